This is an optimization exercise on Yosys and OpenROAD, whose aim is small area, not a production implementation.
Where RTL was checked, it was by simulation tests only, not by an equivalence proof against the original.
Order is by start time. A run may have started before the one above it ended, and the first run may already hold edits.
Some runs may be left out. An edit can pass the tests and still lose a function that they never use.
No functional check of the RTL was part of run 1.
Power is estimated from default activity; no workload was simulated.

--- design/flow/design.v ---
module decralp (
	input [7:0] in1, in2, in3, in4,
	input clk,
	input [255:0] key,
	input [3:0] r,
	output reg [7:0] out1, out2, out3, out4);
genvar k;
wire [7:0] imd5[0:3];
generate
	for (k=0; k<8; k=k+1)
	begin
		xor(imd5[0][k], in1[k], key[k+224-8*r]);
		xor(imd5[1][k], in2[k], key[k+232-8*r]);
		xor(imd5[2][k], in3[k], key[k+240-8*r]);
		xor(imd5[3][k], in4[k], key[k+248-8*r]);
	end
endgenerate
reg [7:0] imd4[0:3];
always@(posedge clk)
begin
if (r==0||r==8)
	begin
		imd4 [0][7:0]<={imd5 [0][0],imd5 [0][7:1]};
		imd4 [1][7:0]<={imd5 [1][0],imd5 [1][7:1]};
		imd4 [2][7:0]<={imd5 [2][0],imd5 [2][7:1]};
		imd4 [3][7:0]<={imd5 [3][0],imd5 [3][7:1]};
	end
else if (r==1||r==9)
	begin
		imd4 [0][7:0]<={imd5 [0][1:0],imd5 [0][7:2]};
		imd4 [1][7:0]<={imd5 [1][1:0],imd5 [1][7:2]};
		imd4 [2][7:0]<={imd5 [2][1:0],imd5 [2][7:2]};
		imd4 [3][7:0]<={imd5 [3][1:0],imd5 [3][7:2]};
	end
else if (r==2||r==10)
	begin
		imd4 [0][7:0]<={imd5 [0][2:0],imd5 [0][7:3]};
		imd4 [1][7:0]<={imd5 [1][2:0],imd5 [1][7:3]};
		imd4 [2][7:0]<={imd5 [2][2:0],imd5 [2][7:3]};
		imd4 [3][7:0]<={imd5 [3][2:0],imd5 [3][7:3]};
	end
else if (r==3||r==11)
	begin
		imd4 [0][7:0]<={imd5 [0][3:0],imd5 [0][7:4]};
		imd4 [1][7:0]<={imd5 [1][3:0],imd5 [1][7:4]};
		imd4 [2][7:0]<={imd5 [2][3:0],imd5 [2][7:4]};
		imd4 [3][7:0]<={imd5 [3][3:0],imd5 [3][7:4]};
	end
else if (r==4||r==12)
	begin
		imd4 [0][7:0]<={imd5 [0][4:0],imd5 [0][7:5]};
		imd4 [1][7:0]<={imd5 [1][4:0],imd5 [1][7:5]};
		imd4 [2][7:0]<={imd5 [2][4:0],imd5 [2][7:5]};
		imd4 [3][7:0]<={imd5 [3][4:0],imd5 [3][7:5]};
	end
else if (r==5||r==13)
	begin
		imd4 [0][7:0]<={imd5 [0][5:0],imd5 [0][7:6]};
		imd4 [1][7:0]<={imd5 [1][5:0],imd5 [1][7:6]};
		imd4 [2][7:0]<={imd5 [2][5:0],imd5 [2][7:6]};
		imd4 [3][7:0]<={imd5 [3][5:0],imd5 [3][7:6]};
	end
else if (r==6||r==14)
	begin
		imd4 [0][7:0]<={imd5 [0][6:0],imd5 [0][7]};
		imd4 [1][7:0]<={imd5 [1][6:0],imd5 [1][7]};
		imd4 [2][7:0]<={imd5 [2][6:0],imd5 [2][7]};
		imd4 [3][7:0]<={imd5 [3][6:0],imd5 [3][7]};
	end
else
	begin
		imd4 [0][7:0]<=imd5 [0][7:0];
		imd4 [1][7:0]<=imd5 [1][7:0];
		imd4 [2][7:0]<=imd5 [2][7:0];
		imd4 [3][7:0]<=imd5 [3][7:0];
	end
end
wire [7:0] a1, a2, a3, a4;
wire [7:0] b1, b2, b3, b4;
wire [7:0] x1, x2, x3, x4;
reg [7:0] y1, y2, y3, y4;
wire [7:0] z1, z2, z3, z4;
assign a1 = imd4 [0];
assign a2 = imd4 [1];
assign a3 = imd4 [2];
assign a4 = imd4 [3];
assign x1=a1<<1;
assign x2=a2<<1;
assign x3=a3<<1;
assign x4=a4<<1;
always@(posedge clk)
begin
	if (a1[7]==1)
	begin
	y1<=(x1^8'h1B);
	end
	else
	begin
	y1<=x1;
	end
	if (a2[7]==1)
	begin
	y2<=(x2^8'h1B);
	end
	else
	begin
	y2<=x2;
	end
	if (a3[7]==1)
	begin
	y3<=(x3^8'h1B);
	end
	else
	begin
	y3<=x3;
	end
	if (a4[7]==1)
	begin
	y4<=(x4^8'h1B);
	end
	else
	begin
	y4<=x4;
	end
end
assign z1=(y1^a1);
assign z2=(y2^a2);
assign z3=(y3^a3);
assign z4=(y4^a4);
wire [7:0] p1, p2, p3, p4;
reg [7:0] q1, q2, q3, q4;
wire [7:0] r1, r2, r3, r4;
assign p1=y1<<1;
assign p2=y2<<1;
assign p3=y3<<1;
assign p4=y4<<1;
always@(posedge clk)
begin
	if (y1[7]==1)
	begin
	q1<=(p1^8'h1B);
	end
	else
	begin
	q1<=p1;
	end
	if (y2[7]==1)
	begin
	q2<=(p2^8'h1B);
	end
	else
	begin
	q2<=p2;
	end
	if (y3[7]==1)
	begin
	q3<=(p3^8'h1B);
	end
	else
	begin
	q3<=p3;
	end
	if (y4[7]==1)
	begin
	q4<=(p4^8'h1B);
	end
	else
	begin
	q4<=p4;
	end
end
assign r1=(q1^a1);
assign r2=(q2^a2);
assign r3=(q3^a3);
assign r4=(q4^a4);
wire [7:0] s1, s2, s3, s4;
reg [7:0] t1, t2, t3, t4;
wire [7:0] u1, u2, u3, u4;
assign s1=q1<<1;
assign s2=q2<<1;
assign s3=q3<<1;
assign s4=q4<<1;
always@(posedge clk)
begin
	if (q1[7]==1)
	begin
	t1<=(s1^8'h1B);
	end
	else
	begin
	t1<=s1;
	end
	if (q2[7]==1)
	begin
	t2<=(s2^8'h1B);
	end
	else
	begin
	t2<=s2;
	end
	if (q3[7]==1)
	begin
	t3<=(s3^8'h1B);
	end
	else
	begin
	t3<=s3;
	end
	if (q4[7]==1)
	begin
	t4<=(s4^8'h1B);
	end
	else
	begin
	t4<=s4;
	end
end
assign u1=(t1^a1);
assign u2=(t2^a2);
assign u3=(t3^a3);
assign u4=(t4^a4);
wire [7:0] d1, d2, d3, d4;
reg [7:0] e1, e2, e3, e4;
wire [7:0] f1, f2, f3, f4;
assign d1=r1<<1;
assign d2=r2<<1;
assign d3=r3<<1;
assign d4=r4<<1;
always@(posedge clk)
begin
	if (r1[7]==1)
	begin
	e1<=(d1^8'h1B);
	end
	else
	begin
	e1<=d1;
	end
	if (r2[7]==1)
	begin
	e2<=(d2^8'h1B);
	end
	else
	begin
	e2<=d2;
	end
	if (r3[7]==1)
	begin
	e3<=(d3^8'h1B);
	end
	else
	begin
	e3<=d3;
	end
	if (r4[7]==1)
	begin
	e4<=(d4^8'h1B);
	end
	else
	begin
	e4<=d4;
	end
end
assign f1=(e1^a1);
assign f2=(e2^a2);
assign f3=(e3^a3);
assign f4=(e4^a4);
wire [7:0] g1, g2, g3, g4;
reg [7:0] h1, h2, h3, h4;
wire [7:0] i1, i2, i3, i4;
assign g1=z1<<1;
assign g2=z2<<1;
assign g3=z3<<1;
assign g4=z4<<1;
always@(posedge clk)
begin
	if (z1[7]==1)
	begin
	h1<=(g1^8'h1B);
	end
	else
	begin
	h1<=g1;
	end
	if (z2[7]==1)
	begin
	h2<=(g2^8'h1B);
	end
	else
	begin
	h2<=g2;
	end
	if (z3[7]==1)
	begin
	h3<=(g3^8'h1B);
	end
	else
	begin
	h3<=g3;
	end
	if (z4[7]==1)
	begin
	h4<=(g4^8'h1B);
	end
	else
	begin
	h4<=g4;
	end
end
assign i1=(h1^a1);
assign i2=(h2^a2);
assign i3=(h3^a3);
assign i4=(h4^a4);
wire [7:0] j1, j2, j3, j4;
reg [7:0] k1, k2, k3, k4;
wire [7:0] l1, l2, l3, l4;
assign j1=h1<<1;
assign j2=h2<<1;
assign j3=h3<<1;
assign j4=h4<<1;
always@(posedge clk)
begin
	if (h1[7]==1)
	begin
	k1<=(j1^8'h1B);
	end
	else
	begin
	k1<=j1;
	end
	if (h2[7]==1)
	begin
	k2<=(j2^8'h1B);
	end
	else
	begin
	k2<=j2;
	end
	if (h3[7]==1)
	begin
	k3<=(j3^8'h1B);
	end
	else
	begin
	k3<=j3;
	end
	if (h4[7]==1)
	begin
	k4<=(j4^8'h1B);
	end
	else
	begin
	k4<=j4;
	end
end
assign l1=(k1^a1);
assign l2=(k2^a2);
assign l3=(k3^a3);
assign l4=(k4^a4);
wire [7:0] m1, m2, m3, m4;
reg [7:0] n1, n2, n3, n4;
assign m1=i1<<1;
assign m2=i2<<1;
assign m3=i3<<1;
assign m4=i4<<1;
always@(posedge clk)
begin
	if (i1[7]==1)
	begin
	n1<=(m1^8'h1B);
	end
	else
	begin
	n1<=m1;
	end
	if (i2[7]==1)
	begin
	n2<=(m2^8'h1B);
	end
	else
	begin
	n2<=m2;
	end
	if (i3[7]==1)
	begin
	n3<=(m3^8'h1B);
	end
	else
	begin
	n3<=m3;
	end
	if (i4[7]==1)
	begin
	n4<=(m4^8'h1B);
	end
	else
	begin
	n4<=m4;
	end
end
assign b1=(n1^f2^l3^u4);
assign b2=(u1^n2^f3^l4);
assign b3=(l1^u2^n3^f4);
assign b4=(f1^l2^u3^n4);
wire [7:0] bimd4[0:3];
assign bimd4 [0] = b1;
assign bimd4 [1] = b2;
assign bimd4 [2] = b3;
assign bimd4 [3] = b4;
wire [3:0] imd3[0:7];
generate
	for (k=0; k<4; k=k+1)
	begin
		assign imd3 [4][k] = bimd4 [0][k];
		assign imd3 [5][k] = bimd4 [0][k+4];
		assign imd3 [6][k] = bimd4 [1][k];
		assign imd3 [7][k] = bimd4 [1][k+4];
		assign imd3 [0][k] = bimd4 [2][k];
		assign imd3 [1][k] = bimd4 [2][k+4];
		assign imd3 [2][k] = bimd4 [3][k];
		assign imd3 [3][k] = bimd4 [3][k+4];
	end
endgenerate
wire [63:0] sbox[0:3];
assign sbox[0]=64'h0123456789ABCDEF;
assign sbox[1]=64'h543210EDCBA9876F;
assign sbox[2]=64'hBA9EDC601572438F;
assign sbox[3]=64'hEDC01245B3A6987F;
wire [3:0] imd2[0:7];
generate
	for (k=0; k<8; k=k+1)
	begin
		assign imd2 [k][0] = sbox [ {key[8*(r+2*k)+1],key[8*(r+2*k)]} ] [4*imd3 [k]];
		assign imd2 [k][1] = sbox [ {key[8*(r+2*k)+1],key[8*(r+2*k)]} ] [4*imd3 [k]+1];
		assign imd2 [k][2] = sbox [ {key[8*(r+2*k)+1],key[8*(r+2*k)]} ] [4*imd3 [k]+2];
		assign imd2 [k][3] = sbox [ {key[8*(r+2*k)+1],key[8*(r+2*k)]} ] [4*imd3 [k]+3];
	end
endgenerate
wire [7:0] splimd1[0:3];
generate
	for (k=0; k<4; k=k+1)
	begin
		assign splimd1 [0][k]	= imd2 [0][k];
		assign splimd1 [0][k+4] = imd2 [1][k];
		assign splimd1 [1][k]	= imd2 [2][k];
		assign splimd1 [1][k+4] = imd2 [3][k];
		assign splimd1 [2][k]	= imd2 [4][k];
		assign splimd1 [2][k+4] = imd2 [5][k];
		assign splimd1 [3][k]	= imd2 [6][k];
		assign splimd1 [3][k+4] = imd2 [7][k];
	end
endgenerate
wire [7:0] imd1[0:3];
generate
	for (k=0; k<8; k=k+1)
	begin
		xor(imd1[0][k], splimd1[0][k], key[k+8*r]);
		xor(imd1[1][k], splimd1[1][k], key[k+8+8*r]);
		xor(imd1[2][k], splimd1[2][k], key[k+16+8*r]);
		xor(imd1[3][k], splimd1[3][k], key[k+24+8*r]);
	end
endgenerate
always@(posedge clk)
begin
	out1<=imd1[0];
	out2<=imd1[1];
	out3<=imd1[2];
	out4<=imd1[3];
end
endmodule
--- design/flow/config.mk ---
export PLATFORM = sky130hd
export DESIGN_NAME = decralp
export DESIGN_NICKNAME = decralp
export VERILOG_FILES = /design/flow/design.v
export SDC_FILE = /design/flow/constraint.sdc
export NUM_CORES = 4
export LEC_CHECK = 0
export CAP_MARGIN = 20
export CORE_MARGIN = 2
export CORE_UTILIZATION = 40
export SLEW_MARGIN = 20
--- design/flow/constraint.sdc ---
create_clock -name core_clock -period 5.0 [get_ports {clk}]
set_input_delay 1.0000 -clock core_clock [delete_from_list [all_inputs] [get_ports {clk}]]
set_output_delay 1.0000 -clock core_clock [all_outputs]
set_load 0.01 [all_outputs]
--- design/flow/run.sh ---
#!/bin/bash
# synth_recipe.tcl (not shown) runs the flow's synth.tcl, then flattens the netlist and writes it again
# the make line also repeats each setting of config.mk as NAME=value (left out here)
make -C /OpenROAD-flow-scripts/flow DESIGN_CONFIG=/design/flow/config.mk WORK_HOME=/design/flow/orfs CLKGATE_MAP_FILE= SYNTH_SCRIPT=/design/flow/synth_recipe.tcl finish
==> results_dict.tcl, run 1 <==
set metrics [dict create \
    root_buffer "clkbuf_16" \
    design_area_um2 32310 \
    pwr-share-comb_pct 75.7 \
    tritoncts "yes" \
    grt-ovfl-total 0 \
    syn_area_per_cell_um2 9.665 \
    hold_slack_ps 356.5 \
    synth_top_family_by_area "multiplexers" \
    power.share.clock_pct 8.4 \
    fin_ws_ps 531.3 \
    finalSetupViolCount 0 \
    die_w_um 262.7 \
    top_register "imd4" \
    required_ps 5480 \
    avgRoutedWirePerCell_um 27.31 \
    ys.warnings.count 2 \
    slew-limit-headroom_pct 22.42 \
    tns_ps 0 \
    first_pass_iters 9 \
    dpl_cell_area_um2 31200 \
    power_density_nw_per_um2 842.2 \
    grt_pass1_wl_um 158800 \
    finalClockSkew_ps 14.71 \
    area_growth_syn_to_layout_pct 20.73 \
    drive_gt1_share_pct 18.48 \
    critPathMaxFanout 29 \
    register_area_um2 5766 \
    syn_area_um2 26760 \
    synth_edf_count 0 \
    post-route-min-period_ps 4469 \
    crit_arrival_ps 4950 \
    synth_fp_nets 3126 \
    switching_share_pct 50.49 \
    initial_core_util_pct 40.56 \
    rsz0062_at_grt "no" \
    yosysSeqAreaShare_pct 21.54 \
    status "complete, no violations" \
    synthSimpleGateAreaFrac_pct 9.907 \
    post_cts_resized 0 \
    multi_input_area_um2 19810 \
    insertion_delay_ps 590 \
    coreArea_um2 65980 \
    port_buffers 324 \
    vdd_drop_max_mv 0.5590 \
    drc_errors 0 \
    hold_viol 0 \
    drt-vias-per-instance 6.381 \
    post-route-period-util_pct 89.37 \
    nets 3397 \
    cts_setup_buffers 0 \
    rows 94 \
    leakagePower_uw 0.01224 \
    power_switching_uw 13740 \
    largest_register_ffs 32 \
    fmax_mhz 223.8 \
    seq_power_share_pct 15.9 \
    first_global_vias 24310 \
    postRouteAntennaNets 0 \
    synth_compound_gate_area_share_pct 16.11 \
    cts_sinks 288 \
    grtUsageTotal_pct 30.00 \
    p_int_uw 13470 \
    cts_max_level 1 \
    crit_path_end_kind "flip-flop" \
    netlist_instances 2769 \
    clkTransAtPathRegs_ps 70 \
    start_kind "primary input" \
    worstMarginPinSlew_ps 1155 \
    gp_congestion 0.9975 \
    hold_path.class "reg -> reg" \
    grt_start_max_net_pins 78 \
    cts.path.max_buffers 3 \
    synth-async-reset-ratio_pct 0 \
    dieArea_um2 68990 \
    dr_total_vias 25160 \
    dp_hpwl_um 83760 \
    place_ws_ps 16.67 \
    drt_iter0_markers 3129 \
    hold_buffers 0 \
    synth_ff_type "dfxtp_1" \
    yosys_register_bits 288 \
    yosys.cell_types.count 88 \
    die_h_um 262.7 \
    synthMuxAreaShare_pct 31.41 \
    cts_inserted_buffers 30 \
    synthXorXnorAreaFrac_pct 13.26 \
    slew_violations 0 \
    critPathKind "in -> reg" \
    final.fill_count 6054 \
    cap_violations 0 \
    io_pins 325 \
    power.total_uw 27210 \
    routed_wl_um 107700 \
    antenna_found_initial 23 \
    synthAdderAreaFrac_pct 2.992 \
]
layout make-up:
type,instances,share of cell area [%]
diodes,17,0.1317
clock buffers,40,2.564
clock inverters,14,0.6312
inverters,43,0.4996
multi-input cells,2220,61.31
flip-flops and latches,288,17.84
well taps,864,3.346
repair buffers,457,13.68
cells in the mapped netlist, types with 7 or more instances:
cell type | instances | area share [%]
mux2_2 | 74 | 3.1
nor2_1 | 183 | 2.6
nor2b_1 | 10 | 0.23
a21oi_1 | 178 | 3.3
o21ai_1 | 10 | 0.19
xor2_1 | 217 | 7.1
clkbuf_1 | 116 | 1.6
a31oi_1 | 26 | 0.61
o22ai_1 | 53 | 1.2
a21o_1 | 7 | 0.20
buf_4 | 24 | 0.67
buf_1 | 14 | 0.20
a221o_1 | 7 | 0.26
and3_1 | 13 | 0.30
xnor2_1 | 179 | 5.9
o221ai_1 | 40 | 1.3
buf_2 | 47 | 0.88
dfxtp_1 | 288 | 22
inv_1 | 37 | 0.52
nand2_1 | 256 | 3.6
a22oi_1 | 22 | 0.62
a311oi_1 | 10 | 0.33
nand3_1 | 28 | 0.52
nand2b_1 | 20 | 0.47
a211oi_1 | 30 | 0.84
mux2i_1 | 154 | 5.8
ha_1 | 64 | 3.0
o211ai_1 | 36 | 1.0
mux4_2 | 265 | 22
o21a_1 | 12 | 0.34
and2_1 | 13 | 0.30
or3_1 | 11 | 0.26
a22o_1 | 7 | 0.23
buf_6 | 13 | 0.55
o21ai_0 | 112 | 2.1
a221oi_1 | 32 | 1.0
nor3_1 | 37 | 0.69
stage by stage:
step | cells | utilization (%)
after floorplan | 2769 | -
after global placement | 3872 | 47.26
after detailed placement | 3872 | 47.28
after CTS | 3926 | 48.85
after global routing | 3941 | 48.96
final | 3943 | 48.97
cells by family (layout without fill, tap and decap cells):
family,after synthesis,count (layout)
compound gates,654,654
xor+xnor,401,401
fa+ha+maj,64,64
buf+inv,261,554
flops,288,288
mux,496,496
other cells,0,17
simple gates,605,605
placed cells by master, fill, tap and decap left out, types with 36 or more instances in the layout:
| master | instances |
|---|---|
| inv_1 | 37 |
| nor3_1 | 37 |
| buf_4 | 120 |
| xor2_1 | 216 |
| o221ai_1 | 40 |
| mux2_2 | 74 |
| dfxtp_1 | 288 |
| nor2_1 | 182 |
| o21ai_0 | 112 |
| o22ai_1 | 53 |
| mux2i_1 | 154 |
| nand2_1 | 256 |
| ha_1 | 62 |
| mux4_2 | 265 |
| o211ai_1 | 36 |
| a21oi_1 | 178 |
| clkdlybuf4s50_1 | 320 |
| xnor2_1 | 171 |
worst max-delay path: stages:
cell and delay (ps):
buf_8 250, inv_2 90, ha_4 410, buf_12 250, clkinv_1 200, buf_4 240, a211oi_1 240, o21bai_1 130
a31oi_1 520, nor2_1 240, xnor2_1 790, a221oi_1 210, a221o_1 320
path summary, 6_finish.rpt:
| path | cells past startpoint | to | slack [ps] | from |
|---|---|---|---|---|
| hold reg to reg | 0 | q1[7] | 360 | y1[6] |
| setup / recovery | 13 | imd4[0][0] | 530 | r[0] |
| hold / removal | 0 | q1[7] | 360 | y1[6] |
| setup reg to reg | 9 | out2[3] | 1490 | imd4[0][1] |
power by group through the flow:
stage,clock network (µW),registers [µW],logic (µW)
finish,2300,4310,20600
detailed placement,0,4370,20200
CTS,2340,4330,20300
global route,2450,4420,22200
floorplan,0,4120,14100
global placement,0,4340,20100
layer usage:
layer,share of wire (%),wire [µm],global-route usage (%)
met1,40,42980,40.48
met2,44,47690,46.22
met3,11,11520,6.531
met4,5.0,5410,13.17
met5,0.062,67,0
==> run 2: changes to the inputs <==
==> design/flow/design.v (replaced) <==
module decralp (
	input [7:0] in1, in2, in3, in4,
	input clk,
	input [255:0] key,
	input [3:0] r,
	output reg [7:0] out1, out2, out3, out4);
function [7:0] xt;
	input [7:0] v;
	xt = {v[6:0], 1'b0} ^ (v[7] ? 8'h1B : 8'h00);
endfunction
function [7:0] rotr;
	input [7:0] v;
	input [2:0] n;
	rotr = ({v, v} >> n);
endfunction
function [3:0] sb;
	input [3:0] v;
	input [1:0] sel;
	reg [63:0] t;
	begin
		case (sel)
			2'd0: t = 64'h0123456789ABCDEF;
			2'd1: t = 64'h543210EDCBA9876F;
			2'd2: t = 64'hBA9EDC601572438F;
			default: t = 64'hEDC01245B3A6987F;
		endcase
		sb = t[4*v +: 4];
	end
endfunction
wire [1:0] rh = r[3:2];
wire [1:0] rl = r[1:0];
reg [7:0] tw [25:31];
integer m;
always @* begin
	for (m = 25; m <= 31; m = m + 1)
		case (rh)
			2'd0: tw[m] = key[8*m +: 8];
			2'd1: tw[m] = key[8*(m-4) +: 8];
			2'd2: tw[m] = key[8*(m-8) +: 8];
			default: tw[m] = key[8*(m-12) +: 8];
		endcase
end
reg [7:0] kw1, kw2, kw3, kw4;
always @* begin
	case (rl)
		2'd0: begin kw1 = tw[28]; kw2 = tw[29]; kw3 = tw[30]; kw4 = tw[31]; end
		2'd1: begin kw1 = tw[27]; kw2 = tw[28]; kw3 = tw[29]; kw4 = tw[30]; end
		2'd2: begin kw1 = tw[26]; kw2 = tw[27]; kw3 = tw[28]; kw4 = tw[29]; end
		default: begin kw1 = tw[25]; kw2 = tw[26]; kw3 = tw[27]; kw4 = tw[28]; end
	endcase
end
wire [7:0] w1 = in1 ^ kw1;
wire [7:0] w2 = in2 ^ kw2;
wire [7:0] w3 = in3 ^ kw3;
wire [7:0] w4 = in4 ^ kw4;
wire [2:0] rn = r[2:0] + 3'd1;
wire [7:0] a1 = rotr(w1, rn);
wire [7:0] a2 = rotr(w2, rn);
wire [7:0] a3 = rotr(w3, rn);
wire [7:0] a4 = rotr(w4, rn);
reg [7:0] c1, c2, c3, c4;
wire [7:0] p13 = a1 ^ a3;
wire [7:0] p24 = a2 ^ a4;
always @(posedge clk) begin
	c1 <= p13 ^ p24;
	c2 <= p24 ^ xt(c1);
	c3 <= a2 ^ a3 ^ xt(c2);
	c4 <= p13 ^ a4 ^ xt(c3);
end
wire [7:0] b2 = c4;
wire [7:0] b3 = c3 ^ c4;
wire [7:0] b4 = c2 ^ c4;
wire [7:0] b1 = c1 ^ c2 ^ b3;
reg [7:0] uo [0:6];
reg [1:0] us [0:17];
always @* begin
	for (m = 0; m <= 17; m = m + 1)
		case (rh)
			2'd0: us[m] = key[8*m +: 2];
			2'd1: us[m] = key[8*(m+4) +: 2];
			2'd2: us[m] = key[8*(m+8) +: 2];
			default: us[m] = key[8*(m+12) +: 2];
		endcase
	for (m = 0; m <= 6; m = m + 1)
		case (rh)
			2'd0: uo[m] = key[8*m +: 8];
			2'd1: uo[m] = key[8*(m+4) +: 8];
			2'd2: uo[m] = key[8*(m+8) +: 8];
			default: uo[m] = key[8*(m+12) +: 8];
		endcase
end
reg [7:0] ko1, ko2, ko3, ko4;
reg [1:0] s0, s1, s2, s3, s4, s5, s6, s7;
always @* begin
	case (rl)
		2'd0: begin ko1 = uo[0]; ko2 = uo[1]; ko3 = uo[2]; ko4 = uo[3];
			s1 = us[2]; s2 = us[4]; s3 = us[6]; s4 = us[8]; s5 = us[10]; s6 = us[12]; s7 = us[14]; end
		2'd1: begin ko1 = uo[1]; ko2 = uo[2]; ko3 = uo[3]; ko4 = uo[4];
			s1 = us[3]; s2 = us[5]; s3 = us[7]; s4 = us[9]; s5 = us[11]; s6 = us[13]; s7 = us[15]; end
		2'd2: begin ko1 = uo[2]; ko2 = uo[3]; ko3 = uo[4]; ko4 = uo[5];
			s1 = us[4]; s2 = us[6]; s3 = us[8]; s4 = us[10]; s5 = us[12]; s6 = us[14]; s7 = us[16]; end
		default: begin ko1 = uo[3]; ko2 = uo[4]; ko3 = uo[5]; ko4 = uo[6];
			s1 = us[5]; s2 = us[7]; s3 = us[9]; s4 = us[11]; s5 = us[13]; s6 = us[15]; s7 = us[17]; end
	endcase
	s0 = ko1[1:0];
end
always @(posedge clk) begin
	out1 <= {sb(b3[7:4], s1), sb(b3[3:0], s0)} ^ ko1;
	out2 <= {sb(b4[7:4], s3), sb(b4[3:0], s2)} ^ ko2;
	out3 <= {sb(b1[7:4], s5), sb(b1[3:0], s4)} ^ ko3;
	out4 <= {sb(b2[7:4], s7), sb(b2[3:0], s6)} ^ ko4;
end
endmodule
==> run 2 against run 1 <==
Fmax decreased by 3.2%. Clock skew decreased by 3.9 ps. Sequential power decreased by 71%. Non-clock buffer count decreased by 48. Flip-flop and latch count decreased by 224. Setup slack got worse by 150 ps. Routed wire length decreased by 41%. Cell count decreased by 38%. Final area decreased by 43%. Global-route usage increased by 3.6 points. Critical path type unchanged. Critical endpoint is now c1[2]. Highest routed layer is now met4.
==> results_dict.tcl, run 2 <==
set metrics [dict create \
    ys.warnings.count 4 \
    place_ws_ps 161.7 \
    postRouteAntennaNets 0 \
    synth_commonest_cells "nor2_1 (147), nand2_1 (145), a21oi_1 (139)" \
    critPathKind "in -> reg" \
    syn_area_um2 14230 \
    fmax_mhz 216.7 \
    synth_ff_type "dfxtp_1" \
    drt_iter0_markers 1892 \
    synth_most_common_cell "nor2_1" \
    finalClockSkew_ps 10.77 \
    dp.cells 2432 \
    die_h_um 192.6 \
    netlist_instances 1710 \
    cp_cell_sequence "clkdlybuf4s50_1, clkinv_1, ha_2, buf_4, nand2b_1, o22ai_1, a2111oi_0, a21oi_1, xnor2_2, o22ai_1, o31a_1, xnor2_2, xor2_1" \
    register_area_um2 1281 \
    antenna_found_initial 5 \
    cts_sinks 64 \
    final_cell_mix "clkdlybuf4s50_1 (322), nor2_1 (147), nand2_1 (145), a21oi_1 (139), xnor2_1 (116)" \
    tns_ps 0 \
    post-route-min-period_ps 4615 \
    cap_violations 0 \
    port_buffers 324 \
    synth_area_leader_cell "mux4_2" \
    root_buffer "clkbuf_16" \
    power_density_nw_per_um2 568.6 \
    synth-async-reset-ratio_pct 0 \
    clkTransAtPathRegs_ps 60 \
    vdd_drop_max_mv 0.5347 \
    hold_path.class "reg -> reg" \
    yosysSeqAreaShare_pct 9.004 \
    first_global_vias 14770 \
    drc_errors 0 \
    cts.path.max_buffers 2 \
    yosys_register_bits 64 \
    grt_pass1_wl_um 93140 \
    worst_path_largest_cell_delay_ps 550 \
    critPathMaxFanout 16 \
    dr_total_vias 15710 \
    crit_path_end_kind "flip-flop" \
    synth_fp_nets 2080 \
    dieArea_um2 37100 \
    design_area_um2 18440 \
    post_cts_resized 0 \
    status "complete, no violations" \
    cts_max_level 3 \
    cts_inserted_buffers 9 \
    area_growth_syn_to_layout_pct 29.60 \
    yosys.area.top_type_share_pct 15.99 \
    fin_ws_ps 384.8 \
    gp_congestion 0.9894 \
    dpl_cell_area_um2 18060 \
    io_pins 325 \
    synth_edf_count 0 \
    final.fill_count 3301 \
    insertion_delay_ps 350 \
    slew-limit-headroom_pct 28.11 \
    crit_arrival_ps 4890 \
    die_w_um 192.6 \
    critPathSlowestCell "a2111oi_0" \
    grt-ovfl-total 0 \
    required_ps 5270 \
    yosys.cell_types.count 88 \
    drt-vias-per-instance 6.406 \
    routed_wl_um 63280 \
    cts_setup_buffers 0 \
    finalSetupViolCount 0 \
    start_kind "primary input" \
    stdcell_count 2452 \
    avgRoutedWirePerCell_um 25.81 \
    dp_hpwl_um 53060 \
    nets 2352 \
    multi_input_area_um2 12110 \
    grtUsageTotal_pct 33.63 \
    final_util_pct 52.23 \
    post-route-period-util_pct 92.30 \
    rows 69 \
    leakagePower_uw 0.006849 \
    layout_commonest_cell "clkdlybuf4s50_1" \
    coreArea_um2 35310 \
    syn_area_per_cell_um2 8.322 \
    synth.area.top_cells "mux4_2 (16%), dfxtp_1 (9.0%), xnor2_1 (7.3%)" \
    slew_violations 0 \
    drive_gt1_share_pct 15.60 \
    tritoncts "yes" \
    grt_start_max_net_pins 55 \
    worstMarginPinSlew_ps 1071 \
    initial_core_util_pct 40.30 \
    hold_buffers 0 \
    first_pass_iters 9 \
    hold_viol 0 \
    rsz0062_at_grt "no" \
]
run 2: cell types whose count changed after synthesis, sizes merged, moves of 56 or more:
cell / before / now
xor2: 220 / 58
mux2i: 154 / 75
mux4: 267 / 101
xnor2: 181 / 125
dfxtp: 288 / 64
nand2: 256 / 145
run 2: worst paths after layout:
kind	startpoint	endpoint	slack [ps]	cells past startpoint
setup / recovery	r[0]	c1[2]	380	13
hold / removal	c1[1]	c2[2]	480	1
setup reg to reg	c4[0]	out3[1]	1810	13
hold reg to reg	c1[1]	c2[2]	480	1
run 2: layer usage:
layer,share of wire [%],global-route usage (%)
met5,0,0
met4,3.6,11.89
met3,8.9,5.601
met2,47,55.64
met1,41,44.11
run 2: report_power, final:
group / total (µW) / switching, µW / internal [µW]
sequential: 1240 / 376 / 867
clock: 763 / 269 / 494
combinational: 8480 / 4840 / 3640
run 2: area by class of cell:
class	count	share of cell area, %
sequential	64	6.948
clock inverter	7	0.6920
multi-input combinational	1448	65.68
inverter	50	1.018
antenna	4	0.05428
timing repair buffer	409	21.26
tap	461	3.128
clock buffer	9	1.221
run 2: kinds of logic after synthesis:
logic type      after synthesis  share of synthesized area [%]
compound gates              556                          27.83
simple gates                397                          12.23
mux                         235                          26.26
buf+inv                     198                          6.216
xor+xnor                    183                          11.69
fa+ha+maj                    77                          6.770
flops                        64                          9.004
run 2: stage by stage:
step / hold slack (ps) / total power (µW)
2_1_floorplan: 451.1 / 7154
3_3_place_gp: 468.6 / 9499
3_5_place_dp: 480.7 / 9585
4_1_cts: 483.4 / 10380
5_1_grt: 512.2 / 11350
6_report: 484.9 / 10490
run 2: critical path, delay by kind of cell:
family / cells / cell delay, ps
adder cells (fa/ha/maj): 1 / 310
AO/OA/AOI/OAI: 5 / 1510
buffers and inverters: 3 / 1000
AND/OR/NAND/NOR: 1 / 340
XOR/XNOR: 3 / 720
==> run 3: changes to the inputs <==
==> design/flow/design.v (replaced) <==
module decralp (
	input [7:0] in1, in2, in3, in4,
	input clk,
	input [255:0] key,
	input [3:0] r,
	output reg [7:0] out1, out2, out3, out4);
function [7:0] xt;
	input [7:0] v;
	xt = {v[6:0], 1'b0} ^ (v[7] ? 8'h1B : 8'h00);
endfunction
function [3:0] sb;
	input [3:0] v;
	input [1:0] sel;
	reg [63:0] t;
	begin
		case (sel)
			2'd0: t = 64'h0123456789ABCDEF;
			2'd1: t = 64'h543210EDCBA9876F;
			2'd2: t = 64'hBA9EDC601572438F;
			default: t = 64'hEDC01245B3A6987F;
		endcase
		sb = t[4*v +: 4];
	end
endfunction
wire [3:0] h = 4'b0001 << r[3:2];
wire [3:0] l = 4'b0001 << r[1:0];
function [7:0] sel4;
	input [3:0] s;
	input [7:0] d0, d1, d2, d3;
	sel4 = ({8{s[0]}} & d0) | ({8{s[1]}} & d1) | ({8{s[2]}} & d2) | ({8{s[3]}} & d3);
endfunction
function [7:0] kb;
	input [255:0] k;
	input integer i;
	kb = k[8*i +: 8];
endfunction
wire [7:0] tw [25:31];
genvar g;
generate
	for (g = 25; g <= 31; g = g + 1) begin : gtw
		assign tw[g] = sel4(h, kb(key, g), kb(key, g-4), kb(key, g-8), kb(key, g-12));
	end
endgenerate
wire [7:0] kw1 = sel4(l, tw[28], tw[27], tw[26], tw[25]);
wire [7:0] kw2 = sel4(l, tw[29], tw[28], tw[27], tw[26]);
wire [7:0] kw3 = sel4(l, tw[30], tw[29], tw[28], tw[27]);
wire [7:0] kw4 = sel4(l, tw[31], tw[30], tw[29], tw[28]);
function [7:0] rot;
	input [7:0] v;
	input [3:0] s;
	input b2;
	reg [7:0] u;
	begin
		u = sel4(s, v, {v[0], v[7:1]}, {v[1:0], v[7:2]}, {v[2:0], v[7:3]});
		u = b2 ? {u[3:0], u[7:4]} : u;
		rot = {u[0], u[7:1]};
	end
endfunction
wire [7:0] a1 = rot(in1 ^ kw1, l, r[2]);
wire [7:0] a2 = rot(in2 ^ kw2, l, r[2]);
wire [7:0] a3 = rot(in3 ^ kw3, l, r[2]);
wire [7:0] a4 = rot(in4 ^ kw4, l, r[2]);
reg [7:0] c1, c2, c3, c4;
wire [7:0] p13 = a1 ^ a3;
wire [7:0] p24 = a2 ^ a4;
always @(posedge clk) begin
	c1 <= p13 ^ p24;
	c2 <= p24 ^ xt(c1);
	c3 <= a2 ^ a3 ^ xt(c2);
	c4 <= p13 ^ a4 ^ xt(c3);
end
wire [7:0] b2 = c4;
wire [7:0] b3 = c3 ^ c4;
wire [7:0] b4 = c2 ^ c4;
wire [7:0] b1 = c1 ^ c2 ^ b3;
wire [7:0] uo [0:17];
generate
	for (g = 0; g <= 6; g = g + 1) begin : guo
		assign uo[g] = sel4(h, kb(key, g), kb(key, g+4), kb(key, g+8), kb(key, g+12));
	end
	for (g = 7; g <= 17; g = g + 1) begin : gus
		assign uo[g][1:0] = sel4(h, kb(key, g), kb(key, g+4), kb(key, g+8), kb(key, g+12));
		assign uo[g][7:2] = 6'd0;
	end
endgenerate
wire [7:0] ko1 = sel4(l, uo[0], uo[1], uo[2], uo[3]);
wire [7:0] ko2 = sel4(l, uo[1], uo[2], uo[3], uo[4]);
wire [7:0] ko3 = sel4(l, uo[2], uo[3], uo[4], uo[5]);
wire [7:0] ko4 = sel4(l, uo[3], uo[4], uo[5], uo[6]);
wire [7:0] s2 = sel4(l, uo[4], uo[5], uo[6], uo[7]);
wire [7:0] s3 = sel4(l, uo[6], uo[7], uo[8], uo[9]);
wire [7:0] s4 = sel4(l, uo[8], uo[9], uo[10], uo[11]);
wire [7:0] s5 = sel4(l, uo[10], uo[11], uo[12], uo[13]);
wire [7:0] s6 = sel4(l, uo[12], uo[13], uo[14], uo[15]);
wire [7:0] s7 = sel4(l, uo[14], uo[15], uo[16], uo[17]);
wire [1:0] s0 = ko1[1:0];
wire [1:0] s1 = ko3[1:0];
always @(posedge clk) begin
	out1 <= {sb(b3[7:4], s1), sb(b3[3:0], s0)} ^ ko1;
	out2 <= {sb(b4[7:4], s3[1:0]), sb(b4[3:0], s2[1:0])} ^ ko2;
	out3 <= {sb(b1[7:4], s5[1:0]), sb(b1[3:0], s4[1:0])} ^ ko3;
	out4 <= {sb(b2[7:4], s7[1:0]), sb(b2[3:0], s6[1:0])} ^ ko4;
end
endmodule
==> design/flow/flow/run.sh (new file) <==
#!/bin/bash
# Own layout flow: ORFS as in standard.sh, with
#  - synthesis as synth_recipe.tcl, but mapping with an area-oriented ABC script
#    and without the half/full adder extraction (registers are untouched: ABC
#    runs without -dff, so the registers and their names are the standard ones)
#  - the smallest buffer on the ports, and CTS without dummy loads.
set -euo pipefail
W=$(pwd)
F=$W/flow
mkdir -p $W/mysynth
sed -e 's|log_cmd abc {\*}\$abc_args|set abc_args [lreplace $abc_args 1 1 '"$F"'/area.abc]\n  log_cmd abc {*}$abc_args|' \
    -e 's|  \[dont_use_adder_kinds\] ne "none"|  0|' \
    $FLOW_HOME/scripts/synth.tcl > $W/mysynth/synth.tcl
grep -q "area.abc" $W/mysynth/synth.tcl
sed "s|source \$::env(SCRIPTS_DIR)/synth.tcl|source $W/mysynth/synth.tcl|" $W/synth_recipe.tcl > $W/mysynth/synth_recipe.tcl
grep -q "mysynth/synth.tcl" $W/mysynth/synth_recipe.tcl

ORFS_DIR=$W/orfs
RES=$ORFS_DIR/results/$FLOW_PLATFORM/decralp/base
make -C $FLOW_HOME DESIGN_CONFIG=$W/config.mk WORK_HOME=$ORFS_DIR CLKGATE_MAP_FILE= \
  SYNTH_SCRIPT=$W/mysynth/synth_recipe.tcl \
  "BUFFER_PORTS_ARGS=-buffer_cell sky130_fd_sc_hd__buf_1" \
  "CTS_ARGS=-sink_clustering_enable -repair_clock_nets -dont_use_dummy_load" \
  finish > $W/make.log 2>&1
: # left out here: write the final layout as DEF
==> design/flow/flow/area.abc (new file) <==
strash
dch
map -a
mfs2
strash
dch
map -a
topo
==> design/flow/standard.sh (new file) <==
#!/bin/bash
# synth_recipe.tcl (not shown) runs the flow's synth.tcl, then flattens the netlist and writes it again
# the make line also repeats each setting of config.mk as NAME=value (left out here)
make -C /OpenROAD-flow-scripts/flow DESIGN_CONFIG=/design/flow/config.mk WORK_HOME=/design/flow/orfs CLKGATE_MAP_FILE= SYNTH_SCRIPT=/design/flow/synth_recipe.tcl "${@:-finish}"
--- a/design/flow/config.mk
+++ b/design/flow/config.mk
@@ -7,5 +7,5 @@
 export LEC_CHECK = 0
 export CAP_MARGIN = 20
 export CORE_MARGIN = 2
-export CORE_UTILIZATION = 40
+export CORE_UTILIZATION = 60
 export SLEW_MARGIN = 20
removed: design/flow/run.sh
==> run 3 against run 2 <==
Area after synthesis is 29% lower. Count of clock-buffer cells in the layout did not move. Setup slack improved by 230 ps. Clock power shrank 28%. Critical path depth is 4 higher. Worst hold slack better by 20 ps. Register-to-register slack worse by 300 ps. Utilization rose by 22 points. Via count down 3.5%. Cell count decreased by 9.3%. Clock skew up 7.2 ps. Sequential power fell by 8%. Largest cell class unchanged.
==> results_dict.tcl, run 3 <==
set metrics [dict create \
    crit_path_end_kind "flip-flop" \
    r2r-start "c4[0]" \
    grt-ovfl-total 0 \
    avgRoutedWirePerCell_um 20.24 \
    post-route-period-util_pct 87.78 \
    synth_top_family_by_area "compound AO/OA/AOI/OAI gates" \
    place_ws_ps 373.9 \
    synth-async-reset-ratio_pct 0 \
    pwr-share-comb_pct 77.2 \
    cp_cell_sequence "buf_1, clkinv_1, nor2_4, clkinv_2, o211ai_1, a21oi_1, nand3_1, clkinv_1, nor2_1, clkinv_1, nor2_1, clkinv_1, nor2_1, nor3_1, o21ai_0, a32oi_1, xor2_1" \
    port_buffers 324 \
    slew_violations 0 \
    hold_viol 0 \
    layout_commonest_cell "nand2_1" \
    yosys.area.top_type_share_pct 18.49 \
    r2r_cells 11 \
    syn_area_per_cell_um2 6.170 \
    ys.warnings.count 1 \
    fmax_mhz 227.9 \
    yosys.cell_types.count 34 \
    insertion_delay_ps 350 \
    post_cts_resized 0 \
    start_kind "primary input" \
    clkTransAtPathRegs_ps 60 \
    slew-limit-headroom_pct 45.18 \
    cap_violations 0 \
    hp-start "c1[6]" \
    dr_total_vias 15160 \
    critPathMaxFanout 15 \
    synth_commonest_cells "nand2_1 (353), a22oi_1 (250), nor2_1 (161)" \
    final_cell_mix "nand2_1 (353), buf_1 (323), a22oi_1 (250), nor2_1 (151), clkinv_1 (138)" \
    initial_core_util_pct 61.20 \
    netlist_instances 1645 \
    vdd_drop_max_mv 0.3029 \
    synth_compound_gate_area_share_pct 42.60 \
    die_h_um 134.1 \
    synthXorXnorAreaFrac_pct 13.72 \
    area_growth_syn_to_layout_pct 20.92 \
    grt_start_max_net_pins 103 \
    cts_inserted_buffers 9 \
    coreArea_um2 16580 \
    seq_power_share_pct 15.4 \
    yosysSeqAreaShare_pct 12.62 \
    p_int_uw 3144 \
    fin_ws_ps 611.1 \
    synthMuxAreaShare_pct 0 \
    tritoncts "yes" \
    synthAdderAreaFrac_pct 0 \
    tns_ps 0 \
    power.total_uw 7408 \
    power.share.clock_pct 7.4 \
    routed_wl_um 45010 \
    synth_fp_nets 1938 \
    rrSetupSlack_ps 1510 \
    multi_input_area_um2 8427 \
    required_ps 5230 \
    leakagePower_uw 0.004476 \
    drive_gt1_share_pct 3.944 \
    first_global_vias 13400 \
    syn_area_um2 10150 \
    cts.path.max_buffers 2 \
    grt_pass1_wl_um 68470 \
    first_pass_iters 16 \
    finalClockSkew_ps 17.94 \
    critPathSlowestCell "o211ai_1" \
    io_pins 325 \
    final.fill_count 1427 \
    gp_congestion 1.056 \
    hold_path_end "c2[7]" \
    switching_share_pct 57.56 \
    grtUsageTotal_pct 47.73 \
    drt_iter0_markers 2502 \
    cts_sinks 64 \
    synthSimpleGateAreaFrac_pct 25.84 \
    cp_common_cell "clkinv_1" \
    rows 47 \
    power_density_nw_per_um2 603.6 \
    register_area_um2 1281 \
    worstHoldPathCells 1 \
    dieArea_um2 17970 \
    synth_most_common_cell "nand2_1" \
    worst_path_largest_cell_delay_ps 480 \
    cts_setup_buffers 0 \
    root_buffer "clkbuf_16" \
    finalSetupViolCount 0 \
    drt-vias-per-instance 6.816 \
    post-route-min-period_ps 4389 \
    stdcell_count 2224 \
    crit_arrival_ps 4610 \
    synth_edf_count 0 \
    cts_max_level 3 \
    synth.area.top_cells "a22oi_1 (18%), nand2_1 (13%), dfxtp_1 (13%)" \
    synth_ff_type "dfxtp_1" \
    nets 2298 \
    yosys_register_bits 64 \
    worstMarginPinSlew_ps 816.4 \
    dp_hpwl_um 34290 \
    hold_buffers 0 \
    worstReg2RegEnd "out3[2]" \
    critPathKind "in -> reg" \
    hold_path.class "reg -> reg" \
    dp.cells 2214 \
    power_switching_uw 4264 \
    synth_area_leader_cell "a22oi_1" \
    die_w_um 134.1 \
    postRouteAntennaNets 0 \
    rsz0062_at_grt "no" \
    antenna_found_initial 2 \
    drc_errors 0 \
    status "complete, no violations" \
]
==> run 3: changes by cell type after synthesis, sizes merged, moves of 77 or more <==
cell    before  now
a22oi       37  250
clkbuf      91    0
ha          77    0
clkinv       4  141
nand3       14  104
nand2      145  353
mux4       101    0
==> run 3: metal layers <==
layer / track usage (%) / part of all wire [%]
met1: 56.62 / 35
met2: 77.24 / 44
met3: 10.28 / 13
met4: 32.69 / 7.8
met5: 0 / 0.024
==> run 3: worst max path at each step <==
stage                          to  slack (ps)  cells after the start  startpoint
after detailed placement  out1[1]         370                     20        r[3]
final                     out1[1]         610                     17        r[3]
after CTS                 out1[1]         730                     20        r[3]
after global placement    out1[1]         510                     17        r[3]
after global routing      out1[5]         450                     18        r[3]
after floorplan             c1[0]          30                     13        r[2]
==> run 3: final cells by class <==
type / instances / area share [%]
Multi-Input combinational cell: 1440 / 68.66
Tap cell: 220 / 2.243
Antenna cell: 1 / 0.02039
Timing Repair Buffer: 349 / 12.37
Clock buffer: 9 / 1.835
Inverter: 141 / 4.435
Sequential cell: 64 / 10.44
==> run 3: cells by family after synthesis <==
family | after synthesis
buffers and inverters | 141
AOI/OAI and AO/OA | 633
xor gates and xnor gates | 159
and+or+nand+nor | 648
DFF | 64
==> run 3: power groups by stage <==
stage / clock [µW] / sequential, µW / combinational, µW
after floorplan: 0 / 1120 / 3960
after global placement: 0 / 1130 / 5480
after detailed placement: 0 / 1140 / 5470
after CTS: 538 / 1130 / 5520
after global routing: 558 / 1170 / 6210
final: 547 / 1140 / 5720
==> run 3: critical path, delay by kind of cell <==
family	cells	cell delay, ps
AO/OA/AOI/OAI	4	880
XOR/XNOR	1	170
buffers and inverters	6	1330
AND/OR/NAND/NOR	6	1220
==> run 3: metrics by stage <==
stage	hold slack, ps	utilization, %	instance area [µm²]
2_1_floorplan	454.1	-	10250
3_3_place_gp	463.7	72.63	12050
3_5_place_dp	493.9	72.63	12050
4_1_cts	502.6	73.99	12270
5_1_grt	506.1	74.01	12270
6_report	504.6	74.01	12270
==> run 4: changes to the inputs <==
--- a/design/flow/design.v
+++ b/design/flow/design.v
@@ -7,20 +7,6 @@
 function [7:0] xt;
 	input [7:0] v;
 	xt = {v[6:0], 1'b0} ^ (v[7] ? 8'h1B : 8'h00);
-endfunction
-function [3:0] sb;
-	input [3:0] v;
-	input [1:0] sel;
-	reg [63:0] t;
-	begin
-		case (sel)
-			2'd0: t = 64'h0123456789ABCDEF;
-			2'd1: t = 64'h543210EDCBA9876F;
-			2'd2: t = 64'hBA9EDC601572438F;
-			default: t = 64'hEDC01245B3A6987F;
-		endcase
-		sb = t[4*v +: 4];
-	end
 endfunction
 wire [3:0] h = 4'b0001 << r[3:2];
 wire [3:0] l = 4'b0001 << r[1:0];
@@ -95,10 +81,35 @@
 wire [7:0] s7 = sel4(l, uo[14], uo[15], uo[16], uo[17]);
 wire [1:0] s0 = ko1[1:0];
 wire [1:0] s1 = ko3[1:0];
+wire [7:0] y1, y2, y3, y4;
+dec_sbox u_sb0 (.v(b3[3:0]), .s(s0),      .k(ko1[3:0]), .y(y1[3:0]));
+dec_sbox u_sb1 (.v(b3[7:4]), .s(s1),      .k(ko1[7:4]), .y(y1[7:4]));
+dec_sbox u_sb2 (.v(b4[3:0]), .s(s2[1:0]), .k(ko2[3:0]), .y(y2[3:0]));
+dec_sbox u_sb3 (.v(b4[7:4]), .s(s3[1:0]), .k(ko2[7:4]), .y(y2[7:4]));
+dec_sbox u_sb4 (.v(b1[3:0]), .s(s4[1:0]), .k(ko3[3:0]), .y(y3[3:0]));
+dec_sbox u_sb5 (.v(b1[7:4]), .s(s5[1:0]), .k(ko3[7:4]), .y(y3[7:4]));
+dec_sbox u_sb6 (.v(b2[3:0]), .s(s6[1:0]), .k(ko4[3:0]), .y(y4[3:0]));
+dec_sbox u_sb7 (.v(b2[7:4]), .s(s7[1:0]), .k(ko4[7:4]), .y(y4[7:4]));
 always @(posedge clk) begin
-	out1 <= {sb(b3[7:4], s1), sb(b3[3:0], s0)} ^ ko1;
-	out2 <= {sb(b4[7:4], s3[1:0]), sb(b4[3:0], s2[1:0])} ^ ko2;
-	out3 <= {sb(b1[7:4], s5[1:0]), sb(b1[3:0], s4[1:0])} ^ ko3;
-	out4 <= {sb(b2[7:4], s7[1:0]), sb(b2[3:0], s6[1:0])} ^ ko4;
+	out1 <= y1;
+	out2 <= y2;
+	out3 <= y3;
+	out4 <= y4;
 end
 endmodule
+module dec_sbox (
+	input [3:0] v,
+	input [1:0] s,
+	input [3:0] k,
+	output [3:0] y);
+reg [63:0] t;
+always @* begin
+	case (s)
+		2'd0: t = 64'h0123456789ABCDEF;
+		2'd1: t = 64'h543210EDCBA9876F;
+		2'd2: t = 64'hBA9EDC601572438F;
+		default: t = 64'hEDC01245B3A6987F;
+	endcase
+end
+assign y = t[4*v +: 4] ^ k;
+endmodule
==> design/flow/flow/run.sh (replaced) <==
#!/bin/bash
# Own layout flow: ORFS as in standard.sh, with
#  - synthesis as synth_recipe.tcl, but the S-box module dec_sbox replaced by a
#    pre-mapped netlist of the same function (flow/dec_sbox_mapped.v), the rest
#    mapped with an area-oriented ABC script and without the half/full adder
#    extraction (registers are untouched: ABC runs without -dff, so the
#    registers and their names are the standard ones)
#  - the smallest buffer on the ports, and CTS without dummy loads.
set -euo pipefail
W=$(pwd)
F=$W/flow
mkdir -p $W/mysynth
sed -e 's|log_cmd abc {\*}\$abc_args|set abc_args [lreplace $abc_args 1 1 '"$F"'/area.abc]\n  log_cmd abc {*}$abc_args|' \
    -e 's|  \[dont_use_adder_kinds\] ne "none"|  0|' \
    $FLOW_HOME/scripts/synth.tcl > $W/mysynth/synth.tcl
grep -q "area.abc" $W/mysynth/synth.tcl
sed "s|source \$::env(SCRIPTS_DIR)/synth.tcl|source $W/mysynth/synth.tcl|" $W/synth_recipe.tcl > $W/mysynth/synth_recipe.tcl
grep -q "mysynth/synth.tcl" $W/mysynth/synth_recipe.tcl
cat > $W/mysynth/premap.tcl <<EOT
read_verilog -overwrite $F/dec_sbox_mapped.v
hierarchy -check -top \$::env(DESIGN_NAME)
EOT

ORFS_DIR=$W/orfs
RES=$ORFS_DIR/results/$FLOW_PLATFORM/decralp/base
make -C $FLOW_HOME DESIGN_CONFIG=$W/config.mk WORK_HOME=$ORFS_DIR CLKGATE_MAP_FILE= \
  SYNTH_SCRIPT=$W/mysynth/synth_recipe.tcl \
  SYNTH_CANONICALIZE_TCL=$W/mysynth/premap.tcl \
  REMOVE_ABC_BUFFERS=1 \
  "BUFFER_PORTS_ARGS=-buffer_cell sky130_fd_sc_hd__buf_1" \
  "CTS_ARGS=-sink_clustering_enable -repair_clock_nets -dont_use_dummy_load -buf_list {sky130_fd_sc_hd__clkbuf_4 sky130_fd_sc_hd__clkbuf_8}" \
  finish > $W/make.log 2>&1
: # left out here: write the final layout as DEF
==> design/flow/flow/dec_sbox_mapped.v (new file) <==
// dec_sbox mapped by ABC (&deepsyn -J 5000 -S 7; dch; map -a)
module dec_sbox (input [3:0] v, input [1:0] s, input [3:0] k, output [3:0] y);
  wire new_n15, new_n16, new_n17, new_n18, new_n19, new_n20, new_n21,
    new_n22, new_n23, new_n24, new_n25, new_n26, new_n27, new_n28, new_n29,
    new_n30, new_n31, new_n32, new_n33, new_n34, new_n35, new_n36, new_n37,
    new_n38, new_n39, new_n40, new_n41, new_n42, new_n44, new_n45, new_n46,
    new_n47, new_n48, new_n49, new_n50, new_n51, new_n52, new_n53, new_n55,
    new_n56, new_n57, new_n58, new_n59, new_n60, new_n61, new_n63, new_n64,
    new_n65, new_n66;
  sky130_fd_sc_hd__nand3_1                          g00(.A(v[1]), .B(v[2]), .C(s[1]), .Y(new_n15));
  sky130_fd_sc_hd__clkinv_1                         g01(.A(v[1]), .Y(new_n16));
  sky130_fd_sc_hd__clkinv_1                         g02(.A(s[0]), .Y(new_n17));
  sky130_fd_sc_hd__clkinv_1                         g03(.A(s[1]), .Y(new_n18));
  sky130_fd_sc_hd__nor2_1                           g04(.A(v[0]), .B(v[3]), .Y(new_n19));
  sky130_fd_sc_hd__a21oi_1                          g05(.A1(new_n19), .A2(new_n18), .B1(new_n16), .Y(new_n20));
  sky130_fd_sc_hd__nand2_1                          g06(.A(v[2]), .B(s[1]), .Y(new_n21));
  sky130_fd_sc_hd__nor2_1                           g07(.A(v[1]), .B(v[2]), .Y(new_n22));
  sky130_fd_sc_hd__clkinv_1                         g08(.A(new_n22), .Y(new_n23));
  sky130_fd_sc_hd__o21ai_0                          g09(.A1(new_n17), .A2(new_n21), .B1(new_n23), .Y(new_n24));
  sky130_fd_sc_hd__nor2_1                           g10(.A(new_n17), .B(new_n18), .Y(new_n25));
  sky130_fd_sc_hd__clkinv_1                         g11(.A(new_n25), .Y(new_n26));
  sky130_fd_sc_hd__a21oi_1                          g12(.A1(new_n26), .A2(new_n21), .B1(new_n24), .Y(new_n27));
  sky130_fd_sc_hd__nor2_1                           g13(.A(v[0]), .B(new_n27), .Y(new_n28));
  sky130_fd_sc_hd__nand2_1                          g14(.A(new_n22), .B(new_n17), .Y(new_n29));
  sky130_fd_sc_hd__nand3_1                          g15(.A(new_n29), .B(v[0]), .C(new_n15), .Y(new_n30));
  sky130_fd_sc_hd__nand2_1                          g16(.A(new_n30), .B(v[3]), .Y(new_n31));
  sky130_fd_sc_hd__o32ai_1                          g17(.A1(new_n16), .A2(new_n17), .A3(new_n20), .B1(new_n31), .B2(new_n28), .Y(new_n32));
  sky130_fd_sc_hd__clkinv_1                         g18(.A(new_n24), .Y(new_n33));
  sky130_fd_sc_hd__o21ai_0                          g19(.A1(v[3]), .A2(s[1]), .B1(s[0]), .Y(new_n34));
  sky130_fd_sc_hd__nor2_1                           g20(.A(v[2]), .B(v[3]), .Y(new_n35));
  sky130_fd_sc_hd__o21ai_0                          g21(.A1(new_n18), .A2(new_n35), .B1(new_n34), .Y(new_n36));
  sky130_fd_sc_hd__nor2_1                           g22(.A(v[0]), .B(new_n17), .Y(new_n37));
  sky130_fd_sc_hd__nor2_1                           g23(.A(v[3]), .B(new_n26), .Y(new_n38));
  sky130_fd_sc_hd__o21ai_0                          g24(.A1(new_n37), .A2(new_n38), .B1(new_n22), .Y(new_n39));
  sky130_fd_sc_hd__o21ai_0                          g25(.A1(v[0]), .A2(new_n36), .B1(new_n39), .Y(new_n40));
  sky130_fd_sc_hd__a31oi_1                          g26(.A1(v[0]), .A2(new_n33), .A3(new_n36), .B1(new_n40), .Y(new_n41));
  sky130_fd_sc_hd__o21ai_0                          g27(.A1(new_n15), .A2(new_n32), .B1(new_n41), .Y(new_n42));
  sky130_fd_sc_hd__xor2_1                           g28(.A(k[0]), .B(new_n42), .X(y[0]));
  sky130_fd_sc_hd__clkinv_1                         g29(.A(new_n35), .Y(new_n44));
  sky130_fd_sc_hd__a21oi_1                          g30(.A1(new_n44), .A2(new_n37), .B1(s[1]), .Y(new_n45));
  sky130_fd_sc_hd__o31ai_1                          g31(.A1(new_n18), .A2(new_n19), .A3(new_n37), .B1(v[2]), .Y(new_n46));
  sky130_fd_sc_hd__o21ai_0                          g32(.A1(v[3]), .A2(s[1]), .B1(new_n23), .Y(new_n47));
  sky130_fd_sc_hd__a221oi_1                         g33(.A1(v[3]), .A2(s[1]), .B1(new_n46), .B2(new_n25), .C1(new_n47), .Y(new_n48));
  sky130_fd_sc_hd__o21ai_0                          g34(.A1(new_n45), .A2(new_n48), .B1(new_n16), .Y(new_n49));
  sky130_fd_sc_hd__a21oi_1                          g35(.A1(s[1]), .A2(new_n19), .B1(new_n38), .Y(new_n50));
  sky130_fd_sc_hd__nor2_1                           g36(.A(new_n27), .B(new_n50), .Y(new_n51));
  sky130_fd_sc_hd__nor2_1                           g37(.A(new_n51), .B(new_n32), .Y(new_n52));
  sky130_fd_sc_hd__nand2_1                          g38(.A(new_n52), .B(new_n49), .Y(new_n53));
  sky130_fd_sc_hd__xor2_1                           g39(.A(k[1]), .B(new_n53), .X(y[1]));
  sky130_fd_sc_hd__nor2_1                           g40(.A(s[0]), .B(new_n19), .Y(new_n55));
  sky130_fd_sc_hd__xnor2_1                          g41(.A(v[2]), .B(new_n55), .Y(new_n56));
  sky130_fd_sc_hd__nor3_1                           g42(.A(new_n20), .B(new_n46), .C(new_n38), .Y(new_n57));
  sky130_fd_sc_hd__nor2_1                           g43(.A(v[0]), .B(v[1]), .Y(new_n58));
  sky130_fd_sc_hd__nor2_1                           g44(.A(new_n22), .B(new_n58), .Y(new_n59));
  sky130_fd_sc_hd__a221oi_1                         g45(.A1(new_n38), .A2(new_n59), .B1(new_n56), .B2(new_n20), .C1(new_n57), .Y(new_n60));
  sky130_fd_sc_hd__o31ai_1                          g46(.A1(v[1]), .A2(s[0]), .A3(new_n53), .B1(new_n60), .Y(new_n61));
  sky130_fd_sc_hd__xnor2_1                          g47(.A(k[2]), .B(new_n61), .Y(y[2]));
  sky130_fd_sc_hd__o21ai_0                          g48(.A1(v[0]), .A2(v[1]), .B1(v[2]), .Y(new_n63));
  sky130_fd_sc_hd__nand2_1                          g49(.A(new_n26), .B(new_n29), .Y(new_n64));
  sky130_fd_sc_hd__nor4_1                           g50(.A(new_n17), .B(new_n58), .C(new_n44), .D(new_n20), .Y(new_n65));
  sky130_fd_sc_hd__a311oi_1                         g51(.A1(v[3]), .A2(new_n63), .A3(new_n64), .B1(new_n65), .C1(new_n48), .Y(new_n66));
  sky130_fd_sc_hd__xor2_1                           g52(.A(k[3]), .B(new_n66), .X(y[3]));
endmodule


--- a/design/flow/config.mk
+++ b/design/flow/config.mk
@@ -7,5 +7,6 @@
 export LEC_CHECK = 0
 export CAP_MARGIN = 20
 export CORE_MARGIN = 2
-export CORE_UTILIZATION = 60
+export CORE_UTILIZATION = 50
+export GPL_TIMING_DRIVEN = 0
 export SLEW_MARGIN = 20
==> run 4 against run 3 <==
Final area down 2.5%. Cell count down 5.0%. Via count down 9.3%. Critical endpoint is now out2[6]. Clock power down 37%. Die area up 13%. Still clean on timing, DRC and antenna. Non-clock buffer count up 10. Largest cell class unchanged. Combinational power down 7.9%. Register-to-register slack better by 340 ps. Highest routed layer is now met4. Clock skew up 1.3 ps. Global-route usage down 8.7 points.
==> results_dict.tcl, run 4 <==
set metrics [dict create \
    grt_start_max_net_pins 41 \
    rows 50 \
    coreArea_um2 18770 \
    avgRoutedWirePerCell_um 19.54 \
    drt_iter0_markers 1600 \
    slew-limit-headroom_pct 49.57 \
    syn_area_um2 9583 \
    power.total_uw 6740 \
    dr_total_vias 13750 \
    area_growth_syn_to_layout_pct 24.89 \
    worst_path_largest_cell_delay_ps 390 \
    wl_met2_um 18990 \
    required_ps 5270 \
    synth-async-reset-ratio_pct 0 \
    vdd_drop_max_mv 0.3117 \
    first_global_vias 12230 \
    synth_area_leader_cell "a22oi_1" \
    post-route-period-util_pct 91.96 \
    die_w_um 142.4 \
    rsz0062_at_grt "no" \
    cts_sinks 64 \
    clkTransAtPathRegs_ps 70 \
    cts_max_level 3 \
    cts_inserted_buffers 9 \
    die_h_um 142.4 \
    port_buffers 324 \
    yosys.cell_types.count 24 \
    crit_arrival_ps 4870 \
    synth_ff_type "dfxtp_1" \
    drive_gt1_share_pct 3.836 \
    tritoncts "yes" \
    grt-ovfl-total 0 \
    yosys.area.top_type_share_pct 22.56 \
    cap_violations 0 \
    hold_path.class "reg -> reg" \
    drt-vias-per-instance 6.511 \
    dp_hpwl_um 32300 \
    io_pins 325 \
    synth_most_common_cell "nand2_1" \
    synth_commonest_cells "nand2_1 (314), a22oi_1 (288), nor2_1 (134)" \
    start_kind "primary input" \
    fin_ws_ps 401.8 \
    worstMarginPinSlew_ps 753.8 \
    routed_wl_um 41260 \
    synth.area.top_cells "a22oi_1 (23%), dfxtp_1 (13%), nand2_1 (12%)" \
    critPathKind "in -> reg" \
    drc_errors 0 \
    synth_edf_count 0 \
    layout_commonest_cell "buf_1" \
    crit_path_end_kind "flip-flop" \
    postRouteAntennaNets 0 \
    syn_area_per_cell_um2 6.363 \
    yosysSeqAreaShare_pct 13.37 \
    leakagePower_uw 0.004467 \
    critPathSlowestCell "o221ai_1" \
    finalClockSkew_ps 19.26 \
    final_cell_mix "buf_1 (322), nand2_1 (314), a22oi_1 (288), nor2_1 (126), xor2_1 (116)" \
    cts.path.max_buffers 2 \
    hold_buffers 0 \
    root_buffer "clkbuf_8" \
    gp_congestion 0.9990 \
    fmax_mhz 217.5 \
    grtUsageTotal_pct 39.04 \
    finalSetupViolCount 0 \
    top_layer "met4" \
    met3WireLength_um 4367 \
    insertion_delay_ps 360 \
    first_pass_iters 7 \
    critPathMaxFanout 40 \
    nets 2172 \
    power_density_nw_per_um2 563.2 \
    final.fill_count 1845 \
    hold_viol 0 \
    dieArea_um2 20290 \
    grt_pass1_wl_um 63940 \
    multi_input_area_um2 7994 \
    yosys_register_bits 64 \
    place_ws_ps -2111 \
    ys.warnings.count 1 \
    cp_cell_sequence "buf_4, inv_8, nor2_4, buf_12, buf_16, clkinvlp_4, o221ai_1, a22oi_1, nand2_1, clkinv_1, o31ai_1, a221oi_1, o21ai_0, nand2_1, o31ai_1, xnor2_1" \
    wl_met1_um 16600 \
    antenna_found_initial 0 \
    status "complete, no violations" \
    register_area_um2 1281 \
    post-route-min-period_ps 4598 \
    slew_violations 0 \
    netlist_instances 1506 \
    initial_core_util_pct 51.06 \
]
[run 4: cell types whose count changed after synthesis, sizes merged, moves of 18 or more]
cell / change
a21oi: -18
a22oi: +38
a31oi: -21
clkinv: -38
nand2: -39
nor2: -27
[run 4: worst paths after layout]
check | start | to | slack [ps] | cells after the start
worst max register to register | c4[2] | out3[2] | 1850 | 12
worst min register to register | c1[6] | c2[7] | 470 | 1
worst max-delay path | r[2] | out2[6] | 400 | 16
worst min-delay path | c1[6] | c2[7] | 470 | 1
[run 4: cell families after synthesis]
family          count (synthesis)  share of synthesized area (%)
flops                          64                          13.37
xor+xnor                      177                          16.18
buf+inv                       103                          4.034
simple gates                  565                          23.80
compound gates                597                          42.62
[run 4: report_power, final]
group	internal, µW	switching [µW]	total (µW)
clock network	160	185	345
registers	852	276	1130
logic	1960	3300	5270
total	2980	3760	6740
[run 4: layout make-up]
class,instances,share of cell area [%]
inverter,103,3.377
tap,234,2.446
timing repair buffer,359,15.62
clock buffer,9,1.035
multi-input combinational,1342,66.80
sequential,64,10.71
antenna,1,0.02091
[run 4: worst max-delay path, delay by kind of cell]
| family | cells | cell delay [ps] |
|---|---|---|
| buffers and inverters | 6 | 1470 |
| and+or+nand+nor | 3 | 630 |
| AOI/OAI and AO/OA | 6 | 1540 |
| xor gates and xnor gates | 1 | 170 |
[run 4: per-stage QoR]
| stage | instances | hold slack [ps] | area [µm²] | setup TNS, ps | utilization (%) |
|---|---|---|---|---|---|
| 2_1_floorplan | 1506 | 455.1 | 9583 | -236880 | - |
| 3_3_place_gp | 2064 | 465.9 | 11090 | -584070 | 59.10 |
| 3_5_place_dp | 2087 | 465.8 | 11710 | -93820 | 62.40 |
| 4_1_cts | 2108 | 471.2 | 11930 | 0 | 63.57 |
| 5_1_grt | 2111 | 490.7 | 11970 | 0 | 63.75 |
| 6_report | 2112 | 472.0 | 11970 | 0 | 63.77 |
[run 4: what timing repair did]
action,4_1_cts,5_1_grt
cloned,3,0
endpoints found under the setup margin,64,46
hold endpoints to repair,0,0
gates resized for setup,5,4
buffers inserted,9,3
pin swaps,8,3
[run 4: per-layer routing]
layer	vias to the layer above	track usage [%]
met5	-	0
met4	0	13.13
met3	104	5.956
met2	911	64.22
met1	6309	52.13
li1	6428	-
==> run 5: changes to the inputs <==
--- a/design/flow/flow/run.sh
+++ b/design/flow/flow/run.sh
@@ -26,7 +26,6 @@
 make -C $FLOW_HOME DESIGN_CONFIG=$W/config.mk WORK_HOME=$ORFS_DIR CLKGATE_MAP_FILE= \
   SYNTH_SCRIPT=$W/mysynth/synth_recipe.tcl \
   SYNTH_CANONICALIZE_TCL=$W/mysynth/premap.tcl \
-  REMOVE_ABC_BUFFERS=1 \
   "BUFFER_PORTS_ARGS=-buffer_cell sky130_fd_sc_hd__buf_1" \
   "CTS_ARGS=-sink_clustering_enable -repair_clock_nets -dont_use_dummy_load -buf_list {sky130_fd_sc_hd__clkbuf_4 sky130_fd_sc_hd__clkbuf_8}" \
   finish > $W/make.log 2>&1
--- a/design/flow/config.mk
+++ b/design/flow/config.mk
@@ -8,5 +8,4 @@
 export CAP_MARGIN = 20
 export CORE_MARGIN = 2
 export CORE_UTILIZATION = 50
-export GPL_TIMING_DRIVEN = 0
 export SLEW_MARGIN = 20
==> run 5 against run 4 <==
Routed wire length barely moved. Sequential power barely moved. Largest cell class unchanged. Fmax rose by 2.7%. Flip-flop and latch count did not move. Die area did not move. Clock skew rose by 11 ps. Utilization fell by 1.7 points. Via count rose by 0.39%.
==> results_dict.tcl, run 5 <==
set metrics [dict create \
    cts_max_level 3 \
    routed_wl_um 41270 \
    post-route-period-util_pct 89.51 \
    dp_hpwl_um 32360 \
    synth_ff_type "dfxtp_1" \
    final_util_pct 62.11 \
    rsz0062_at_grt "no" \
    design_area_um2 11660 \
    first_global_vias 12210 \
    coreArea_um2 18770 \
    synth_fp_nets 1799 \
    p_int_uw 2959 \
    critPathMaxFanout 25 \
    post-route-min-period_ps 4475 \
    finalSetupViolCount 0 \
    io_pins 325 \
    post_cts_resized 0 \
    grt-ovfl-total 0 \
    hold_slack_ps 501.9 \
    dpl_cell_area_um2 11530 \
    rows 50 \
    area_growth_syn_to_layout_pct 21.63 \
    port_buffers 324 \
    pwr-share-comb_pct 78.1 \
    first_pass_iters 7 \
    synth_commonest_cells "nand2_1 (314), a22oi_1 (288), nor2_1 (134)" \
    dp.cells 2092 \
    synth-async-reset-ratio_pct 0 \
    nets 2162 \
    drc_errors 0 \
    hold_path.class "reg -> reg" \
    drt_iter0_markers 1780 \
    root_buffer "clkbuf_8" \
    syn_area_um2 9583 \
    dieArea_um2 20290 \
    tritoncts "yes" \
    postRouteAntennaNets 0 \
    die_w_um 142.4 \
    synth_most_common_cell "nand2_1" \
    netlist_instances 1506 \
    die_h_um 142.4 \
    cts_inserted_buffers 9 \
    power.share.clock_pct 5.1 \
    cts.path.max_buffers 2 \
    avgRoutedWirePerCell_um 19.63 \
    vdd_drop_max_mv 0.3224 \
    crit_arrival_ps 4770 \
    final_cell_mix "buf_1 (323), nand2_1 (312), a22oi_1 (288), nor2_1 (123), xor2_1 (116)" \
    cap_violations 0 \
    cts_sinks 64 \
    status "complete, no violations" \
    grtUsageTotal_pct 38.75 \
    power_switching_uw 3868 \
    hold_viol 0 \
    stdcell_count 2102 \
    synth.area.top_cells "a22oi_1 (23%), dfxtp_1 (13%), nand2_1 (12%)" \
    crit_path_end_kind "flip-flop" \
    dr_total_vias 13810 \
    cts_setup_buffers 0 \
    drt-vias-per-instance 6.568 \
    critPathKind "in -> reg" \
    synth_area_leader_cell "a22oi_1" \
    switching_share_pct 56.65 \
    syn_area_per_cell_um2 6.363 \
    leakagePower_uw 0.004331 \
    insertion_delay_ps 360 \
    grt_start_max_net_pins 119 \
    tns_ps 0 \
    yosys.cell_types.count 24 \
    slew-limit-headroom_pct 46.89 \
    layout_commonest_cell "buf_1" \
    required_ps 5290 \
    worstMarginPinSlew_ps 794.0 \
    yosysSeqAreaShare_pct 13.37 \
    hold_buffers 0 \
    yosys_register_bits 64 \
    grt_pass1_wl_um 63380 \
    gp_congestion 1.044 \
    synth_edf_count 0 \
    slew_violations 0 \
    start_kind "primary input" \
    ys.warnings.count 1 \
    drive_gt1_share_pct 3.856 \
    power_density_nw_per_um2 585.7 \
    yosys.area.top_type_share_pct 22.56 \
    fmax_mhz 223.4 \
    initial_core_util_pct 51.06 \
    seq_power_share_pct 16.8 \
    clkTransAtPathRegs_ps 80 \
    finalClockSkew_ps 30.63 \
    antenna_found_initial 1 \
]
-- run 5: cell count changes in the layout (fill, tap and decap cells not counted), moves of 4 or more --
cell     change
buf_16      -13
buf_12       -4
o21ai_0      -4
buf_4        +9
o21ai_1      +4
-- run 5: final cells by class --
cell class                 count  area, µm²
multi-input combinational   1339       8036
antenna                        1      2.502
fill                        1846       7112
clock buffer                   9      123.9
sequential                    64       1281
inverter                     103      416.7
tap                          234      292.8
timing repair buffer         352       1503
-- run 5: logic make-up after synthesis --
family                    synth area share (%)
DFF                                      13.37
AOI/OAI and AO/OA                        42.62
xor gates and xnor gates                 16.18
and+or+nand+nor                          23.80
buffers and inverters                    4.034
-- run 5: per-layer routing --
layer	track usage, %	part of all wire, %
met1	52.14	40
met2	60.93	45
met3	7.537	11
met4	15.22	3.6
met5	0	0
-- run 5: stage by stage --
step / power, µW / worst slack [ps]
after floorplan: 5032 / -80.30
after CTS: 6714 / 696.7
after detailed placement: 6354 / 326.2
final: 6827 / 524.6
after global routing: 7446 / 390.7
after global placement: 6387 / 310.6
-- run 5: worst paths after layout --
kind | from | to | slack [ps] | cells after the start
setup / recovery | r[3] | out2[2] | 520 | 16
hold / removal | c1[6] | c2[7] | 500 | 1
setup reg to reg | c4[0] | out3[2] | 1790 | 9
hold reg to reg | c1[6] | c2[7] | 500 | 1
-- run 5: worst max-delay path, cell delays in order --
cell	delay (ps)
buf_1	320
clkinv_1	330
nor2_4	180
buf_4	300
buf_4	350
nand2_1	120
nand3_1	170
a22oi_1	100
nand2_1	280
clkinv_1	210
o31ai_1	410
a221oi_1	150
o21ai_0	270
nand2_1	140
o31ai_1	270
xnor2_1	150
-- run 5: power by group through the flow --
stage	Clock (µW)	Sequential, µW	Combinational (µW)
floorplan	0	1140	3900
global placement	0	1150	5230
detailed placement	0	1150	5200
CTS	353	1140	5220
global route	375	1180	5890
finish	348	1150	5330
==> run 6: changes to the inputs <==
==> design/flow/design.v (replaced) <==
module decralp (
	input [7:0] in1, in2, in3, in4,
	input clk,
	input [255:0] key,
	input [3:0] r,
	output reg [7:0] out1, out2, out3, out4);
function [7:0] xt;
	input [7:0] v;
	xt = {v[6:0], 1'b0} ^ (v[7] ? 8'h1B : 8'h00);
endfunction
wire [31:0] kw, ko;
wire [11:0] ks;
dec_keysel u_ks (.key(key), .r(r), .kw(kw), .ko(ko), .ks(ks));
wire [31:0] an;
dec_rot u_rot (.w({in4, in3, in2, in1} ^ kw), .r(r[2:0]), .an(an));
wire [7:0] a1 = ~an[7:0];
wire [7:0] a2 = ~an[15:8];
wire [7:0] a3 = ~an[23:16];
wire [7:0] a4 = ~an[31:24];
reg [7:0] c1, c2, c3, c4;
wire [7:0] p13 = a1 ^ a3;
wire [7:0] p24 = a2 ^ a4;
always @(posedge clk) begin
	c1 <= p13 ^ p24;
	c2 <= p24 ^ xt(c1);
	c3 <= a2 ^ a3 ^ xt(c2);
	c4 <= p13 ^ a4 ^ xt(c3);
end
wire [7:0] b2 = c4;
wire [7:0] b3 = c3 ^ c4;
wire [7:0] b4 = c2 ^ c4;
wire [7:0] b1 = c1 ^ c2 ^ b3;
wire [7:0] y1, y2, y3, y4;
dec_sbox u_sb0 (.v(b3[3:0]), .s(ko[1:0]),   .k(ko[3:0]),   .y(y1[3:0]));
dec_sbox u_sb1 (.v(b3[7:4]), .s(ko[17:16]), .k(ko[7:4]),   .y(y1[7:4]));
dec_sbox u_sb2 (.v(b4[3:0]), .s(ks[1:0]),   .k(ko[11:8]),  .y(y2[3:0]));
dec_sbox u_sb3 (.v(b4[7:4]), .s(ks[3:2]),   .k(ko[15:12]), .y(y2[7:4]));
dec_sbox u_sb4 (.v(b1[3:0]), .s(ks[5:4]),   .k(ko[19:16]), .y(y3[3:0]));
dec_sbox u_sb5 (.v(b1[7:4]), .s(ks[7:6]),   .k(ko[23:20]), .y(y3[7:4]));
dec_sbox u_sb6 (.v(b2[3:0]), .s(ks[9:8]),   .k(ko[27:24]), .y(y4[3:0]));
dec_sbox u_sb7 (.v(b2[7:4]), .s(ks[11:10]), .k(ko[31:28]), .y(y4[7:4]));
always @(posedge clk) begin
	out1 <= y1;
	out2 <= y2;
	out3 <= y3;
	out4 <= y4;
end
endmodule
module dec_keysel (
	input [255:0] key,
	input [3:0] r,
	output [31:0] kw,
	output [31:0] ko,
	output [11:0] ks);
genvar g;
generate
	for (g = 0; g < 4; g = g + 1) begin : gk
		assign kw[8*g +: 8] = key[8*(28+g-r) +: 8];
		assign ko[8*g +: 8] = key[8*(r+g) +: 8];
	end
	for (g = 2; g < 8; g = g + 1) begin : gs
		assign ks[2*(g-2) +: 2] = key[8*(r+2*g) +: 2];
	end
endgenerate
endmodule
module dec_rot (
	input [31:0] w,
	input [2:0] r,
	output [31:0] an);
wire [2:0] n = r + 3'd1;
genvar g;
generate
	for (g = 0; g < 4; g = g + 1) begin : gr
		wire [15:0] d = {w[8*g +: 8], w[8*g +: 8]} >> n;
		assign an[8*g +: 8] = ~d[7:0];
	end
endgenerate
endmodule
module dec_sbox (
	input [3:0] v,
	input [1:0] s,
	input [3:0] k,
	output [3:0] y);
reg [63:0] t;
always @* begin
	case (s)
		2'd0: t = 64'h0123456789ABCDEF;
		2'd1: t = 64'h543210EDCBA9876F;
		2'd2: t = 64'hBA9EDC601572438F;
		default: t = 64'hEDC01245B3A6987F;
	endcase
end
assign y = t[4*v +: 4] ^ k;
endmodule
--- a/design/flow/flow/run.sh
+++ b/design/flow/flow/run.sh
@@ -1,7 +1,8 @@
 #!/bin/bash
 # Own layout flow: ORFS as in standard.sh, with
-#  - synthesis as synth_recipe.tcl, but the S-box module dec_sbox replaced by a
-#    pre-mapped netlist of the same function (flow/dec_sbox_mapped.v), the rest
+#  - synthesis as synth_recipe.tcl, but the modules dec_sbox, dec_keysel and
+#    dec_rot replaced by pre-mapped netlists of the same functions
+#    (flow/dec_sbox_mapped.v, and the netlist flow/gen_premap.py writes), the rest
 #    mapped with an area-oriented ABC script and without the half/full adder
 #    extraction (registers are untouched: ABC runs without -dff, so the
 #    registers and their names are the standard ones)
@@ -16,7 +17,9 @@
 grep -q "area.abc" $W/mysynth/synth.tcl
 sed "s|source \$::env(SCRIPTS_DIR)/synth.tcl|source $W/mysynth/synth.tcl|" $W/synth_recipe.tcl > $W/mysynth/synth_recipe.tcl
 grep -q "mysynth/synth.tcl" $W/mysynth/synth_recipe.tcl
+python3 $F/gen_premap.py $W/mysynth/premap.v > $W/gen_premap.log 2>&1
 cat > $W/mysynth/premap.tcl <<EOT
+read_verilog -overwrite $W/mysynth/premap.v
 read_verilog -overwrite $F/dec_sbox_mapped.v
 hierarchy -check -top \$::env(DESIGN_NAME)
 EOT
==> design/flow/flow/gen_premap.py (new file) <==
#!/usr/bin/env python3
"""Writes flow/premap.v: gate-level (sky130_fd_sc_hd) netlists of dec_keysel and
dec_rot, the same functions as the behavioural modules in rtl/decralp.v.
4:1 selects use active-low one-hot selects: y = (s0|d0)(s1|d1)(s2|d2)(s3|d3),
built as nor2(o22ai, o22ai)."""
import sys
P = 'sky130_fd_sc_hd__'
out = []
cnt = [0]
def inst(cell, **pins):
    cnt[0] += 1
    conn = ', '.join('.%s(%s)' % (k, v) for k, v in pins.items())
    out.append('  %s%s g%d (%s);' % (P, cell, cnt[0], conn))
wires = []
def wire(name):
    wires.append(name)
    return name
def mux4(sn, d, y):
    x1 = wire('x%d_a' % (cnt[0] + 1)); inst('o22ai_1', A1=sn[0], A2=d[0], B1=sn[1], B2=d[1], Y=x1)
    x2 = wire('x%d_b' % (cnt[0] + 1)); inst('o22ai_1', A1=sn[2], A2=d[2], B1=sn[3], B2=d[3], Y=x2)
    inst('nor2_1', A=x1, B=x2, Y=y)
def decoder(hi, lo, tag):
    # active-low one-hot of {hi,lo}: n0 = hi|lo, n1 = hi|~lo, n2 = ~hi|lo, n3 = ~(hi&lo)
    n = [wire('%sn%d' % (tag, i)) for i in range(4)]
    inst('or2_1', A=hi, B=lo, X=n[0])
    inst('or2b_1', A=hi, B_N=lo, X=n[1])
    inst('or2b_1', A=lo, B_N=hi, X=n[2])
    inst('nand2_1', A=hi, B=lo, Y=n[3])
    return n

def keysel():
    global out, wires, cnt
    out, wires = [], []
    hn = decoder('r[3]', 'r[2]', 'h')
    ln = decoder('r[1]', 'r[0]', 'l')
    K = lambda byte, bit: 'key[%d]' % (8 * byte + bit)
    # whitening: tw[m] = byte m - 4*r[3:2], m = 25..31
    tw = {}
    for m in range(25, 32):
        for b in range(8):
            tw[m, b] = wire('tw%d_%d' % (m, b))
            mux4(hn, [K(m - 4 * i, b) for i in range(4)], tw[m, b])
    for j in range(4):
        for b in range(8):
            mux4(ln, [tw[28 + j - i, b] for i in range(4)], 'kw[%d]' % (8 * j + b))
    # output: uo[m] = byte m + 4*r[3:2]; full bytes m = 0..6, bits 1:0 up to 17
    uo = {}
    for m in range(0, 18):
        for b in (range(8) if m <= 6 else range(2)):
            uo[m, b] = wire('uo%d_%d' % (m, b))
            mux4(hn, [K(m + 4 * i, b) for i in range(4)], uo[m, b])
    for i in range(4):
        for b in range(8):
            mux4(ln, [uo[i + t, b] for t in range(4)], 'ko[%d]' % (8 * i + b))
    for k in range(2, 8):
        for b in range(2):
            mux4(ln, [uo[2 * k + t, b] for t in range(4)], 'ks[%d]' % (2 * (k - 2) + b))
    body = out
    hdr = ['module dec_keysel (input [255:0] key, input [3:0] r, output [31:0] kw, output [31:0] ko, output [11:0] ks);']
    return hdr + ['  wire %s;' % w for w in wires] + body + ['endmodule']

def rot():
    global out, wires, cnt
    out, wires = [], []
    ln = decoder('r[1]', 'r[0]', 'l')
    r2n = wire('r2n'); inst('clkinv_1', A='r[2]', Y=r2n)
    for j in range(4):
        v = ['w[%d]' % (8 * j + b) for b in range(8)]
        u = [wire('u%d_%d' % (j, b)) for b in range(8)]
        for b in range(8):
            mux4(ln, [v[(b + t) % 8] for t in range(4)], u[b])
        # zn[b] = ~(r[2] ? u[b+4] : u[b]);  an[b] = zn[(b+1)%8]
        for b in range(8):
            bb = (b + 1) % 8
            inst('o22ai_1', A1='r[2]', A2=u[bb], B1=r2n, B2=u[(bb + 4) % 8], Y='an[%d]' % (8 * j + b))
    hdr = ['module dec_rot (input [31:0] w, input [2:0] r, output [31:0] an);']
    return hdr + ['  wire %s;' % w for w in wires] + out + ['endmodule']

text = ['// generated by gen/gen_premap.py', ''] + keysel() + [''] + rot() + ['']
open(sys.argv[1] if len(sys.argv) > 1 else 'flow/premap.v', 'w').write('\n'.join(text))
==> run 6 against run 5 <==
Still clean on timing, DRC and antenna. Worst hold slack got worse by 25 ps. Register-to-register slack got worse by 160 ps. Power increased by 6.6%. Sequential power about the same. Critical path depth decreased by 3. First-iteration DRC count decreased by 14%. Cell count decreased by 4.9%. Count of clock-buffer cells in the layout unchanged. Largest cell class unchanged. Largest power group unchanged.
==> results_dict.tcl, run 6 <==
set metrics [dict create \
    netlist_instances 1396 \
    cts_max_level 3 \
    ys.warnings.count 1 \
    dieArea_um2 18900 \
    vdd_drop_max_mv 0.7396 \
    power_density_nw_per_um2 662.7 \
    coreArea_um2 17360 \
    post_cts_resized 0 \
    syn_area_um2 8909 \
    synth_ff_type "dfxtp_1" \
    cts_sinks 64 \
    final.fill_count 1752 \
    synth_fp_nets 1689 \
    hold_path.class "reg -> reg" \
    drt-vias-per-instance 6.707 \
    avgRoutedWirePerCell_um 19.54 \
    port_buffers 324 \
    leakagePower_uw 0.003573 \
    dr_total_vias 13410 \
    r2r_cells 10 \
    cts.path.max_buffers 2 \
    first_pass_iters 7 \
    hold_path_end "c2[2]" \
    tritoncts "yes" \
    hp-start "c1[1]" \
    yosys.area.top_type_share_pct 36.24 \
    hold_buffers 0 \
    gp_congestion 1.025 \
    syn_area_per_cell_um2 6.381 \
    final_cell_mix "o22ai_1 (516), nor2_1 (338), buf_1 (324), xor2_1 (90), xnor2_1 (87)" \
    drt_iter0_markers 1536 \
    critPathKind "in -> reg" \
    first_global_vias 11420 \
    yosys_register_bits 64 \
    rsz0062_at_grt "no" \
    slew_violations 0 \
    rrSetupSlack_ps 1630 \
    fin_ws_ps 746.7 \
    status "complete, no violations" \
    crit_path_end_kind "flip-flop" \
    postRouteAntennaNets 0 \
    antenna_found_initial 0 \
    synth.area.top_cells "o22ai_1 (36%), dfxtp_1 (14%), nor2_1 (14%)" \
    startpoint "r[2]" \
    die_w_um 137.5 \
    worstMarginPinSlew_ps 1026 \
    worstHoldPathCells 1 \
    cts_setup_buffers 0 \
    required_ps 5260 \
    root_buffer "clkbuf_8" \
    antenna_cells 0 \
    layout_commonest_cell "o22ai_1" \
    synth_edf_count 0 \
    drive_gt1_share_pct 3.495 \
    cap_violations 0 \
    tns_ps 0 \
    crit_arrival_ps 4520 \
    io_pins 325 \
    synth-async-reset-ratio_pct 0 \
    synth_area_leader_cell "o22ai_1" \
    post-route-min-period_ps 4253 \
    grt-ovfl-total 0 \
    fmax_mhz 235.1 \
    drc_errors 0 \
    routed_wl_um 39050 \
    die_h_um 137.5 \
    worstReg2RegEnd "out3[6]" \
    insertion_delay_ps 360 \
    synth_commonest_cells "o22ai_1 (516), nor2_1 (338), xor2_1 (90)" \
    post-route-period-util_pct 85.07 \
    cts_inserted_buffers 9 \
    yosysSeqAreaShare_pct 14.38 \
    nets 2069 \
    place_ws_ps 545.2 \
    finalClockSkew_ps 21.97 \
    clkTransAtPathRegs_ps 70 \
    grtUsageTotal_pct 39.49 \
    register_area_um2 1281 \
    r2r-start "c4[7]" \
    dp_hpwl_um 30390 \
    area_growth_syn_to_layout_pct 23.23 \
    multi_input_area_um2 7436 \
    start_kind "primary input" \
    hold_viol 0 \
    grt_start_max_net_pins 57 \
    rows 48 \
    synth_most_common_cell "o22ai_1" \
    yosys.cell_types.count 19 \
    initial_core_util_pct 51.33 \
    finalSetupViolCount 0 \
    grt_pass1_wl_um 58810 \
    critPathMaxFanout 44 \
    slew-limit-headroom_pct 31.60 \
]
## run 6: changes by cell type in the layout (fill, tap and decap cells not counted), sizes merged, moves of 30 or more
cell | before | now
o21ai | 102 | 72
nand2 | 314 | 43
o22ai | 12 | 516
nor2 | 134 | 338
a21oi | 73 | 32
a22oi | 288 | 0
nand3 | 97 | 16
clkinv | 103 | 57
## run 6: cell type report
class                           count  share of cell area, %
Tap cell                          225                  2.564
Sequential cell                    64                  11.67
Timing Repair Buffer              369                  14.95
Inverter                           57                  1.949
Multi-Input combinational cell   1275                  67.73
Clock buffer                        9                  1.128
## run 6: how the worst max path moves through the flow
| stage | to | slack (ps) | cells after the start |
|---|---|---|---|
| after global routing | out1[6] | 520 | 15 |
| after global placement | out1[6] | 600 | 15 |
| after CTS | out1[6] | 920 | 15 |
| after detailed placement | out2[6] | 550 | 17 |
| after floorplan | out1[6] | 470 | 12 |
| final | c1[3] | 750 | 13 |
## run 6: metal layers
| layer | vias up | global-route usage [%] | part of all wire (%) |
|---|---|---|---|
| met1 | 5992 | 47.65 | 38 |
| li1 | 6309 | - | - |
| met4 | 0 | 25.26 | 6.8 |
| met5 | - | 0 | 0 |
| met2 | 943 | 65.01 | 45 |
| met3 | 164 | 6.439 | 9.9 |
## run 6: worst max-delay path, stage by stage
cell	delay (ps)
buf_1	290
or2b_4	570
buf_4	280
o22ai_1	100
nor2_1	230
o22ai_1	120
nor2_1	180
xor2_1	480
o22ai_1	130
nor2_1	250
o22ai_1	160
xnor2_1	430
xor2_1	280
## run 6: power by group
group / switching (µW) / internal [µW]
registers: 296 / 858
clock network: 199 / 160
logic: 3630 / 2130
## run 6: cells by family after synthesis
family                 count (synthesis)  share of synthesized area, %
AO/OA/AOI/OAI                        676                         47.13
buffers and inverters                 57                         2.402
XOR/XNOR                             177                         17.40
flip-flops                            64                         14.38
AND/OR/NAND/NOR                      422                         18.68
## run 6: metrics by stage
stage	hold slack, ps	util (%)	area (µm²)	total power (µW)	std cells
final	476.8	63.25	10980	7275	1999
after global routing	498.0	63.25	10980	7854	1999
after CTS	479.1	63.25	10980	7133	1999
after detailed placement	472.8	62.54	10850	6749	1990
after global placement	460.7	62.54	10850	6726	1990
after floorplan	452.9	-	8914	5169	1396
==> run 7: changes to the inputs <==
==> design/flow/flow/gen_premap.py (replaced) <==
#!/usr/bin/env python3
"""Writes flow/premap.v: gate-level (sky130_fd_sc_hd) netlists of dec_keysel and
dec_rot, the same functions as the behavioural modules in rtl/decralp.v.
4:1 selects use active-low one-hot selects: y = (s0|d0)(s1|d1)(s2|d2)(s3|d3),
built as nor2(o22ai, o22ai)."""
import sys
P = 'sky130_fd_sc_hd__'
out = []
cnt = [0]
def inst(cell, **pins):
    cnt[0] += 1
    conn = ', '.join('.%s(%s)' % (k, v) for k, v in pins.items())
    out.append('  %s%s g%d (%s);' % (P, cell, cnt[0], conn))
wires = []
def wire(name):
    wires.append(name)
    return name
def mux4(sn, d, y):
    x1 = wire('x%d_a' % (cnt[0] + 1)); inst('o22ai_1', A1=sn[0], A2=d[0], B1=sn[1], B2=d[1], Y=x1)
    x2 = wire('x%d_b' % (cnt[0] + 1)); inst('o22ai_1', A1=sn[2], A2=d[2], B1=sn[3], B2=d[3], Y=x2)
    inst('nor2_1', A=x1, B=x2, Y=y)
def decoder(hi, lo, tag, copies):
    # active-low one-hot of {hi,lo}: n0 = hi|lo, n1 = hi|~lo, n2 = ~hi|lo,
    # n3 = ~(hi&lo); one copy of the four nand2 gates per group of loads
    hin = wire('%sin' % tag); inst('clkinv_1', A=hi, Y=hin)
    lon = wire('%son' % tag); inst('clkinv_1', A=lo, Y=lon)
    res = []
    for c in range(copies):
        n = [wire('%sn%d_%d' % (tag, i, c)) for i in range(4)]
        inst('nand2_1', A=hin, B=lon, Y=n[0])
        inst('nand2_1', A=hin, B=lo, Y=n[1])
        inst('nand2_1', A=hi, B=lon, Y=n[2])
        inst('nand2_1', A=hi, B=lo, Y=n[3])
        res.append(n)
    return res
def grp(decs, i, total):
    # the decoder copy for load i of total
    return decs[min(len(decs) - 1, i * len(decs) // total)]

def keysel():
    global out, wires, cnt
    out, wires = [], []
    hw = decoder('r[3]', 'r[2]', 'hw', 3)
    ho = decoder('r[3]', 'r[2]', 'ho', 4)
    lw = decoder('r[1]', 'r[0]', 'lw', 2)
    lo = decoder('r[1]', 'r[0]', 'lo', 3)
    K = lambda byte, bit: 'key[%d]' % (8 * byte + bit)
    # whitening: tw[m] = byte m - 4*r[3:2], m = 25..31
    tw = {}
    for m in range(25, 32):
        for b in range(8):
            tw[m, b] = wire('tw%d_%d' % (m, b))
            mux4(grp(hw, 8 * (m - 25) + b, 56), [K(m - 4 * i, b) for i in range(4)], tw[m, b])
    for j in range(4):
        for b in range(8):
            mux4(grp(lw, 8 * j + b, 32), [tw[28 + j - i, b] for i in range(4)], 'kw[%d]' % (8 * j + b))
    # output: uo[m] = byte m + 4*r[3:2]; full bytes m = 0..6, bits 1:0 up to 17
    uo = {}
    idx = 0
    for m in range(0, 18):
        for b in (range(8) if m <= 6 else range(2)):
            uo[m, b] = wire('uo%d_%d' % (m, b))
            mux4(grp(ho, idx, 78), [K(m + 4 * i, b) for i in range(4)], uo[m, b])
            idx += 1
    idx = 0
    for i in range(4):
        for b in range(8):
            mux4(grp(lo, idx, 44), [uo[i + t, b] for t in range(4)], 'ko[%d]' % (8 * i + b))
            idx += 1
    for k in range(2, 8):
        for b in range(2):
            mux4(grp(lo, idx, 44), [uo[2 * k + t, b] for t in range(4)], 'ks[%d]' % (2 * (k - 2) + b))
            idx += 1
    body = out
    hdr = ['module dec_keysel (input [255:0] key, input [3:0] r, output [31:0] kw, output [31:0] ko, output [11:0] ks);']
    return hdr + ['  wire %s;' % w for w in wires] + body + ['endmodule']

def rot():
    global out, wires, cnt
    out, wires = [], []
    lr = decoder('r[1]', 'r[0]', 'lr', 2)
    r2n = wire('r2n'); inst('clkinv_1', A='r[2]', Y=r2n)
    for j in range(4):
        v = ['w[%d]' % (8 * j + b) for b in range(8)]
        u = [wire('u%d_%d' % (j, b)) for b in range(8)]
        for b in range(8):
            mux4(grp(lr, 8 * j + b, 32), [v[(b + t) % 8] for t in range(4)], u[b])
        # zn[b] = ~(r[2] ? u[b+4] : u[b]);  an[b] = zn[(b+1)%8]
        for b in range(8):
            bb = (b + 1) % 8
            inst('o22ai_1', A1='r[2]', A2=u[bb], B1=r2n, B2=u[(bb + 4) % 8], Y='an[%d]' % (8 * j + b))
    hdr = ['module dec_rot (input [31:0] w, input [2:0] r, output [31:0] an);']
    return hdr + ['  wire %s;' % w for w in wires] + out + ['endmodule']

text = ['// generated by gen/gen_premap.py', ''] + keysel() + [''] + rot() + ['']
open(sys.argv[1] if len(sys.argv) > 1 else 'flow/premap.v', 'w').write('\n'.join(text))
--- a/design/flow/config.mk
+++ b/design/flow/config.mk
@@ -8,4 +8,5 @@
 export CAP_MARGIN = 20
 export CORE_MARGIN = 2
 export CORE_UTILIZATION = 50
+export GPL_TIMING_DRIVEN = 0
 export SLEW_MARGIN = 20
==> run 7 against run 6 <==
Still clean. Register-to-register slack lost 30 ps. Critical path depth grew 1. Clock skew grew 5.9 ps. Cell count grew 0.70%. Count of clock-buffer cells in the layout is the same. First-iteration DRC count grew 94%. Flip-flop and latch count is the same. Via count grew 5.3%. Non-clock buffer count shrank 45. Sequential power is essentially flat. Setup slack lost 500 ps. Combinational power shrank 0.7%. Largest cell class unchanged. Largest power group unchanged.
==> results_dict.tcl, run 7 <==
set metrics [dict create \
    cp_cell_sequence "clkbuf_2, clkinv_1, nand2_2, o22ai_1, nor2_1, o22ai_1, nor2_1, clkinv_1, o31ai_1, a221oi_1, o21ai_0, nand2_1, o31ai_1, xnor2_1" \
    port_buffers 324 \
    worstHoldPathCells 1 \
    grt_pass1_wl_um 68280 \
    root_buffer "clkbuf_8" \
    hold_slack_ps 473.6 \
    rsz0062_at_grt "no" \
    worstMarginPinSlew_ps 877.2 \
    netlist_instances 1450 \
    drt_iter0_markers 2987 \
    cts_inserted_buffers 9 \
    syn_area_per_cell_um2 6.263 \
    yosys_register_bits 64 \
    first_pass_iters 6 \
    met3WireLength_um 7476 \
    leakagePower_uw 0.003445 \
    crit_path_end_kind "flip-flop" \
    synth-async-reset-ratio_pct 0 \
    required_ps 5290 \
    critPathMaxFanout 19 \
    drive_gt1_share_pct 1.458 \
    dp_hpwl_um 36590 \
    worstReg2RegEnd "out3[6]" \
    hold_viol 0 \
    synth.area.top_cells "o22ai_1 (36%), dfxtp_1 (14%), nor2_1 (14%)" \
    final_cell_mix "o22ai_1 (516), nor2_1 (336), buf_1 (322), xor2_1 (90), xnor2_1 (87)" \
    first_global_vias 12170 \
    worst_path_largest_cell_delay_ps 600 \
    die_w_um 138.8 \
    yosys.cell_types.count 17 \
    synth_most_common_cell "o22ai_1" \
    gp_congestion 1.086 \
    yosysSeqAreaShare_pct 14.11 \
    multi_input_area_um2 7599 \
    crit_arrival_ps 5050 \
    insertion_delay_ps 370 \
    cap_violations 0 \
    syn_area_um2 9081 \
    vdd_drop_max_mv 0.7401 \
    register_area_um2 1281 \
    coreArea_um2 17900 \
    top_layer "met4" \
    layout_commonest_cell "o22ai_1" \
    cts.path.max_buffers 2 \
    post-route-period-util_pct 95.09 \
    dr_total_vias 14120 \
    finalSetupViolCount 0 \
    wl_met1_um 17080 \
    status "complete, no violations" \
    rows 49 \
    start_kind "primary input" \
    rrSetupSlack_ps 1600 \
    synth_commonest_cells "o22ai_1 (516), nor2_1 (338), nand2_1 (96)" \
    nets 2078 \
    synth_edf_count 0 \
    grtUsageTotal_pct 44.62 \
    area_growth_syn_to_layout_pct 18.59 \
    synth_area_leader_cell "o22ai_1" \
    hp-start "c1[4]" \
    hold_path_end "c2[5]" \
    tritoncts "yes" \
    place_ws_ps -621.9 \
    fmax_mhz 210.3 \
    drt-vias-per-instance 7.012 \
    synth_fp_nets 1743 \
    avgRoutedWirePerCell_um 23.07 \
    post-route-min-period_ps 4755 \
    grt-ovfl-total 0 \
    yosys.area.top_type_share_pct 35.55 \
    postRouteAntennaNets 0 \
    cts_sinks 64 \
    antenna_found_initial 1 \
    io_pins 325 \
    slew_violations 0 \
    routed_wl_um 46440 \
    r2r_cells 9 \
    die_h_um 138.8 \
    fin_ws_ps 245.3 \
    critPathSlowestCell "nor2_1" \
    cts_max_level 3 \
    slew-limit-headroom_pct 41.52 \
    worst-path-buf-inv 3 \
    synth_ff_type "dfxtp_1" \
    grt_start_max_net_pins 50 \
    dieArea_um2 19260 \
    finalClockSkew_ps 27.83 \
    clkTransAtPathRegs_ps 70 \
    hold_path.class "reg -> reg" \
    power_density_nw_per_um2 669.1 \
    final.fill_count 1830 \
    drc_errors 0 \
    initial_core_util_pct 50.73 \
    ys.warnings.count 1 \
    wl_met2_um 19240 \
    critPathKind "in -> reg" \
    r2r-start "c4[4]" \
    crit_family "simple AND/OR/NAND/NOR gates" \
]
-- run 7: cell types whose count changed after synthesis, sizes merged --
cell and delta:
nand2 +53, clkinv +10, or2b -6, or2 -3
-- run 7: what timing repair did --
item | CTS | global route
setup endpoints to repair | 4 | 25
hold endpoints to repair | 0 | 0
buffers inserted | 0 | 0
gates resized for setup | 12 | 8
hold buffers | 0 | 0
-- run 7: logic make-up after synthesis --
logic type,count (synthesis),synth area share [%]
AO/OA/AOI/OAI,676,46.24
XOR/XNOR,177,17.07
flip-flops,64,14.11
AND/OR/NAND/NOR,466,19.81
buffers and inverters,67,2.769
-- run 7: final cells by class --
class,instances,area share (%)
Timing Repair Buffer,324,11.34
Sequential cell,64,11.90
Multi-Input combinational cell,1319,70.56
Antenna cell,1,0.02324
Clock buffer,9,1.150
Inverter,67,2.370
Tap cell,229,2.661
-- run 7: metrics by stage --
stage                     instance area (µm²)  TNS, ps  power [µW]  instances  utilization, %
after CTS                               10740        0        6989       2012           59.99
after floorplan                          9081        0        5172       1450               -
after detailed placement                10590    -6172        6623       2003           59.13
after global routing                    10770        0        7737       2013           60.16
after global placement                  10580   -62650        6549       2003           59.12
final                                   10770        0        7206       2013           60.16
-- run 7: how the worst max path moves through the flow --
stage,depth (start not counted),slack (ps),endpoint,from
2_1_floorplan,13,1370,out1[6],r[3]
3_3_place_gp,14,-1650,out1[6],r[2]
3_5_place_dp,14,-620,out1[6],r[2]
4_1_cts,14,10,out1[6],r[3]
5_1_grt,16,1,out1[6],r[3]
6_report,14,250,out1[2],r[3]
-- run 7: metal layers --
layer	up-vias	global-route usage, %
met5	-	0
met4	0	19.30
met3	181	13.71
met2	1380	67.10
met1	6206	59.06
li1	6349	-
-- run 7: power breakdown --
part | leakage [µW] | switching [µW] | internal (µW)
registers | 0.000540 | 276 | 858
logic | 0.00284 | 3700 | 2020
clock network | 0.0000647 | 189 | 160
==> run 8: changes to the inputs <==
--- a/design/flow/flow/run.sh
+++ b/design/flow/flow/run.sh
@@ -30,6 +30,6 @@
   SYNTH_SCRIPT=$W/mysynth/synth_recipe.tcl \
   SYNTH_CANONICALIZE_TCL=$W/mysynth/premap.tcl \
   "BUFFER_PORTS_ARGS=-buffer_cell sky130_fd_sc_hd__buf_1" \
-  "CTS_ARGS=-sink_clustering_enable -repair_clock_nets -dont_use_dummy_load -buf_list {sky130_fd_sc_hd__clkbuf_4 sky130_fd_sc_hd__clkbuf_8}" \
+  "CTS_ARGS=-sink_clustering_enable -repair_clock_nets -dont_use_dummy_load -sink_clustering_size 16 -sink_clustering_max_diameter 60 -buf_list {sky130_fd_sc_hd__clkbuf_8}" \
   finish > $W/make.log 2>&1
 : # left out here: write the final layout as DEF
==> run 8 against run 7 <==
Highest routed layer unchanged. Register-to-register slack about the same. Via count unchanged. Combinational power about the same. Synthesized cell count unchanged. Die area unchanged. Count of clock-buffer cells in the layout unchanged. Global-route usage unchanged. Final area unchanged. Sequential power about the same. Worst hold slack unchanged. Critical path depth unchanged. Critical endpoint unchanged. Setup slack unchanged.
==> results_dict.tcl, run 8 <==
set metrics [dict create \
    syn_area_um2 9081 \
    cts_sinks 64 \
    first_pass_iters 6 \
    layout_commonest_cell "o22ai_1" \
    synth_area_leader_cell "o22ai_1" \
    hold_path_end "c2[5]" \
    post_cts_resized 12 \
    dr_total_vias 14120 \
    area_growth_syn_to_layout_pct 18.59 \
    dieArea_um2 19260 \
    synth_commonest_cells "o22ai_1 (516), nor2_1 (338), nand2_1 (96)" \
    required_ps 5290 \
    top_layer "met4" \
    first_global_vias 12170 \
    worstHoldPathCells 1 \
    ys.warnings.count 1 \
    synth_edf_count 0 \
    root_buffer "clkbuf_8" \
    synth_ff_type "dfxtp_1" \
    die_h_um 138.8 \
    critPathMaxFanout 19 \
    syn_area_per_cell_um2 6.263 \
    pwr-share-comb_pct 79.4 \
    crit_arrival_ps 5050 \
    status "complete, no violations" \
    cts.path.max_buffers 2 \
    design_area_um2 10770 \
    hold_viol 0 \
    worstMarginPinSlew_ps 877.2 \
    critPathSlowestCell "nor2_1" \
    postRouteAntennaNets 0 \
    power_density_nw_per_um2 669.1 \
    cap_violations 0 \
    hold_path.class "reg -> reg" \
    stdcell_count 2013 \
    hp-start "c1[4]" \
    yosys.cell_types.count 17 \
    drive_gt1_share_pct 1.458 \
    drt-vias-per-instance 7.012 \
    synth.area.top_cells "o22ai_1 (36%), dfxtp_1 (14%), nor2_1 (14%)" \
    rsz0062_at_grt "no" \
    routed_wl_um 46440 \
    wl_met1_um 17080 \
    power_switching_uw 4170 \
    netlist_instances 1450 \
    finalSetupViolCount 0 \
    tritoncts "yes" \
    drc_errors 0 \
    clkTransAtPathRegs_ps 70 \
    initial_core_util_pct 50.73 \
    leakagePower_uw 0.003445 \
    wl_met2_um 19240 \
    gp_congestion 1.086 \
    final_cell_mix "o22ai_1 (516), nor2_1 (336), buf_1 (322), xor2_1 (90), xnor2_1 (87)" \
    synth_fp_nets 1743 \
    crit_path_end_kind "flip-flop" \
    final_util_pct 60.16 \
    yosys.area.top_type_share_pct 35.55 \
    grt_start_max_net_pins 50 \
    hold_slack_ps 473.6 \
    grt_pass1_wl_um 68280 \
    coreArea_um2 17900 \
    slew-limit-headroom_pct 41.52 \
    hold_buffers 0 \
    finalClockSkew_ps 27.83 \
    nets 2078 \
    avgRoutedWirePerCell_um 23.07 \
    power.share.clock_pct 4.8 \
    post-route-min-period_ps 4755 \
    p_int_uw 3036 \
    io_pins 325 \
    cts_max_level 3 \
    post-route-period-util_pct 95.09 \
    synth_most_common_cell "o22ai_1" \
    r2r-start "c4[4]" \
    cp_cell_sequence "clkbuf_2, clkinv_1, nand2_2, o22ai_1, nor2_1, o22ai_1, nor2_1, clkinv_1, o31ai_1, a221oi_1, o21ai_0, nand2_1, o31ai_1, xnor2_1" \
    cts_inserted_buffers 9 \
    critPathKind "in -> reg" \
    fmax_mhz 210.3 \
    worst_path_largest_cell_delay_ps 600 \
    worstReg2RegEnd "out3[6]" \
    grtUsageTotal_pct 44.62 \
    rrSetupSlack_ps 1600 \
    yosys_register_bits 64 \
    synth-async-reset-ratio_pct 0 \
    met3WireLength_um 7476 \
    r2r_cells 9 \
    dp.cells 2003 \
    yosysSeqAreaShare_pct 14.11 \
    rows 49 \
    die_w_um 138.8 \
    grt-ovfl-total 0 \
    tns_ps 0 \
    switching_share_pct 57.87 \
    dpl_cell_area_um2 10590 \
    port_buffers 324 \
    start_kind "primary input" \
    slew_violations 0 \
    drt_iter0_markers 2987 \
    insertion_delay_ps 370 \
    cts_setup_buffers 0 \
    antenna_found_initial 1 \
    dp_hpwl_um 36590 \
    seq_power_share_pct 15.7 \
    vdd_drop_max_mv 0.7401 \
]
-- run 8: cell counts after synthesis --
Identical to the previous run, type by type.
-- run 8: how the worst max path moves through the flow --
stage	start	end	slack, ps	cells after the start
CTS	r[3]	out1[6]	10	14
finish	r[3]	out1[2]	250	14
floorplan	r[3]	out1[6]	1370	13
global placement	r[2]	out1[6]	-1650	14
detailed placement	r[2]	out1[6]	-620	14
global route	r[3]	out1[6]	1	16
-- run 8: worst max-delay path, delay by kind of cell --
| kind | cells | cell delay (ps) |
|---|---|---|
| AND/OR/NAND/NOR | 4 | 1530 |
| AO/OA/AOI/OAI | 6 | 1310 |
| buffers and inverters | 3 | 1040 |
| XOR/XNOR | 1 | 150 |
-- run 8: power by group through the flow --
stage | clock (µW) | sequential (µW) | combinational, µW
floorplan | 0 | 1140 | 4030
global placement | 0 | 1140 | 5410
finish | 349 | 1130 | 5720
CTS | 349 | 1130 | 5510
global route | 368 | 1170 | 6200
detailed placement | 0 | 1140 | 5480
-- run 8: logic make-up (layout without fill, tap and decap cells) --
| logic type | after synthesis | count (layout) | share of synthesized area [%] |
|---|---|---|---|
| xor+xnor | 177 | 177 | 17.07 |
| simple gates | 466 | 466 | 19.81 |
| buf+inv | 67 | 400 | 2.769 |
| other cells | 0 | 1 | 0 |
| flops | 64 | 64 | 14.11 |
| compound gates | 676 | 676 | 46.24 |
-- run 8: per-layer routing --
metal	GRT usage [%]	vias up
met5	0	-
met4	19.30	0
met3	13.71	181
met2	67.10	1380
met1	59.06	6206
li1	-	6349
-- run 8: area by class of cell --
class / instances / area [µm²]
inverters: 67 / 255.2
clock buffers: 9 / 123.9
well taps: 229 / 286.5
multi-input cells: 1319 / 7599
flip-flops and latches: 64 / 1281
repair buffers: 324 / 1221
fillers: 1830 / 7133
diodes: 1 / 2.502
-- run 8: stage by stage --
| stage | worst slack (ps) | power, µW |
|---|---|---|
| floorplan | 1368 | 5172 |
| global placement | -1646 | 6549 |
| detailed placement | -621.9 | 6623 |
| CTS | 11.82 | 6989 |
| global route | 1.284 | 7737 |
| finish | 245.3 | 7206 |

## afterwards: timing with drivers on the ports
In the flow no input, the clock included, has a driving cell. The finished layouts below were timed again as built, in two steps. Step 1 sets driving cells, clkbuf_16 on the clock port and buf_2 on the other inputs (assumed; they add their load-dependent delay and slew). Step 2 adds t to the input delays and takes it off the output delays; t is the mean of the earliest and latest rising clock arrival at the registers after step 1. Input paths then give back, and output paths get back, about the clock's delay inside the block. Three values: ideal ports, drivers, drivers and shift; two values: the first two.
run | t, ns | setup slack, ns | hold slack, ns
run 1 | 0.641 | 0.531 / 0.540 / -0.101 | 0.356 / 0.356 / 0.356
run 2 | 0.384 | 0.385 / 0.371 / -0.013 | 0.485 / 0.485 / 0.485
run 3 | 0.394 | 0.611 / 0.633 / 0.239 | 0.505 / 0.505 / 0.505
run 4 | 0.384 | 0.402 / 0.375 / -0.009 | 0.472 / 0.472 / 0.472
run 5 | 0.385 | 0.525 / 0.535 / 0.150 | 0.502 / 0.502 / 0.502
run 6 | 0.402 | 0.747 / 0.745 / 0.342 | 0.477 / 0.477 / 0.477
run 7 | 0.401 | 0.245 / 0.198 / -0.203 | 0.474 / 0.474 / 0.474
run 8 | 0.401 | 0.245 / 0.198 / -0.203 | 0.474 / 0.474 / 0.474
With both steps, setup timing fails in 5 of these runs, where it was met with ideal ports. The setup slack of run 1, which loses most, moves by +0.009 ns with the drivers and by -0.632 ns with both steps.
